Source: an optimization exercise on an open RTL-to-GDS flow (aim: small area). Production flows keep margins and buffers that such runs may drop. At most, simulation tests tie the RTL to the original design; equivalence was not proved. The runs stand in the order in which they began. Some may have run side by side, so a run need not build on the results above it, and the first need not be the original design. Some runs may be left out. An edit can pass the tests and still lose a function that they never use. Only the layout flow was run in runs 2 to 6; the RTL was not checked for function there. The flow treats the clock pin as an ideal source, which a real chip does not have. No activity file was given, so power comes from the tool's default toggle rates.

[flow/run.sh]
#!/bin/bash
# synth_recipe.tcl (not shown) runs the flow's synth.tcl, then flattens the netlist and writes it again
# the make line also repeats each setting of config.mk as NAME=value (left out here)
make -C /OpenROAD-flow-scripts/flow DESIGN_CONFIG=/design/flow/config.mk WORK_HOME=/design/flow/orfs CLKGATE_MAP_FILE= SYNTH_SCRIPT=/design/flow/synth_recipe.tcl finish
[flow/config.mk]
export PLATFORM = sky130hd
export DESIGN_NAME = apb_slave_timer
export DESIGN_NICKNAME = apb_slave_timer
export VERILOG_FILES = /design/flow/design.v
export SDC_FILE = /design/flow/constraint.sdc
export NUM_CORES = 4
export LEC_CHECK = 0
export CAP_MARGIN = 20
export CORE_MARGIN = 2
export CORE_UTILIZATION = 40
export SLEW_MARGIN = 20
[flow/constraint.sdc]
create_clock -name core_clock -period 5.0 [get_ports {clk}]
set_input_delay 1.0000 -clock core_clock [delete_from_list [all_inputs] [get_ports {clk}]]
set_output_delay 1.0000 -clock core_clock [all_outputs]
set_load 0.01 [all_outputs]
[flow/design.v]
module apb_slave_timer(clk, rst,
			psel, penable, pwrite, paddr, pwdata, prdata,
			pready,
			irq);
	input	clk;
	input	rst;
	input	psel;
	input	penable;
	input	pwrite;
	input	[15:0] paddr;
	input	[31:0] pwdata;
	output	reg [31:0] prdata;
	output	reg pready;
	output	irq;
	reg	[1:0] tmr_cfg;
	reg	[31:0] tmr_cnt;
	reg	[31:0] tmr_div;
	reg	[31:0] tmr_free_cnt;
	assign irq = tmr_cfg[1];
always	@(posedge clk) begin
	tmr_free_cnt <= tmr_free_cnt + 1;
	if (tmr_cfg[0]) begin
		tmr_cnt <= tmr_cnt - 1;
		if (tmr_cnt == 0) begin
			tmr_cnt <= tmr_div;
			tmr_cfg[1] <= 1;
		end
	end
	prdata <= 'bx;
	pready <= 0;
	if (psel) begin
		pready <= penable;
		if (penable && pwrite) begin
			case (paddr)
				0: begin
					tmr_cfg <= pwdata[1:0];
					if (tmr_cfg[0] ^ pwdata[0]) begin
						if (pwdata[0]) begin
							tmr_cnt <= tmr_div;
						end
					end
				end
				1: tmr_cnt <= pwdata;
				2: begin tmr_div <= pwdata;
				end
				3: tmr_free_cnt <= pwdata;
			endcase
		end
		case (paddr)
			0: prdata[1:0] <= tmr_cfg;
			1: prdata <= tmr_cnt;
			2: prdata <= tmr_div;
			3: begin
				prdata <= tmr_free_cnt;
			end
		endcase
	end
	if (rst) begin
		tmr_free_cnt <= 0;
		tmr_cnt <= 0;
		tmr_div <= 0;
		tmr_cfg <= 0;
	end
end
endmodule
==> impl_metrics.toml, run 1 <==
[status]
status = "timing/DRC/antenna clean"

[layout]
n_antenna_cell = 0
multi_input_area_sq_mm = 0.004402
final_common_cell = "nand2_1"
seqCellArea_sq_mm = 0.002623
fillCellCount = 1848
syn_to_final_growth_pct = 21.86
fin_nets = 1069
drive_gt1_share_pct = 7.018
layout_common_cells = "nand2_1, dfxtp_1, clkdlybuf4s50_1, nor2_1, a21oi_1"

[flow_run]
drv_cap = 0

[pwr]
swShare_pct = 22.27
p_per_area_mw_per_mm2 = 277.5
pwr-share-seq_pct = 42.4
pwr-share-comb_pct = 5.5
power_frac_clock_pct = 52.1
p_leak_nw = 3.114
switchingPower_uw = 551.6
p_int_mw = 1.925
ir_drop_v = 0.0002486
power_mw = 2.477

[routing]
vias = 7493
drt_iter0_markers = 781
drt-pass1-iter-count = 7
postRouteWirelength_mm = 24.87
vias_per_cell = 5.971
ant_nets = 0
drcViolationCount = 0
post_drt_wl_per_cell_microns = 19.81

[min_path]
hold_start = "tmr_div[20]$_SDFFE_PP0P_"
whs_path_depth = 2
hp-class = "reg2reg"
min_to = "tmr_div[20]$_SDFFE_PP0P_"

[floorplan]
rows = 49
core_sq_mm = 0.01796
die_width_microns = 139.3
die_h_microns = 139.3
start_util_pct = 40.78
dieArea_sq_mm = 0.01941
io_pins = 87

[yosys]
synthFlopType = "dfxtp_1"
synth_cells = 962
yosysUniqueCellTypes = 64
ys_async_sr_fraction_pct = 0
syn_avg_cell_area_sq_um = 7.615
ys_ff_latch = 131
yosys_warnings = 1
synth_edf_count = 0
synth_nets = 1018
synth_area_sq_mm = 0.007326
ys_seq_area_share_pct = 35.80

[clock_tree]
cts_hold_buffers = 0
postCtsResizedCells = 0
numCtsBuffers = 17
cts_buffer_depth = 2
root_buffer = "clkbuf_16"
cts_max_level = 4
cts.clk_slew.worst_paths_ps = 60
tritoncts = "done"
cts_setup_buffers = 0
clk-insertion-delay-late_ps = 430
numClockSinks = 131

[placement]
place_congestion = 0.9825
port_buffers = 86
dp.final_hpwl_mm = 16.95

[critical_path]
critical_path.cell_chain = "clkdlybuf4s50_1, nor4_2, nand3_1, or2_1, or3_1, buf_4, nand2_1, a21oi_1"
cp_max_fo = 18
end_kind = "flip-flop"
reg2reg_setup_slack_ps = 1810
cp-start-kind = "primary input"
r2r_start = "tmr_cnt[4]$_SDFF_PP0_"
required_ps = 5260
r2r-end = "tmr_cnt[8]$_SDFF_PP0_"
crit_path_start = "paddr[13]"
reg2reg_depth = 6
cp.arrival_ps = 3600
cpPeakStageDelay_ps = 700
cpMaxStageDelayCell = "or3_1"
worst-setup-path-type = "in2reg"

[global_route]
grt_pass1_vias = 6995
grt_max_degree = 73
grt.total_usage_pct = 25.35
grt_pass1_wl_mm = 39.35
grt.overflow.total = 0
antenna_found_initial = 0

[timing]
fin_skew_ps = 7.714
setup_viol = 0
slew_headroom_pct = 37.91
setup-tns-final_ps = 0
hold_violations = 0
tightestPinTransition_ps = 927.9
rsz0062_at_grt = "no"
maxSlewViolCount = 0
layout_min_cycle_time_ps = 3334
timing.fmax_ghz = 0.2999
fin_crit_sh_pct = 66.68
[cell usage after synthesis (12+ instances only)]
| cell type | instances | area [sq um] |
|---|---|---|
| nand2_1 | 157 | 589.3 |
| dfxtp_1 | 131 | 2623 |
| nor2_1 | 83 | 311.6 |
| a21oi_1 | 76 | 380.4 |
| o21ai_0 | 61 | 305.3 |
| clkbuf_1 | 54 | 202.7 |
| a211oi_1 | 34 | 255.2 |
| nand3_1 | 31 | 155.2 |
| nor3_1 | 31 | 155.2 |
| xor2_1 | 25 | 219.0 |
| mux2i_1 | 24 | 240.2 |
| nand4_1 | 18 | 112.6 |
| nor2b_1 | 16 | 100.1 |
| xnor2_1 | 15 | 131.4 |
| and3_1 | 14 | 87.58 |
| inv_1 | 14 | 52.55 |
| o22ai_1 | 14 | 87.58 |
| a22oi_1 | 12 | 90.09 |
| nor4_1 | 12 | 75.07 |
[worst max-delay path, delay by kind of cell]
kind / cells / cell delay [ps]
AND/OR/NAND/NOR: 5 / 1770
buffers and inverters: 2 / 760
AO/OA/AOI/OAI: 1 / 60
[cell families (layout without fill, tap and decap cells)]
logic type	after synthesis	in the layout	synth area share, %
and+or+nand+nor	415	415	28.04
AOI/OAI and AO/OA	264	264	22.75
DFF	131	131	35.80
buffers and inverters	82	146	4.372
xor gates and xnor gates	40	40	4.782
muxes	27	27	3.740
adders and majority gates	3	3	0.5124
[worst max-delay path by stage]
stage | endpoint | slack, ps | depth (start not counted)
after global placement | tmr_div[20]$_SDFFE_PP0P_ | 1330 | 8
after floorplan | tmr_free_cnt[20]$_SDFF_PP0_ | 2210 | 8
after global routing | tmr_div[30]$_SDFFE_PP0P_ | 1470 | 8
after detailed placement | tmr_div[27]$_SDFFE_PP0P_ | 1220 | 8
after CTS | tmr_div[27]$_SDFFE_PP0P_ | 1660 | 8
final | tmr_div[22]$_SDFFE_PP0P_ | 1670 | 8
[through the flow]
stage               worst slack [ps]  utilization (%)  hold slack [ps]  instance area (sq um)  cells
global route                    1472            49.70            480.7                   8927   1255
finish                          1666            49.70            455.9                   8927   1255
global placement                1325            46.28            442.2                   8313   1223
floorplan                       2213                -            431.9                   7326    962
detailed placement              1224            46.28            447.4                   8313   1223
CTS                             1663            49.65            456.2                   8919   1255
[registers in the layout, indices dropped and copies added, names as in the netlist]
name and count:
prdata 32, pready 1, tmr_cfg 2, tmr_cnt 32
tmr_div 32, tmr_free_cnt 32
[power by group through the flow]
stage          Sequential [mW]  Clock [mW]  Combinational, mW
6_report                  1.05        1.29              0.136
3_5_place_dp              1.07           0              0.133
5_1_grt                   1.05        1.36              0.144
3_3_place_gp              1.07           0              0.134
4_1_cts                   1.05        1.31              0.134
2_1_floorplan             1.07           0             0.0595
[cell type report]
cell class	instances	share of cell area [%]
Multi-Input combinational cell	749	49.31
Timing Repair Buffer	100	10.74
Clock buffer	23	5.354
Sequential cell	131	29.38
Inverter	14	0.5886
Tap cell	229	3.210
Clock inverter	9	1.430
[metal layers]
layer	routed length [microns]	GRT usage (%)	up-vias
met4	495	8.666	0
met3	1864	5.299	42
met2	10920	38.31	313
met1	11580	35.93	3547
li1	-	-	3591
met5	0	0	-
==> run 2, diff against run 1 <==
==> flow/design.v (replaced) <==
module apb_slave_timer(clk, rst,
			psel, penable, pwrite, paddr, pwdata, prdata,
			pready,
			irq);
	input	clk;
	input	rst;
	input	psel;
	input	penable;
	input	pwrite;
	input	[15:0] paddr;
	input	[31:0] pwdata;
	output	reg [31:0] prdata;
	output	reg pready;
	output	irq;
	parameter INV_C = 1, INV_D = 0, INV_F = 0, INV_P = 0;
	reg	[1:0] tmr_cfg;
	reg	[31:0] cnt_q, div_q, free_q, prdata_q;
	wire	[31:0] tmr_cnt = cnt_q ^ {32{INV_C[0]}};
	wire	[31:0] tmr_div = div_q ^ {32{INV_D[0]}};
	wire	[31:0] tmr_free_cnt = free_q ^ {32{INV_F[0]}};
	always @* prdata = prdata_q ^ {32{INV_P[0]}};
	assign irq = tmr_cfg[1];
	wire	wr = psel & penable & pwrite & ~|paddr[15:2];
	wire	w0 = wr & (paddr[1:0] == 2'd0);
	wire	w1 = wr & (paddr[1:0] == 2'd1);
	wire	w2 = wr & (paddr[1:0] == 2'd2);
	wire	w3 = wr & (paddr[1:0] == 2'd3);
	wire	ld1 = w1 & ~rst, kp1 = ~(w1 | rst);
	wire	ld2 = w2 & ~rst, kp2 = ~(w2 | rst);
	wire	ld3 = w3 & ~rst, kp3 = ~(w3 | rst);
	wire	[32:0] fc;
	assign	fc[0] = 1'b1;
	genvar i;
	generate for (i = 0; i < 32; i = i + 1) begin : g_fc
		assign fc[i+1] = fc[i] & tmr_free_cnt[i];
	end endgenerate
	wire	[31:0] free_inc = tmr_free_cnt ^ fc[31:0];
	wire	[32:0] bc;
	assign	bc[0] = tmr_cfg[0];
	generate for (i = 0; i < 32; i = i + 1) begin : g_bc
		assign bc[i+1] = bc[i] & ~tmr_cnt[i];
	end endgenerate
	wire	[31:0] cnt_dec = tmr_cnt ^ bc[31:0];
	wire	hit = bc[32];
	wire	ld_en = w0 & ~tmr_cfg[0] & pwdata[0];
	wire	[31:0] cnt_nx = (cnt_dec | {32{ld_en}}) & (tmr_div | {32{~(hit | ld_en)}});
always	@(posedge clk) begin
	free_q <= {32{INV_F[0]}} ^ (({32{ld3}} & pwdata) | ({32{kp3}} & free_inc));
	div_q <= {32{INV_D[0]}} ^ (({32{ld2}} & pwdata) | ({32{kp2}} & tmr_div));
	cnt_q <= {32{INV_C[0]}} ^ (({32{ld1}} & pwdata) | ({32{kp1}} & cnt_nx));
	if (rst)
		tmr_cfg <= 2'b00;
	else if (w0)
		tmr_cfg <= pwdata[1:0];
	else if (hit)
		tmr_cfg[1] <= 1'b1;
	pready <= psel & penable;
	case (paddr[1:0])
		2'd0: prdata_q <= {32{INV_P[0]}} ^ {tmr_cnt[31:2], tmr_cfg};
		2'd1: prdata_q <= {32{INV_P[0]}} ^ tmr_cnt;
		2'd2: prdata_q <= {32{INV_P[0]}} ^ tmr_div;
		default: prdata_q <= {32{INV_P[0]}} ^ tmr_free_cnt;
	endcase
end
endmodule
--- a/flow/config.mk
+++ b/flow/config.mk
@@ -7,5 +7,7 @@
 export LEC_CHECK = 0
+export ABC_AREA = 1
 export CAP_MARGIN = 20
 export CORE_MARGIN = 2
-export CORE_UTILIZATION = 40
+export CORE_UTILIZATION = 70
+export CTS_BUF_LIST = sky130_fd_sc_hd__clkbuf_4 sky130_fd_sc_hd__clkbuf_8
 export SLEW_MARGIN = 20
==> run 2 against run 1 <==
Compared with the run above:
- the run now fails in 4_1_cts
- synthesized area fell by 25%
- synthesized cell count fell by 34%
==> impl_metrics.toml, run 2 <==
[floorplan]
rows = 32
die_width_microns = 92.78
start_util_pct = 71.76
die_h_microns = 92.78
io_pins = 87

[clock_tree]
cts_buffer_depth = 2
root_buffer = "clkbuf_8"
numCtsBuffers = 17
cts_setup_buffers = 1
numClockSinks = 131
cts_max_level = 4
cts_hold_buffers = 0
postCtsResizedCells = 64

[yosys]
synth_area_leaders = "dfxtp_1, ha_1, nand2_1, a21oi_1, inv_1"
yosys_warnings = 1
synth_area_sq_mm = 0.005517
synth_cells = 639
ys_seq_area_share_pct = 47.54
ys_async_sr_fraction_pct = 0
synth_top_cells_by_count = "dfxtp_1, nand2_1, inv_1"
synth_top_area_share_pct = 47.54
syn_avg_cell_area_sq_um = 8.633
synth_edf_count = 0
ys_ff_latch = 131
synth_nets = 754
yosysUniqueCellTypes = 23
synthFlopType = "dfxtp_1"
yosysMostFrequentCell = "dfxtp_1"
yosysTopAreaCell = "dfxtp_1"

[status]
lastStage = "4_1_cts"
firstError = "[ERROR DPL-0038] Utilization greater than 100%, impossible to legalize"
status = "did not finish"

[placement]
port_buffers = 86
placedCellCount = 807
place_congestion = 0.9271
placed_cell_area_sq_mm = 0.007232
dp.final_hpwl_mm = 12.16
## run 2: cell families after synthesis
logic type / count (synthesis) / synth area share, %
AO/OA/AOI/OAI: 167 / 18.12
buffers and inverters: 109 / 8.006
XOR/XNOR: 1 / 0.1588
AND/OR/NAND/NOR: 169 / 12.11
flip-flops: 131 / 47.54
adder cells (fa/ha/maj): 62 / 14.06
## run 2: worst max-delay path by stage
stage                     slack [ps]           endpoint
after floorplan                 -610  cnt_q[21]$_DFF_P_
after global placement          -800   cnt_q[0]$_DFF_P_
after detailed placement       -1080   cnt_q[2]$_DFF_P_
## run 2: metrics by stage
| stage | total power, mW | worst slack [ps] |
|---|---|---|
| 3_3_place_gp | 1.174 | -802.0 |
| 2_1_floorplan | 1.116 | -614.7 |
| 3_5_place_dp | 1.182 | -1075 |
## run 2: power groups by stage
stage                     registers [mW]  clock network [mW]  logic, mW
after global placement              1.07                   0      0.102
after detailed placement            1.07                   0      0.110
after floorplan                     1.07                   0     0.0427
==> run 3, diff against run 2 <==
--- a/flow/config.mk
+++ b/flow/config.mk
@@ -10,4 +10,3 @@
 export CORE_MARGIN = 2
-export CORE_UTILIZATION = 70
-export CTS_BUF_LIST = sky130_fd_sc_hd__clkbuf_4 sky130_fd_sc_hd__clkbuf_8
+export CORE_UTILIZATION = 40
 export SLEW_MARGIN = 20
==> run 3 against run 2 <==
Compared with the run above:
- now fails the layout checks on setup timing
- synthesized area stayed put
- synthesized cell count stayed put
==> impl_metrics.toml, run 3 <==
[status]
so_faults = "setup timing"
status = "finished with violations"

[critical_path]
cp.arrival_ps = 6090
r2r_start = "tmr_cfg[0]$_SDFFE_PP0P_"
cp-start-kind = "flip-flop"
crit_path_start = "tmr_cfg[0]$_SDFFE_PP0P_"
crit_top_cell = "ha_4"
reg2reg_depth = 36
cpMaxStageDelayCell = "dfxtp_2"
cp_max_fo = 8
worst-setup-path-type = "reg2reg"
end_kind = "flip-flop"
cpPeakStageDelay_ps = 330
required_ps = 5300

[global_route]
grt.total_usage_pct = 21.99
grt_pass1_vias = 4814
grt.overflow.total = 0
grt_pass1_wl_mm = 24.56
antenna_found_initial = 0
grt_max_degree = 37

[yosys]
synth_area_sq_mm = 0.005517
yosysUniqueCellTypes = 23
synth_area_leaders = "dfxtp_1, ha_1, nand2_1, a21oi_1, inv_1"
ys_async_sr_fraction_pct = 0
yosysTopAreaCell = "dfxtp_1"
yosys_warnings = 1
synthFlopType = "dfxtp_1"
syn_avg_cell_area_sq_um = 8.633
synth_edf_count = 0
ys_seq_area_share_pct = 47.54
yosysMostFrequentCell = "dfxtp_1"
synth_nets = 754
synth_top_area_share_pct = 47.54
synth_cells = 639
ys_ff_latch = 131
synth_top_cells_by_count = "dfxtp_1, nand2_1, inv_1"

[pwr]
power_mw = 2.303
ir_drop_v = 0.0002288
p_per_area_mw_per_mm2 = 279.6
p_leak_nw = 2.977

[timing]
timing.fmax_ghz = 0.1727
fin_crit_sh_pct = 115.8
fin_skew_ps = 9.536
layout_min_cycle_time_ps = 5789
rsz0062_at_grt = "yes"
slew_headroom_pct = 39.08
setup_ws_ps = -788.7
maxSlewViolCount = 0
hold_violations = 0
setup_viol = 36
tightestPinTransition_ps = 912.9

[flow_run]
drv_cap = 0

[layout]
fillCellCount = 1133
fin_nets = 848
n_antenna_cell = 0
multi_input_area_sq_mm = 0.003522
drive_gt1_share_pct = 23.12
final_cells = 920
syn_to_final_growth_pct = 49.29
layout_common_cells = "dfxtp_1, clkdlybuf4s50_1, nand2_1, inv_1, ha_4"
seqCellArea_sq_mm = 0.002628
final_common_cell = "dfxtp_1"

[clock_tree]
numClockSinks = 131
tritoncts = "done"
cts_buffer_depth = 2
root_buffer = "clkbuf_16"
cts_max_level = 4
cts.clk_slew.worst_paths_ps = 50
clk-insertion-delay-late_ps = 420
numCtsBuffers = 17
cts_hold_buffers = 0

[placement]
place_congestion = 0.8104
preCtsSetupSlack_ps = -951.7
placedCellCount = 885
dp.final_hpwl_mm = 9.968
port_buffers = 86

[floorplan]
die_h_microns = 121.4
start_util_pct = 41.33
core_sq_mm = 0.01335
dieArea_sq_mm = 0.01475
io_pins = 87
die_width_microns = 121.4
rows = 42

[min_path]
whs_path_depth = 2
hp-class = "reg2reg"
hold_start = "div_q[5]$_DFF_P_"

[routing]
vias = 4769
vias_per_cell = 5.184
drcViolationCount = 0
drt-pass1-iter-count = 5
post_drt_wl_per_cell_microns = 16.75
postRouteWirelength_mm = 15.41
ant_nets = 0
drt_iter0_markers = 222
==> run 3: cell counts after synthesis <==
Identical to the previous run, type by type.
==> run 3: stage by stage <==
stage	utilization [%]	cell area, sq um	TNS [ps]	hold WS, ps
2_1_floorplan	-	6295	-20040	452.5
3_3_place_gp	55.10	7355	-28820	484.3
3_5_place_dp	55.10	7355	-31370	499.9
4_1_cts	60.23	8039	-28580	505.8
5_1_grt	61.70	8235	-30540	525.4
6_report	61.70	8235	-26200	506.4
==> run 3: routing by layer <==
layer | GRT usage, % | up-vias | share of wire (%)
met5 | 0 | - | 0
met2 | 38.73 | 124 | 51
li1 | - | 2373 | -
met4 | 7.543 | 0 | 1.7
met1 | 25.95 | 2252 | 42
met3 | 5.498 | 20 | 5.0
==> run 3: cell families after synthesis <==
family | after synthesis | synth area share (%)
AOI/OAI and AO/OA | 167 | 18.12
xor gates and xnor gates | 1 | 0.1588
adders and majority gates | 62 | 14.06
buffers and inverters | 109 | 8.006
DFF | 131 | 47.54
and+or+nand+nor | 169 | 12.11
==> run 3: cell type report <==
type | instances | area share [%]
clock buffers | 24 | 5.849
flip-flops and latches | 131 | 31.91
inverters | 75 | 3.570
well taps | 176 | 2.674
clock inverters | 6 | 0.6685
multi-input cells | 402 | 42.77
repair buffers | 106 | 12.56
==> run 3: final timing paths <==
kind / endpoint / slack (ps)
worst max register to register: cnt_q[18]$_DFF_P_ / -790
worst min-delay path: div_q[5]$_DFF_P_ / 510
worst max-delay path: cnt_q[18]$_DFF_P_ / -790
worst min register to register: div_q[5]$_DFF_P_ / 510
==> run 3: worst max-delay path, delay by kind of cell, from the launching register on <==
family	cells	cell delay [ps]
and+or+nand+nor	2	230
buffers and inverters	1	100
adders and majority gates	32	4900
AOI/OAI and AO/OA	1	50
DFF	1	330
==> run 3: what timing repair did <==
| action | CTS | global route |
|---|---|---|
| gates resized for setup | 32 | 43 |
| setup buffers | 1 | 0 |
| pin swaps | 6 | 31 |
| endpoints found under the setup margin | 37 | 37 |
| gates cloned | 3 | 0 |
==> run 3: report_power, final <==
part	leakage (nW)	total, mW	switching, mW	internal [mW]
combinational	1.65	0.111	0.0600	0.0513
clock	0.269	1.14	0.429	0.712
sequential	1.06	1.05	0.00232	1.05
total	2.98	2.30	0.491	1.81
==> run 4, diff against run 3 <==
==> flow/design.v (replaced) <==
module apb_slave_timer(clk, rst,
			psel, penable, pwrite, paddr, pwdata, prdata,
			pready,
			irq);
	input	clk;
	input	rst;
	input	psel;
	input	penable;
	input	pwrite;
	input	[15:0] paddr;
	input	[31:0] pwdata;
	output	reg [31:0] prdata;
	output	reg pready;
	output	irq;
	localparam BLK = 8;
	reg	[1:0] tmr_cfg;
	reg	[31:0] tmr_cnt_n;	 
	reg	[31:0] tmr_div;
	reg	[31:0] tmr_free_cnt;
	wire	[31:0] tmr_cnt = ~tmr_cnt_n;
	assign irq = tmr_cfg[1];
	wire	wr = psel & penable & pwrite & ~|paddr[15:2];
	wire	w0 = wr & (paddr[1:0] == 2'd0);
	wire	w1 = wr & (paddr[1:0] == 2'd1);
	wire	w2 = wr & (paddr[1:0] == 2'd2);
	wire	w3 = wr & (paddr[1:0] == 2'd3);
	wire	ld1 = w1 & ~rst, kp1 = ~(w1 | rst);
	wire	ld2 = w2 & ~rst, kp2 = ~(w2 | rst);
	wire	ld3 = w3 & ~rst, kp3 = ~(w3 | rst);
	genvar i, k;
	wire	[32:0] fc;		 
	wire	[32/BLK:0] fbc;		 
	assign	fbc[0] = 1'b1;
	generate for (k = 0; k < 32/BLK; k = k + 1) begin : g_fb
		assign fbc[k+1] = fbc[k] & (&tmr_free_cnt[k*BLK +: BLK]);
		assign fc[k*BLK] = fbc[k];
		for (i = k*BLK; i < k*BLK + BLK - 1; i = i + 1) begin : g_fc
			assign fc[i+1] = fc[i] & tmr_free_cnt[i];
		end
	end endgenerate
	wire	[31:0] free_inc = tmr_free_cnt ^ fc[31:0];
	wire	[32:0] bc;
	wire	[32/BLK:0] bbc;
	assign	bbc[0] = tmr_cfg[0];
	generate for (k = 0; k < 32/BLK; k = k + 1) begin : g_bb
		assign bbc[k+1] = bbc[k] & (&tmr_cnt_n[k*BLK +: BLK]);
		assign bc[k*BLK] = bbc[k];
		for (i = k*BLK; i < k*BLK + BLK - 1; i = i + 1) begin : g_bc
			assign bc[i+1] = bc[i] & tmr_cnt_n[i];
		end
	end endgenerate
	wire	[31:0] cnt_dec = tmr_cnt ^ bc[31:0];
	wire	hit = bbc[32/BLK];	 
	wire	ld_en = w0 & ~tmr_cfg[0] & pwdata[0];
	wire	[31:0] cnt_nx = (cnt_dec | {32{ld_en}}) & (tmr_div | {32{~(hit | ld_en)}});
always	@(posedge clk) begin
	tmr_free_cnt <= ({32{ld3}} & pwdata) | ({32{kp3}} & free_inc);
	tmr_div <= ({32{ld2}} & pwdata) | ({32{kp2}} & tmr_div);
	tmr_cnt_n <= ~(({32{ld1}} & pwdata) | ({32{kp1}} & cnt_nx));
	if (rst)
		tmr_cfg <= 2'b00;
	else if (w0)
		tmr_cfg <= pwdata[1:0];
	else if (hit)
		tmr_cfg[1] <= 1'b1;
	pready <= psel & penable;
	case (paddr[1:0])
		2'd0: prdata <= {tmr_cnt[31:2], tmr_cfg};
		2'd1: prdata <= tmr_cnt;
		2'd2: prdata <= tmr_div;
		default: prdata <= tmr_free_cnt;
	endcase
end
endmodule
==> flow/flow/run.sh (new file) <==
#!/bin/bash
# Own layout flow: the standard ORFS flow with
#  - an area-oriented ABC mapping script (flow/abc_area.script) for synthesis,
#    otherwise the standard synthesis (same registers, names and cells);
#  - port buffers of the smallest buffer cell;
#  - a clock tree of small clock buffers, without dummy loads;
#  - power (area) recovery after global routing.
# Each tool's output goes to the ORFS logs under orfs/logs and to the
# make logs written here.
set -euo pipefail
W=$PWD
rm -rf "$W/own_scripts"
cp -r "$FLOW_HOME/scripts" "$W/own_scripts"
cp "$W/flow/abc_area.script" "$W/own_scripts/abc_area.script"
SCRIPTS_DIR="$W/own_scripts" bash standard.sh synth > "$W/make_synth.log" 2>&1

export BUFFER_PORTS_ARGS="-buffer_cell sky130_fd_sc_hd__buf_1"
export CTS_ARGS="${OWN_CTS_ARGS:--sink_clustering_enable -repair_clock_nets -dont_use_dummy_load -buf_list {sky130_fd_sc_hd__clkbuf_4 sky130_fd_sc_hd__clkbuf_8}}"
export RECOVER_POWER=100
bash standard.sh > "$W/make_layout.log" 2>&1
==> flow/flow/abc_area.script (new file) <==
&get -n
&st
&dch -f
&nf -a
&put
topo
==> flow/standard.sh (new file) <==
#!/bin/bash
# synth_recipe.tcl (not shown) runs the flow's synth.tcl, then flattens the netlist and writes it again
# the make line also repeats each setting of config.mk as NAME=value (left out here)
make -C /OpenROAD-flow-scripts/flow DESIGN_CONFIG=/design/flow/config.mk WORK_HOME=/design/flow/orfs CLKGATE_MAP_FILE= SYNTH_SCRIPT=/design/flow/synth_recipe.tcl "${@:-finish}"
--- a/flow/config.mk
+++ b/flow/config.mk
@@ -10,3 +10,3 @@
 export CORE_MARGIN = 2
-export CORE_UTILIZATION = 40
+export CORE_UTILIZATION = 60
 export SLEW_MARGIN = 20
removed: flow/run.sh
==> run 4 against run 3 <==
Compared with the run above:
- the layout fails its checks (capacitance limit, slew limit)
- design area shrank 25%
- largest cell class unchanged
- critical path depth is 30 lower
- total power decreased by 24%
- utilization rose by 9.1 points
- die area shrank 35%
==> impl_metrics.toml, run 4 <==
[status]
status = "finished with violations"
so_faults = "capacitance limit, slew limit"

[global_route]
grt_pass1_wl_mm = 22.90
grt.total_usage_pct = 29.85
grt_max_degree = 37
grt_pass1_vias = 4645
antenna_found_initial = 0
grt.overflow.total = 0

[clock_tree]
cts_max_level = 4
postCtsResizedCells = 0
numCtsBuffers = 17
cts_hold_buffers = 0
cts_setup_buffers = 0
cts_buffer_depth = 2
tritoncts = "done"
root_buffer = "clkbuf_8"
clk-insertion-delay-late_ps = 430
numClockSinks = 131
cts.clk_slew.worst_paths_ps = 60

[yosys]
syn_avg_cell_area_sq_um = 10.99
synth_edf_count = 0
synth_top_area_share_pct = 49.28
synth_nets = 592
synth_area_leaders = "dfxtp_1, ha_1, a22o_1, o21ai_0, o211a_1"
ys_ff_latch = 131
synth_cells = 484
ys_seq_area_share_pct = 49.28
synth_top_cells_by_count = "dfxtp_1, o21ai_0, a22o_1"
yosysTopAreaCell = "dfxtp_1"
synth_area_sq_mm = 0.005321
ys_async_sr_fraction_pct = 0
yosys_warnings = 1
yosysUniqueCellTypes = 25
yosysMostFrequentCell = "dfxtp_1"
synthFlopType = "dfxtp_1"

[critical_path]
cp-start-kind = "primary input"
end_kind = "flip-flop"
cp_max_fo = 33
cpPeakStageDelay_ps = 1450
worst-setup-path-type = "in2reg"
cpMaxStageDelayCell = "clkbuf_1"
crit_buf_inv = 3
reg2reg_setup_slack_ps = 1920
cp.arrival_ps = 4330
required_ps = 5300
critical_path.cell_chain = "buf_1, buf_4, nor2b_1, clkbuf_1, a21oi_4, a22o_1"
crit_family = "buffers and inverters"

[floorplan]
die_h_microns = 98.18
start_util_pct = 61.32
rows = 34
core_sq_mm = 0.008678
dieArea_sq_mm = 0.009638
die_width_microns = 98.18
io_pins = 87

[timing]
rsz0062_at_grt = "no"
fin_crit_sh_pct = 80.78
slew_headroom_pct = -32.63
layout_min_cycle_time_ps = 4039
fin_skew_ps = 23.06
timing.fmax_ghz = 0.2476
setup_viol = 0
tightestPinTransition_ps = 1989
setup-tns-final_ps = 0
maxSlewViolCount = 34
hold_violations = 0

[routing]
vias = 4641
post_drt_wl_per_cell_microns = 20.14
drcViolationCount = 0
drt-pass1-iter-count = 5
ant_nets = 0
drt_iter0_markers = 261
vias_per_cell = 6.546
postRouteWirelength_mm = 14.28

[layout]
fillCellCount = 720
seqCellArea_sq_mm = 0.002623
n_antenna_cell = 0
fin_util_pct = 70.79
final_common_cell = "dfxtp_1"
fin_nets = 711
layout_common_cells = "dfxtp_1, buf_1, o21ai_0, a22o_1, ha_1"
drive_gt1_share_pct = 5.158
syn_to_final_growth_pct = 15.45
multi_input_area_sq_mm = 0.002719

[pwr]
p_per_area_mw_per_mm2 = 286.4
p_leak_nw = 2.660
ir_drop_v = 0.0001877

[flow_run]
drv_cap = 1

[placement]
place_congestion = 0.8321
port_buffers = 86
dp.final_hpwl_mm = 8.983

[min_path]
hp-class = "reg2reg"
run 4: area by class of cell:
type                       count  share of cell area [%]
clock buffer                  17                   3.809
inverter                       2                  0.1222
multi-input combinational    351                   44.26
sequential                   131                   42.69
tap                          108                   2.200
timing repair buffer         100                   6.925
run 4: final timing paths:
path / startpoint / end / cells after the start
max: paddr[1] / tmr_div[7]$_DFF_P_ / 6
min: tmr_cnt_n[30]$_DFF_P_ / prdata[30]$_DFF_P_ / 1
max reg2reg: tmr_free_cnt[0]$_DFF_P_ / tmr_free_cnt[30]$_DFF_P_ / 12
min reg2reg: tmr_cnt_n[30]$_DFF_P_ / prdata[30]$_DFF_P_ / 1
run 4: cells by family after synthesis:
kind of cell,synth area share (%)
simple gates,5.855
flops,49.28
buf+inv,0.1411
xor+xnor,1.317
fa+ha+maj,12.93
compound gates,30.47
run 4: power by group:
part,internal (mW),switching (mW)
Combinational,0.0170,0.0545
Clock,0.299,0.340
Sequential,1.05,0.00197
Total,1.36,0.397
run 4: metal layers:
layer	GRT usage, %	routed length [microns]	up-vias
li1	-	-	2165
met1	37.76	6247	2275
met2	50.00	6956	177
met3	6.514	837	24
met4	11.59	238	0
met5	0	0	-
run 4: stage by stage:
stage	setup slack (ps)	total power, mW	area, sq um	std cells	hold slack, ps
final	960.9	1.759	6143	709	475.0
after global routing	869.5	1.816	6143	709	491.9
after CTS	1906	1.766	6167	709	472.7
after detailed placement	1756	1.143	5933	692	468.3
after global placement	1829	1.142	5933	692	460.7
after floorplan	884.2	1.093	5321	484	439.8
==> run 5, diff against run 4 <==
--- a/flow/flow/run.sh
+++ b/flow/flow/run.sh
@@ -6,3 +6,3 @@
 #  - a clock tree of small clock buffers, without dummy loads;
-#  - power (area) recovery after global routing.
+#  - the ORFS defaults elsewhere.
 # Each tool's output goes to the ORFS logs under orfs/logs and to the
@@ -17,4 +17,3 @@
 export BUFFER_PORTS_ARGS="-buffer_cell sky130_fd_sc_hd__buf_1"
-export CTS_ARGS="${OWN_CTS_ARGS:--sink_clustering_enable -repair_clock_nets -dont_use_dummy_load -buf_list {sky130_fd_sc_hd__clkbuf_4 sky130_fd_sc_hd__clkbuf_8}}"
-export RECOVER_POWER=100
+export CTS_ARGS="${OWN_CTS_ARGS:--sink_clustering_enable -repair_clock_nets -dont_use_dummy_load -sink_clustering_size 30 -sink_clustering_max_diameter 200 -buf_list {sky130_fd_sc_hd__clkbuf_4 sky130_fd_sc_hd__clkbuf_8}}"
 bash standard.sh > "$W/make_layout.log" 2>&1
--- a/flow/config.mk
+++ b/flow/config.mk
@@ -10,3 +10,3 @@
 export CORE_MARGIN = 2
-export CORE_UTILIZATION = 60
+export CORE_UTILIZATION = 70
 export SLEW_MARGIN = 20
==> run 5 against run 4 <==
Compared with the run above:
- now clean on timing, DRC and antenna
- fmax up 34%
- combinational power up 3.4%
- register-to-register slack better by 60 ps
- wire length up 3.5%
- flip-flop and latch count unchanged
- clock skew up 3.1 ps
- synthesized area unchanged
- first-iteration DRC count up 74%
- clock power down 0.9%
- final cell count down 0.99%
- total power down 0.20%
- critical path type is now reg2reg
- largest cell class unchanged
- highest routed layer unchanged
==> impl_metrics.toml, run 5 <==
[routing]
drcViolationCount = 0
vias = 4844
ant_nets = 0
vias_per_cell = 6.900
post_drt_wl_per_cell_microns = 21.04
postRouteWirelength_mm = 14.77
drt-pass1-iter-count = 5
drt_iter0_markers = 455

[layout]
drive_gt1_share_pct = 6.633
final_cells = 702
syn_to_final_growth_pct = 15.73
fin_util_pct = 84.45
postLayoutCellArea_sq_mm = 0.006158
layout_common_cells = "dfxtp_1, buf_1, o21ai_0, a22o_1, ha_1"
final_common_cell = "dfxtp_1"
n_antenna_cell = 0
fin_nets = 713

[timing]
maxSlewViolCount = 0
setup_viol = 0
tightestPinTransition_ps = 1046
slew_headroom_pct = 30.08
whs_ps = 477.6
rsz0062_at_grt = "no"
timing.fmax_ghz = 0.3312
setup-tns-final_ps = 0
layout_min_cycle_time_ps = 3019
fin_crit_sh_pct = 60.38
fin_skew_ps = 26.21
setup_ws_ps = 1981
hold_violations = 0

[global_route]
grt_max_degree = 37
antenna_found_initial = 0
grt.total_usage_pct = 35.97
grt.overflow.total = 0
grt_pass1_vias = 4909
grt_pass1_wl_mm = 23.70

[pwr]
p_int_mw = 1.365
pwr-share-seq_pct = 59.7
power_mw = 1.756
power_frac_clock_pct = 36.0
p_leak_nw = 2.683
p_per_area_mw_per_mm2 = 285.1
swShare_pct = 22.27
ir_drop_v = 0.0002025
pwr-share-comb_pct = 4.2
switchingPower_uw = 391.1

[clock_tree]
numClockSinks = 131
postCtsResizedCells = 0
numCtsBuffers = 17
tritoncts = "done"
cts_hold_buffers = 0
cts.clk_slew.worst_paths_ps = 70
root_buffer = "clkbuf_8"
cts_max_level = 4
cts_buffer_depth = 2
clk-insertion-delay-late_ps = 420
cts_setup_buffers = 0

[yosys]
yosysTopAreaCell = "dfxtp_1"
synthFlopType = "dfxtp_1"
synth_top_cells_by_count = "dfxtp_1, o21ai_0, a22o_1"
ys_async_sr_fraction_pct = 0
synth_edf_count = 0
synth_nets = 592
syn_avg_cell_area_sq_um = 10.99
synth_cells = 484
yosys_warnings = 1
ys_ff_latch = 131
synth_area_leaders = "dfxtp_1, ha_1, a22o_1, o21ai_0, o211a_1"
yosysUniqueCellTypes = 25
synth_top_area_share_pct = 49.28
ys_seq_area_share_pct = 49.28
synth_area_sq_mm = 0.005321
yosysMostFrequentCell = "dfxtp_1"

[floorplan]
io_pins = 87
rows = 31
die_width_microns = 91.19
die_h_microns = 91.19
dieArea_sq_mm = 0.008316
start_util_pct = 72.98
core_sq_mm = 0.007292

[critical_path]
r2r_start = "tmr_cnt_n[1]$_DFF_P_"
required_ps = 5350
cp_max_fo = 4
reg2reg_depth = 14
cp-start-kind = "flip-flop"
cp.arrival_ps = 3370
end_kind = "flip-flop"
worst-setup-path-type = "reg2reg"
r2r-end = "tmr_cnt_n[31]$_DFF_P_"
reg2reg_setup_slack_ps = 1980

[min_path]
hold_start = "tmr_cnt_n[21]$_DFF_P_"
hp-class = "reg2reg"
min_to = "prdata[21]$_DFF_P_"
whs_path_depth = 1

[placement]
placedCellCount = 685
preCtsSetupSlack_ps = 1800
port_buffers = 86
dp.final_hpwl_mm = 9.438
place_congestion = 0.9213
placed_cell_area_sq_mm = 0.005924

[status]
status = "timing/DRC/antenna clean"

[flow_run]
drv_cap = 0
## run 5: cell counts after synthesis
No cell type changed its count.
## run 5: power by group through the flow
| stage | combinational, mW | sequential [mW] | clock, mW |
|---|---|---|---|
| final | 0.0739 | 1.05 | 0.633 |
| after global routing | 0.0785 | 1.05 | 0.676 |
| after CTS | 0.0714 | 1.05 | 0.631 |
| after detailed placement | 0.0701 | 1.07 | 0 |
| after global placement | 0.0695 | 1.07 | 0 |
| after floorplan | 0.0212 | 1.07 | 0 |
## run 5: final cells by class
cell class | count | area [sq um]
inverters | 2 | 7.507
fillers | 467 | 1134
well taps | 99 | 123.9
multi-input cells | 351 | 2728
clock buffers | 17 | 234.0
flip-flops and latches | 131 | 2623
repair buffers | 102 | 442.9
## run 5: cell families after synthesis
| logic type | after synthesis | synth area share (%) |
|---|---|---|
| compound gates | 230 | 30.47 |
| flops | 131 | 49.28 |
| simple gates | 58 | 5.855 |
| fa+ha+maj | 55 | 12.93 |
| xor+xnor | 8 | 1.317 |
| buf+inv | 2 | 0.1411 |
## run 5: per-layer routing
layer / wire length (microns) / global-route usage, % / vias up
li1: - / - / 2175
met1: 5767 / 42.54 / 2329
met2: 7356 / 62.10 / 294
met3: 1280 / 8.050 / 46
met4: 369 / 16.54 / 0
met5: 0 / 0 / -
## run 5: how the worst max path moves through the flow
stage	from	end	slack, ps	cells past startpoint
floorplan	paddr[3]	tmr_cnt_n[0]$_DFF_P_	880	4
global placement	paddr[1]	tmr_cnt_n[9]$_DFF_P_	1840	7
detailed placement	paddr[3]	tmr_free_cnt[7]$_DFF_P_	1800	8
CTS	tmr_cnt_n[1]$_DFF_P_	tmr_cnt_n[31]$_DFF_P_	2040	14
global route	tmr_cnt_n[1]$_DFF_P_	tmr_cnt_n[31]$_DFF_P_	1860	14
finish	tmr_cnt_n[1]$_DFF_P_	tmr_cnt_n[31]$_DFF_P_	1980	14
## run 5: worst max-delay path: stages (launching register included)
cell and delay, ps:
dfxtp_1 390, nand3_1 120, nor3_1 620, and3_1 250
ha_1 140, ha_1 170, ha_1 160, ha_1 170
ha_1 160, ha_1 150, ha_1 150, xor2_1 140
o21ai_0 100, o211a_1 150, a21oi_1 100
==> run 6, diff against run 5 <==
--- a/flow/config.mk
+++ b/flow/config.mk
@@ -10,3 +10,3 @@
 export CORE_MARGIN = 2
-export CORE_UTILIZATION = 70
+export CORE_UTILIZATION = 60
 export SLEW_MARGIN = 20
==> run 6 against run 5 <==
Compared with the run above:
- synthesized cell count unchanged
- critical endpoint is now tmr_free_cnt[30]$_DFF_P_
- worst hold slack worse by 4.0 ps
- largest power group unchanged
- final cell count up 1.0%
- clock skew down 1.2 ps
- via count down 3.9%
- non-clock buffer count down 2
- sequential power about the same
- utilization down 13 points
- combinational power down 1%
==> impl_metrics.toml, run 6 <==
[status]
status = "timing/DRC/antenna clean"

[yosys]
synth_top_area_share_pct = 49.28
synth_top_cells_by_count = "dfxtp_1, o21ai_0, a22o_1"
yosysUniqueCellTypes = 25
synth_edf_count = 0
synth_cells = 484
synth_nets = 592
yosysTopAreaCell = "dfxtp_1"
yosys_warnings = 1
synth_area_sq_mm = 0.005321
synthFlopType = "dfxtp_1"
synth_area_leaders = "dfxtp_1, ha_1, a22o_1, o21ai_0, o211a_1"
syn_avg_cell_area_sq_um = 10.99
ys_async_sr_fraction_pct = 0
ys_seq_area_share_pct = 49.28
ys_ff_latch = 131
yosysMostFrequentCell = "dfxtp_1"

[routing]
drcViolationCount = 0
post_drt_wl_per_cell_microns = 20.13
postRouteWirelength_mm = 14.27
ant_nets = 0
vias = 4653
vias_per_cell = 6.563
drt_iter0_markers = 274
drt-pass1-iter-count = 5

[placement]
dp.final_hpwl_mm = 8.983
place_congestion = 0.8321
port_buffers = 86
preCtsSetupSlack_ps = 1756
placedCellCount = 692

[timing]
maxSlewViolCount = 0
fin_crit_sh_pct = 61.48
setup_ws_ps = 1926
setup-tns-final_ps = 0
timing.fmax_ghz = 0.3253
slew_headroom_pct = 26.01
hold_violations = 0
fin_skew_ps = 25.02
tightestPinTransition_ps = 1107
layout_min_cycle_time_ps = 3074
rsz0062_at_grt = "no"
whs_ps = 473.6
setup_viol = 0

[layout]
drive_gt1_share_pct = 6.323
n_antenna_cell = 0
final_common_cell = "dfxtp_1"
fillCellCount = 713
fin_nets = 711
fin_util_pct = 71.06
final_cells = 709
layout_common_cells = "dfxtp_1, buf_1, o21ai_0, a22o_1, ha_1"
syn_to_final_growth_pct = 15.89

[clock_tree]
cts_buffer_depth = 2
root_buffer = "clkbuf_8"
numCtsBuffers = 17
cts.clk_slew.worst_paths_ps = 70
cts_setup_buffers = 0
cts_max_level = 4
clk-insertion-delay-late_ps = 430
numClockSinks = 131
postCtsResizedCells = 0
cts_hold_buffers = 0
tritoncts = "done"

[pwr]
ir_drop_v = 0.0001900
p_per_area_mw_per_mm2 = 286.6
p_leak_nw = 2.676

[global_route]
grt_pass1_wl_mm = 22.90
grt_max_degree = 37
grt_pass1_vias = 4645
antenna_found_initial = 0
grt.overflow.total = 0
grt.total_usage_pct = 29.85

[flow_run]
drv_cap = 0

[critical_path]
worst-setup-path-type = "reg2reg"
cp.arrival_ps = 3390
required_ps = 5310
end_kind = "flip-flop"
cp_max_fo = 3
cp-start-kind = "flip-flop"

[floorplan]
die_h_microns = 98.18
io_pins = 87
die_width_microns = 98.18
rows = 34
dieArea_sq_mm = 0.009638
start_util_pct = 61.32
core_sq_mm = 0.008678

[min_path]
hp-class = "reg2reg"
[run 6: metal layers]
layer / vias up / track usage [%] / wire length, microns
met4: 0 / 11.59 / 269
met5: - / 0 / 0
met2: 190 / 50.00 / 6992
met3: 29 / 6.514 / 897
met1: 2270 / 37.76 / 6114
li1: 2164 / - / -
[run 6: final timing paths]
kind	startpoint	endpoint	slack, ps	cells past startpoint
min reg2reg	tmr_cnt_n[16]$_DFF_P_	prdata[16]$_DFF_P_	470	1
max	tmr_free_cnt[0]$_DFF_P_	tmr_free_cnt[30]$_DFF_P_	1930	12
max reg2reg	tmr_free_cnt[0]$_DFF_P_	tmr_free_cnt[30]$_DFF_P_	1930	12
min	tmr_cnt_n[16]$_DFF_P_	prdata[16]$_DFF_P_	470	1
[run 6: final cells by class]
type / count / area (sq um) / share of cell area [%]
inverters: 2 / 7.507 / 0.1217
multi-input cells: 351 / 2728 / 44.23
clock buffers: 17 / 234.0 / 3.794
repair buffers: 100 / 440.4 / 7.141
flip-flops and latches: 131 / 2623 / 42.52
well taps: 108 / 135.1 / 2.191
[run 6: report_power, final]
| group | internal, mW | leakage (nW) | switching [mW] |
|---|---|---|---|
| sequential | 1.05 | 1.06 | 0.00203 |
| clock | 0.299 | 0.122 | 0.347 |
| combinational | 0.0183 | 1.50 | 0.0546 |
| total | 1.36 | 2.68 | 0.403 |
[run 6: per-stage QoR]
| stage | instance area, sq um | total power, mW |
|---|---|---|
| floorplan | 5321 | 1.093 |
| CTS | 6167 | 1.766 |
| detailed placement | 5933 | 1.143 |
| global placement | 5933 | 1.142 |
| finish | 6167 | 1.767 |
| global route | 6167 | 1.818 |
[run 6: cells by family (layout without fill, tap and decap cells)]
logic type      Yosys count  count (layout)  share of synthesized area, %
compound gates          230             230                         30.47
xor+xnor                  8               8                         1.317
flops                   131             131                         49.28
simple gates             58              58                         5.855
fa+ha+maj                55              55                         12.93
buf+inv                   2             119                        0.1411
[run 6: worst max-delay path: stages (launching register included)]
cell and delay, ps:
dfxtp_1 370, ha_1 200, nand3_1 150, nor4_1 670
and2_0 230, ha_1 180, ha_1 160, ha_1 150
ha_1 150, ha_1 150, ha_1 140, ha_1 220
a22o_1 200
==> run 7, diff against run 6 <==
--- a/flow/design.v
+++ b/flow/design.v
@@ -17,5 +17,6 @@
 	reg	[31:0] tmr_cnt_n;	 
-	reg	[31:0] tmr_div;
+	reg	[31:0] tmr_div_n;	 
 	reg	[31:0] tmr_free_cnt;
 	wire	[31:0] tmr_cnt = ~tmr_cnt_n;
+	wire	[31:0] tmr_div = ~tmr_div_n;
 	assign irq = tmr_cfg[1];
@@ -57,3 +58,3 @@
 	tmr_free_cnt <= ({32{ld3}} & pwdata) | ({32{kp3}} & free_inc);
-	tmr_div <= ({32{ld2}} & pwdata) | ({32{kp2}} & tmr_div);
+	tmr_div_n <= ~(({32{ld2}} & pwdata) | ({32{kp2}} & tmr_div));
 	tmr_cnt_n <= ~(({32{ld1}} & pwdata) | ({32{kp1}} & cnt_nx));
==> flow/flow/run.sh (replaced) <==
#!/bin/bash
# Own layout flow: the standard ORFS flow, except
#  - synthesis: the standard synthesis runs first (its registers, names and
#    cells are kept); then flow/gen_netlist.py writes the datapath as cells
#    with those register names, Yosys/ABC (flow/abc_area.script) maps the
#    remaining control logic, and that netlist replaces 1_2_yosys.v. If any
#    of this fails, the standard netlist is kept.
#  - port buffers of the smallest buffer cell;
#  - a clock tree of small clock buffers, without dummy loads.
# Each tool's output goes to its own log file here (and ORFS's under orfs/logs).
set -euo pipefail
W=$PWD
PLAT=${FLOW_PLATFORM:-sky130hd}
RES=$W/orfs/results/$PLAT/apb_slave_timer/base
LOGS=$W/orfs/logs/$PLAT/apb_slave_timer/base
LIB=$FLOW_HOME/platforms/$PLAT/lib/sky130_fd_sc_hd__tt_025C_1v80.lib

bash standard.sh synth > "$W/make_synth.log" 2>&1
cp "$RES/1_2_yosys.v" "$W/standard_1_2_yosys.v"

own_ok=0
if python3 "$W/flow/gen_netlist.py" "$W/standard_1_2_yosys.v" "$W/mixed.v" > "$W/gen_netlist.log" 2>&1; then
  DU=$(grep -o -- '-dont_use [^ ]*' "$LOGS/1_2_yosys.log" | sort -u | tr '\n' ' ')
  sed -e "s|@LIB@|$LIB|g" -e "s|@MIXED@|$W/mixed.v|" -e "s|@ABC@|$W/flow/abc_area.script|" \
      -e "s|@DONTUSE@|$DU|" -e "s|@OUT@|$W/own_1_2_yosys.v|" "$W/flow/own_synth.ys.in" > "$W/own_synth.ys"
  if yosys -l "$W/own_synth.log" "$W/own_synth.ys" > /dev/null 2>&1; then
    own_ok=1
  fi
fi
echo "own synthesis used: $own_ok" | tee "$W/own_synth_used.txt"
if [[ $own_ok == 1 ]]; then
  cp "$W/own_1_2_yosys.v" "$RES/1_2_yosys.v"
  rm -f "$RES/1_synth.odb" "$RES/1_synth.sdc"
  bash standard.sh synth > "$W/make_synth2.log" 2>&1
fi

export BUFFER_PORTS_ARGS="-buffer_cell sky130_fd_sc_hd__buf_1"
export CTS_ARGS="-sink_clustering_enable -repair_clock_nets -dont_use_dummy_load -buf_list {sky130_fd_sc_hd__clkbuf_4 sky130_fd_sc_hd__clkbuf_8}"
bash standard.sh > "$W/make_layout.log" 2>&1
==> flow/flow/gen_netlist.py (new file) <==
#!/usr/bin/env python3
"""Write the design's datapath as sky130hd cells, with the control logic left as
Verilog for Yosys/ABC to map.

usage: gen_netlist.py STANDARD_NETLIST OUT.v

STANDARD_NETLIST is the standard synthesis of rtl/apb_slave_timer.v; the
flip-flops here take its instance names (one per register bit), so the layout
keeps the standard synthesis's registers.  Exits non-zero if the registers do
not match what this script builds.
"""
import re
import sys

std, out = sys.argv[1], sys.argv[2]
txt = open(std).read()
names = {}
for typ, inst in re.findall(r'\n\s*(sky130_fd_sc_hd__\w+)\s+(\\\S+|\w+)\s*\(', txt):
    if not typ.startswith('sky130_fd_sc_hd__df'):
        continue
    if typ != 'sky130_fd_sc_hd__dfxtp_1':
        sys.exit(f'unexpected register cell {typ} {inst}')
    m = re.match(r'\\(\w+)(?:\[(\d+)\])?\$_\w+$', inst)
    if not m:
        sys.exit(f'unexpected register name {inst}')
    key = (m.group(1), int(m.group(2)) if m.group(2) is not None else None)
    names[key] = inst

want = {('pready', None)}
for i in range(2):
    want.add(('tmr_cfg', i))
for r in ('tmr_cnt_n', 'tmr_div_n', 'tmr_free_cnt', 'prdata'):
    for i in range(32):
        want.add((r, i))
if set(names) != want:
    sys.exit(f'registers differ: {sorted(set(names) ^ want)}')

# carry blocks of the free-running counter and the countdown borrow chain:
# block start bits (each block ripples through half adders from its carry in)
FREE_BLOCKS = [0, 12, 22]
CNT_BLOCKS = [0, 11, 22]

L = []
w = L.append
cells = []
n_inst = [0]


def cell(typ, **pins):
    n_inst[0] += 1
    conn = ', '.join(f'.{p}({n})' for p, n in pins.items())
    cells.append(f'  sky130_fd_sc_hd__{typ} g{n_inst[0]} ({conn});')


def ff(reg, i, d, q):
    inst = names[(reg, i)]
    cells.append(f'  sky130_fd_sc_hd__dfxtp_1 {inst} (.CLK(clk), .D({d}), .Q({q}));')


w('module apb_slave_timer(clk, rst, psel, penable, pwrite, paddr, pwdata, prdata, pready, irq);')
w('  input clk; input rst; input psel; input penable; input pwrite;')
w('  input [15:0] paddr; input [31:0] pwdata;')
w('  output [31:0] prdata; output pready; output irq;')
w('  wire [1:0] tmr_cfg; wire [31:0] tmr_cnt_n, tmr_div_n, tmr_free_cnt;')
w('  wire [31:0] cn_d, dn_d, fr_d, pr_d;')
w('  wire [32:0] fc, bc;')
w('  wire [31:0] fs, cs, cy, rn;')
w('  wire cfg0_d, cfg1_d, pready_d;')
w('  assign irq = tmr_cfg[1];')
# control, mapped by ABC
w('  wire wr = psel & penable & pwrite & ~|paddr[15:2];')
w('  wire w0 = wr & (paddr[1:0] == 2\'d0);')
w('  wire w1 = wr & (paddr[1:0] == 2\'d1);')
w('  wire w2 = wr & (paddr[1:0] == 2\'d2);')
w('  wire w3 = wr & (paddr[1:0] == 2\'d3);')
w('  wire ld1 = w1 & ~rst, kp1n = w1 | rst;')
w('  wire ld2 = w2 & ~rst, kp2n = w2 | rst;')
w('  wire ld3 = w3 & ~rst, kp3 = ~(w3 | rst);')
w('  wire hit = tmr_cfg[0] & (&tmr_cnt_n);')
w('  wire ld_en = w0 & ~tmr_cfg[0] & pwdata[0];')
w('  wire len = ~ld_en;')
w('  wire rl = hit | ld_en;')
w('  wire s2n = ~(paddr[1] & ~paddr[0]);')
w('  wire s3 = paddr[1] & paddr[0];')
w('  assign pready_d = psel & penable;')
w('  assign cfg0_d = rst ? 1\'b0 : w0 ? pwdata[0] : tmr_cfg[0];')
w('  assign cfg1_d = rst ? 1\'b0 : w0 ? pwdata[1] : (tmr_cfg[1] | hit);')
w('  wire [1:0] cfgr = paddr[1] ? (paddr[0] ? tmr_free_cnt[1:0] : ~tmr_div_n[1:0]) : (paddr[0] ? ~tmr_cnt_n[1:0] : tmr_cfg);')
w('  assign pr_d[1:0] = cfgr;')
# block carries (lookahead), mapped by ABC
w("  assign fc[0] = 1'b1;")
for k, b in enumerate(FREE_BLOCKS):
    if b:
        w(f'  assign fc[{b}] = &tmr_free_cnt[{b-1}:0];')
w('  assign bc[0] = tmr_cfg[0];')
for k, b in enumerate(CNT_BLOCKS):
    if b:
        w(f'  assign bc[{b}] = tmr_cfg[0] & (&tmr_cnt_n[{b-1}:0]);')
# free bit 0: no half adder (carry in is 1)
w("  assign fr_d[0] = (ld3 & pwdata[0]) | (kp3 & ~tmr_free_cnt[0]);")
w('  assign fc[1] = tmr_free_cnt[0];')

for i in range(32):
    # free-running counter: sum through a half adder (xor at a block's end)
    if i > 0:
        last = (i + 1 in FREE_BLOCKS) or i == 31
        if last:
            cell('xor2_1', A=f'tmr_free_cnt[{i}]', B=f'fc[{i}]', X=f'fs[{i}]')
        else:
            cell('ha_1', A=f'tmr_free_cnt[{i}]', B=f'fc[{i}]', SUM=f'fs[{i}]', COUT=f'fc[{i+1}]')
        cell('a22o_1', A1='ld3', A2=f'pwdata[{i}]', B1='kp3', B2=f'fs[{i}]', X=f'fr_d[{i}]')
    # divisor (held inverted): ~((div & keep) | (load & pwdata))
    cell('a2bb2oi_1', A1_N=f'tmr_div_n[{i}]', A2_N='kp2n', B1='ld2', B2=f'pwdata[{i}]', Y=f'dn_d[{i}]')
    # countdown (held inverted): cs = ~(cnt - borrow)
    last = (i + 1 in CNT_BLOCKS) or i == 31
    if last:
        cell('xor2_1', A=f'tmr_cnt_n[{i}]', B=f'bc[{i}]', X=f'cs[{i}]')
    else:
        cell('ha_1', A=f'tmr_cnt_n[{i}]', B=f'bc[{i}]', SUM=f'cs[{i}]', COUT=f'bc[{i+1}]')
    # cy = keep & ((dec | ld_en) & (div | ~rl)); on a hit dec is all ones
    cell('a221oi_1', A1=f'cs[{i}]', A2='len', B1=f'tmr_div_n[{i}]', B2='rl', C1='kp1n', Y=f'cy[{i}]')
    cell('a21oi_1', A1='ld1', A2=f'pwdata[{i}]', B1=f'cy[{i}]', Y=f'cn_d[{i}]')
    # read mux, bits 31:2: paddr[1] ? (paddr[0] ? free : div) : cnt
    if i >= 2:
        cell('a2bb2oi_1', A1_N=f'tmr_div_n[{i}]', A2_N='s2n', B1='s3', B2=f'tmr_free_cnt[{i}]', Y=f'rn[{i}]')
        cell('o21ai_0', A1='paddr[1]', A2=f'tmr_cnt_n[{i}]', B1=f'rn[{i}]', Y=f'pr_d[{i}]')

for i in range(32):
    ff('tmr_free_cnt', i, f'fr_d[{i}]', f'tmr_free_cnt[{i}]')
    ff('tmr_div_n', i, f'dn_d[{i}]', f'tmr_div_n[{i}]')
    ff('tmr_cnt_n', i, f'cn_d[{i}]', f'tmr_cnt_n[{i}]')
    ff('prdata', i, f'pr_d[{i}]', f'prdata[{i}]')
ff('tmr_cfg', 0, 'cfg0_d', 'tmr_cfg[0]')
ff('tmr_cfg', 1, 'cfg1_d', 'tmr_cfg[1]')
ff('pready', None, 'pready_d', 'pready')

open(out, 'w').write('\n'.join(L + cells + ['endmodule', '']))
==> flow/flow/own_synth.ys.in (new file) <==
# Own synthesis: the datapath cells written by gen_netlist.py are kept as
# they are; the control logic is mapped by ABC with flow/abc_area.script.
read_liberty -lib @LIB@
read_verilog @MIXED@
hierarchy -check -top apb_slave_timer
synth -top apb_slave_timer -flatten -nofsm -noshare
opt -purge
abc -script @ABC@ -liberty @LIB@ @DONTUSE@
opt_clean -purge
setundef -zero
hilomap -singleton -hicell sky130_fd_sc_hd__conb_1 HI -locell sky130_fd_sc_hd__conb_1 LO
insbuf -buf sky130_fd_sc_hd__buf_4 A X
splitnets
opt_clean -purge
check -assert
write_verilog -noattr -nohex -nodec @OUT@
stat -liberty @LIB@
==> run 7 against run 6 <==
Compared with the run above:
- clock skew up 5.4 ps
- combinational power up 13%
- critical path depth down 4
- count of clock-buffer cells in the layout unchanged
- non-clock buffer count down 3
- critical path type is now in2reg
==> impl_metrics.toml, run 7 <==
[layout]
fillCellCount = 655
fin_nets = 672
n_antenna_cell = 0
final_cells = 665
final_common_cell = "dfxtp_1"
drive_gt1_share_pct = 6.071
syn_to_final_growth_pct = 15.88
layout_common_cells = "dfxtp_1, buf_1, a2bb2oi_1, ha_1, a21oi_1"
postLayoutCellArea_sq_mm = 0.005989

[pwr]
p_per_area_mw_per_mm2 = 294.7
p_leak_nw = 2.380
pwr-share-seq_pct = 59.4
switchingPower_uw = 391.7
p_int_mw = 1.373
power_frac_clock_pct = 35.9
ir_drop_v = 0.0001934
power_mw = 1.765
swShare_pct = 22.19
pwr-share-comb_pct = 4.7

[floorplan]
io_pins = 87
die_h_microns = 96.82
die_width_microns = 96.82
rows = 33
start_util_pct = 62.28
dieArea_sq_mm = 0.009373
core_sq_mm = 0.008299

[critical_path]
crit_family = "simple AND/OR/NAND/NOR gates"
reg2reg_setup_slack_ps = 1830
r2r-end = "tmr_cnt_n[30]$_DFF_P_"
cp-start-kind = "primary input"
crit_buf_inv = 2
cpPeakStageDelay_ps = 650
reg2reg_depth = 15
cpMaxStageDelayCell = "o21bai_2"
required_ps = 5350
cp_num_cells = 8
r2r_start = "tmr_cnt_n[6]$_DFF_P_"
cp_max_fo = 17
cp.arrival_ps = 3630
critical_path.cell_chain = "buf_1, nor4_1, nand3_1, or4_1, o21bai_2, buf_4, a221oi_1, a21oi_1"
worst-setup-path-type = "in2reg"
end_kind = "flip-flop"

[clock_tree]
cts_setup_buffers = 0
numClockSinks = 131
numCtsBuffers = 17
postCtsResizedCells = 0
clk-insertion-delay-late_ps = 430
cts_buffer_depth = 2
cts.clk_slew.worst_paths_ps = 60
cts_hold_buffers = 0
tritoncts = "done"
root_buffer = "clkbuf_8"
cts_max_level = 4

[routing]
vias_per_cell = 6.639
postRouteWirelength_mm = 13.59
vias = 4415
ant_nets = 0
drt_iter0_markers = 226
post_drt_wl_per_cell_microns = 20.43
drcViolationCount = 0
drt-pass1-iter-count = 5

[timing]
hold_violations = 0
setup_viol = 0
maxSlewViolCount = 0
setup-tns-final_ps = 0
tightestPinTransition_ps = 787.5
layout_min_cycle_time_ps = 3284
fin_crit_sh_pct = 65.68
timing.fmax_ghz = 0.3045
fin_skew_ps = 30.45
slew_headroom_pct = 47.46
rsz0062_at_grt = "no"

[placement]
port_buffers = 86
dp.final_hpwl_mm = 8.648
placed_cell_area_sq_mm = 0.005756
place_congestion = 0.8213
placedCellCount = 648

[min_path]
min_to = "prdata[20]$_DFF_P_"
hold_start = "tmr_cnt_n[20]$_DFF_P_"
hp-class = "reg2reg"
whs_path_depth = 1

[yosys]
yosys_warnings = 1
syn_avg_cell_area_sq_um = 11.59
synth_cells = 446
synth_nets = 556
synth_area_sq_mm = 0.005169

[global_route]
grt_pass1_vias = 4317
antenna_found_initial = 0
grt.total_usage_pct = 29.42
grt_max_degree = 33
grt_pass1_wl_mm = 22.00
grt.overflow.total = 0

[status]
status = "timing/DRC/antenna clean"

[flow_run]
drv_cap = 0
[run 7: power by group through the flow]
stage	clock network (mW)	registers [mW]	logic, mW
after floorplan	0	1.07	0.0338
after global placement	0	1.07	0.0797
after detailed placement	0	1.07	0.0811
after CTS	0.641	1.05	0.0812
after global routing	0.692	1.05	0.0883
final	0.633	1.05	0.0824
[run 7: worst reg2reg max path, cell delays in order (launching register included)]
cell,delay [ps]
dfxtp_1,370
nand4_1,190
nor2_1,200
nand2_1,70
nor3_1,400
ha_1,240
ha_1,150
ha_1,140
ha_1,130
ha_1,140
ha_1,150
ha_1,150
ha_1,150
ha_1,220
a221oi_1,260
a21oi_1,60
[run 7: how the worst max path moves through the flow]
stage                     startpoint               endpoint  slack (ps)
after floorplan             paddr[0]   tmr_div_n[0]$_DFF_P_         610
after global placement      paddr[4]   tmr_cnt_n[6]$_DFF_P_        1410
after detailed placement    paddr[8]  tmr_cnt_n[12]$_DFF_P_        1320
after CTS                   paddr[8]  tmr_cnt_n[14]$_DFF_P_        1770
after global routing        paddr[8]  tmr_cnt_n[12]$_DFF_P_        1540
final                       paddr[8]   tmr_cnt_n[9]$_DFF_P_        1720
[run 7: metal layers]
layer	vias to the layer above	track usage [%]	share of wire (%)
li1	2059	-	-
met3	19	7.081	7.7
met4	0	9.751	0.97
met5	-	0	0
met2	200	47.76	47
met1	2137	38.69	45
[run 7: cell type report]
class	instances	area, sq um	area share, %
sequential	131	2623	43.79
clock buffer	17	234.0	3.906
tap	105	131.4	2.193
timing repair buffer	97	405.4	6.768
inverter	5	18.77	0.3133
multi-input combinational	310	2577	43.03
[run 7: metrics by stage]
step	setup slack (ps)	hold WS, ps	utilization [%]
finish	1716	470.3	72.17
global route	1542	499.2	72.17
CTS	1773	470.8	72.17
detailed placement	1322	462.4	69.35
global placement	1407	456.8	69.35
floorplan	606.3	439.8	-
==> run 8, diff against run 7 <==
--- a/flow/flow/run.sh
+++ b/flow/flow/run.sh
@@ -8,3 +8,5 @@
 #  - port buffers of the smallest buffer cell;
-#  - a clock tree of small clock buffers, without dummy loads.
+#  - a clock tree of clkbuf_4 buffers, without dummy loads; flow/cts_hook.tcl
+#    then swaps any clock buffer whose flip-flop clock pins see a slew above
+#    OWN_CTS_MAX_SLEW for the next stronger one.
 # Each tool's output goes to its own log file here (and ORFS's under orfs/logs).
@@ -37,3 +39,5 @@
 export BUFFER_PORTS_ARGS="-buffer_cell sky130_fd_sc_hd__buf_1"
-export CTS_ARGS="-sink_clustering_enable -repair_clock_nets -dont_use_dummy_load -buf_list {sky130_fd_sc_hd__clkbuf_4 sky130_fd_sc_hd__clkbuf_8}"
+export CTS_ARGS="-sink_clustering_enable -repair_clock_nets -dont_use_dummy_load -buf_list {sky130_fd_sc_hd__clkbuf_4}"
+export PRE_CTS_TCL="$W/flow/cts_hook.tcl"
+export OWN_CTS_MAX_SLEW=0.110
 bash standard.sh > "$W/make_layout.log" 2>&1
==> flow/flow/cts_hook.tcl (new file) <==
# PRE_CTS hook. clock_tree_synthesis (run by ORFS's cts.tcl with CTS_ARGS) is
# wrapped: after the tree is built from small clock buffers, every clock
# buffer whose flip-flop clock pins see a slew above OWN_CTS_MAX_SLEW (ns,
# placement estimate) is swapped for the next stronger clock buffer, until
# none does. cts.tcl legalizes the placement right after.
rename clock_tree_synthesis own_orig_clock_tree_synthesis
proc clock_tree_synthesis { args } {
  own_orig_clock_tree_synthesis {*}$args
  set_propagated_clock [all_clocks]
  set limit $::env(OWN_CTS_MAX_SLEW)
  set next [dict create sky130_fd_sc_hd__clkbuf_1 sky130_fd_sc_hd__clkbuf_2 \
    sky130_fd_sc_hd__clkbuf_2 sky130_fd_sc_hd__clkbuf_4 \
    sky130_fd_sc_hd__clkbuf_4 sky130_fd_sc_hd__clkbuf_8 \
    sky130_fd_sc_hd__clkbuf_8 sky130_fd_sc_hd__clkbuf_16]
  set db [ord::get_db]
  for {set pass 0} {$pass < 4} {incr pass} {
    estimate_parasitics -placement
    set swapped 0
    foreach inst [[ord::get_db_block] getInsts] {
      set m [[$inst getMaster] getName]
      if {![dict exists $next $m]} continue
      set x [$inst findITerm X]
      if {$x eq "NULL" || [$x getNet] eq "NULL"} continue
      set worst 0
      foreach it [[$x getNet] getITerms] {
        if {[[$it getMTerm] getName] ne "CLK"} continue
        set pin [get_pins "[[$it getInst] getName]/CLK"]
        set s [get_property $pin slew_max]
        if {$s > $worst} { set worst $s }
      }
      if {$worst > $limit} {
        $inst swapMaster [$db findMaster [dict get $next $m]]
        incr swapped
        puts "own cts: [$inst getName] $m -> [dict get $next $m] (flip-flop clock slew $worst)"
      }
    }
    if {$swapped == 0} break
  }
}
==> run 8 against run 7 <==
Compared with the run above:
- worst hold slack worse by 28 ps
- via count fell by 0.79%
- clock skew up 2.9 ps
- critical path depth stayed put
- sequential power is essentially flat
- synthesized area stayed put
- design area is 1.5% lower
- largest cell class unchanged
==> impl_metrics.toml, run 8 <==
[timing]
slew_headroom_pct = 47.04
maxSlewViolCount = 0
tightestPinTransition_ps = 793.9
layout_min_cycle_time_ps = 3240
hold_violations = 0
setup-tns-final_ps = 0
rsz0062_at_grt = "no"
timing.fmax_ghz = 0.3086
fin_skew_ps = 33.35
setup_viol = 0
fin_crit_sh_pct = 64.81

[clock_tree]
tritoncts = "done"
cts_setup_buffers = 0
numClockSinks = 131
cts_hold_buffers = 0
numCtsBuffers = 17
clk-insertion-delay-late_ps = 520
postCtsResizedCells = 0
cts.clk_slew.worst_paths_ps = 100

[critical_path]
cp-start-kind = "primary input"
end_kind = "flip-flop"
required_ps = 5420
reg2reg_depth = 15
worst-setup-path-type = "in2reg"
reg2reg_setup_slack_ps = 1830
cp.arrival_ps = 3660
cp_max_fo = 17
r2r-end = "tmr_cnt_n[30]$_DFF_P_"
r2r_start = "tmr_cnt_n[4]$_DFF_P_"

[global_route]
grt_max_degree = 33
grt_pass1_vias = 4341
grt_pass1_wl_mm = 21.92
grt.overflow.total = 0
gr-usage-met1_pct = 38.59
grt_use_met2_pct = 47.44
use_met3_pct = 7.225
grt.total_usage_pct = 29.10
top_usage_layer = "met2"
antenna_found_initial = 0

[min_path]
whs_path_depth = 1
hp-class = "reg2reg"
min_to = "prdata[26]$_DFF_P_"
hold_start = "tmr_cnt_n[26]$_DFF_P_"

[floorplan]
dieArea_sq_mm = 0.009373
core_sq_mm = 0.008299
start_util_pct = 62.28
rows = 33
die_width_microns = 96.82
die_h_microns = 96.82
io_pins = 87

[pwr]
ir_drop_v = 0.0002128
pwr-share-comb_pct = 5.1
power_frac_clock_pct = 30.4
switchingPower_uw = 370.3
pwr-share-seq_pct = 64.5
p_int_mw = 1.254
swShare_pct = 22.80
p_per_area_mw_per_mm2 = 275.2
p_leak_nw = 2.344

[placement]
place_congestion = 0.8213
dp.final_hpwl_mm = 8.648
port_buffers = 86
placedCellCount = 648

[routing]
vias_per_cell = 6.586
drcViolationCount = 0
vias = 4380
ant_nets = 0
post_drt_wl_per_cell_microns = 20.24
drt_iter0_markers = 233
postRouteWirelength_mm = 13.46
drt-pass1-iter-count = 5

[yosys]
yosys_warnings = 1
syn_avg_cell_area_sq_um = 11.59
synth_cells = 446
synth_area_sq_mm = 0.005169
synth_nets = 556

[layout]
drive_gt1_share_pct = 6.071
fin_nets = 672
layout_common_cells = "dfxtp_1, buf_1, a2bb2oi_1, ha_1, a21oi_1"
final_common_cell = "dfxtp_1"
syn_to_final_growth_pct = 14.19
n_antenna_cell = 0
final_cells = 665

[status]
status = "timing/DRC/antenna clean"

[flow_run]
drv_cap = 0
==> run 8: worst max-delay path by stage <==
stage,slack [ps],cells past startpoint,to,from
2_1_floorplan,610,3,tmr_div_n[0]$_DFF_P_,paddr[0]
3_3_place_gp,1410,8,tmr_cnt_n[6]$_DFF_P_,paddr[4]
6_report,1760,8,tmr_cnt_n[0]$_DFF_P_,paddr[8]
5_1_grt,1630,8,tmr_cnt_n[12]$_DFF_P_,paddr[8]
4_1_cts,1830,8,tmr_cnt_n[0]$_DFF_P_,paddr[8]
3_5_place_dp,1320,8,tmr_cnt_n[12]$_DFF_P_,paddr[8]
==> run 8: final cells by class <==
type / instances / area [sq um]
flip-flops and latches: 131 / 2623
multi-input cells: 310 / 2577
fillers: 657 / 2397
repair buffers: 97 / 405.4
clock buffers: 17 / 146.4
well taps: 105 / 131.4
inverters: 5 / 18.77
==> run 8: power by group through the flow <==
stage | registers, mW | clock network [mW] | logic, mW
finish | 1.05 | 0.494 | 0.0824
detailed placement | 1.07 | 0 | 0.0811
CTS | 1.05 | 0.501 | 0.0814
global route | 1.05 | 0.552 | 0.0885
floorplan | 1.07 | 0 | 0.0338
global placement | 1.07 | 0 | 0.0797
==> run 8: critical path, stage by stage <==
cell      delay [ps]
buf_1             70
nor4_1           270
nand3_1          420
or4_1            620
o21bai_2         650
buf_4            370
a221oi_1         110
a21oi_1          140
==> run 8: per-layer routing <==
layer / vias to the layer above / wire length, microns
li1: 2060 / -
met1: 2125 / 6090
met2: 170 / 6233
met3: 25 / 951
met4: 0 / 183
met5: - / 0
==> run 8: per-stage QoR <==
step | worst slack [ps] | hold WS, ps | cell area, sq um | utilization, % | total power, mW
detailed placement | 1322 | 462.4 | 5756 | 69.35 | 1.153
global route | 1634 | 465.6 | 5902 | 71.11 | 1.688
global placement | 1407 | 456.8 | 5756 | 69.35 | 1.152
CTS | 1826 | 438.7 | 5902 | 71.11 | 1.630
floorplan | 606.3 | 439.8 | 5169 | - | 1.106
finish | 1760 | 441.9 | 5902 | 71.11 | 1.624
==> run 9, diff against run 8 <==
==> flow/flow/abc_area.script (replaced) <==
&get -n
&st
&dc2
&dch -f
&nf -a -p
&put
topo
--- a/flow/config.mk
+++ b/flow/config.mk
@@ -8,5 +8,6 @@
 export ABC_AREA = 1
-export CAP_MARGIN = 20
+export CAP_MARGIN = 5
 export CORE_MARGIN = 2
 export CORE_UTILIZATION = 60
-export SLEW_MARGIN = 20
+export GPL_TIMING_DRIVEN = 0
+export SLEW_MARGIN = 5
==> run 9 against run 8 <==
Compared with the run above:
- synthesized cell count fell by 0.67%
- still clean
- first-iteration DRC count fell by 13%
- largest power group unchanged
- final cell count fell by 0.60%
- die area fell by 0.28%
==> impl_metrics.toml, run 9 <==
[status]
status = "timing/DRC/antenna clean"

[floorplan]
core_sq_mm = 0.008258
die_h_microns = 96.68
io_pins = 87
rows = 33
start_util_pct = 62.41
dieArea_sq_mm = 0.009347
die_width_microns = 96.68

[timing]
tightestPinTransition_ps = 930.7
hold_violations = 0
setup_viol = 0
whs_ps = 477.4
rsz0062_at_grt = "no"
setup_ws_ps = 1765
timing.fmax_ghz = 0.3091
slew_headroom_pct = 37.62
layout_min_cycle_time_ps = 3235
maxSlewViolCount = 0
fin_skew_ps = 42.98
fin_crit_sh_pct = 64.70

[yosys]
synth_cells = 443
synth_area_sq_mm = 0.005154
yosys_warnings = 1
synth_nets = 553
syn_avg_cell_area_sq_um = 11.63

[clock_tree]
numCtsBuffers = 17
cts_setup_buffers = 0
tritoncts = "done"
numClockSinks = 131
postCtsResizedCells = 0
cts.clk_slew.worst_paths_ps = 100
clk-insertion-delay-late_ps = 520
cts_hold_buffers = 0

[critical_path]
cp_max_fo = 3
required_ps = 5400
worst-setup-path-type = "reg2reg"
end_kind = "flip-flop"
cp-start-kind = "flip-flop"
cp.arrival_ps = 3630
crit_path_start = "tmr_cnt_n[1]$_DFF_P_"
r2r-end = "tmr_cnt_n[20]$_DFF_P_"
reg2reg_setup_slack_ps = 1770
reg2reg_depth = 15
r2r_start = "tmr_cnt_n[1]$_DFF_P_"

[pwr]
pwr-share-seq_pct = 64.4
power_frac_clock_pct = 30.2
p_per_area_mw_per_mm2 = 271.6
pwr-share-comb_pct = 5.4
p_int_mw = 1.250
swShare_pct = 23.23
p_leak_nw = 2.385
switchingPower_uw = 378.3
ir_drop_v = 0.0001763

[global_route]
antenna_found_initial = 0
grt_max_degree = 37
grt_pass1_vias = 4513
grt.overflow.total = 0
grt.total_usage_pct = 29.26
grt_pass1_wl_mm = 22.00

[min_path]
hp-class = "reg2reg"
whs_path_depth = 1
hold_start = "tmr_cnt_n[23]$_DFF_P_"
min_to = "prdata[23]$_DFF_P_"

[placement]
dp.final_hpwl_mm = 8.888
preCtsSetupSlack_ps = 1069
placed_cell_area_sq_mm = 0.005854
port_buffers = 86
place_congestion = 0.8712

[flow_run]
drv_cap = 0

[routing]
vias = 4382
drt_iter0_markers = 203
post_drt_wl_per_cell_microns = 20.49
drcViolationCount = 0
drt-pass1-iter-count = 5
ant_nets = 0
postRouteWirelength_mm = 13.55
vias_per_cell = 6.629

[layout]
postLayoutCellArea_sq_mm = 0.005996
fin_nets = 668
n_antenna_cell = 0
final_common_cell = "dfxtp_1"
drive_gt1_share_pct = 6.655
layout_common_cells = "dfxtp_1, buf_1, a2bb2oi_1, ha_1"
syn_to_final_growth_pct = 16.34
fillCellCount = 644
==> run 9: cell count changes in the layout (fill, tap and decap cells not counted), moves of 3 or more <==
cell      change
nor4_2        -3
buf_16        +4
buf_4        -10
clkinv_1      -3
o21ai_4       +3
buf_6         +3
==> run 9: per-layer routing <==
metal / vias up / part of all wire, % / track usage [%]
met4: 0 / 1.3 / 12.13
li1: 2046 / - / -
met3: 18 / 6.5 / 7.876
met1: 2137 / 44 / 37.99
met2: 181 / 48 / 46.26
met5: - / 0 / 0
==> run 9: stage by stage <==
stage	power, mW	TNS, ps	util [%]	cells
global placement	1.151	-147920	67.91	634
floorplan	1.107	0	-	443
detailed placement	1.159	0	70.89	644
global route	1.684	0	72.61	661
finish	1.629	0	72.61	661
CTS	1.635	0	72.59	661
==> run 9: power by group through the flow <==
stage                     clock network (mW)  logic, mW  registers, mW
after floorplan                            0     0.0342           1.07
after global placement                     0     0.0792           1.07
after detailed placement                   0     0.0863           1.07
after CTS                              0.500     0.0864           1.05
after global routing                   0.541     0.0937           1.05
final                                  0.493     0.0877           1.05
==> run 9: final cells by class <==
class	instances	area [sq um]	area share, %
timing repair buffer	96	510.5	8.514
sequential	131	2623	43.74
tap	105	131.4	2.191
inverter	2	7.507	0.1252
multi-input combinational	310	2584	43.09
clock buffer	17	140.1	2.337
==> run 9: critical path, stage by stage, from the launching register on <==
cell and delay, ps:
dfxtp_1 400, nand4_1 140, nor3_1 470, and2_0 230, ha_1 150, ha_1 140
ha_1 170, ha_1 160, ha_1 150, ha_1 140, ha_1 150, ha_1 150
ha_1 140, ha_1 220, a221oi_1 260, a21oi_1 60
==> run 9: worst max path at each step <==
stage	slack, ps	depth (start not counted)	to
final	1770	15	tmr_cnt_n[20]$_DFF_P_
after global routing	1570	16	tmr_cnt_n[21]$_DFF_P_
after CTS	1600	4	tmr_free_cnt[7]$_DFF_P_
after detailed placement	1070	4	tmr_free_cnt[24]$_DFF_P_
after global placement	-2510	4	tmr_div_n[16]$_DFF_P_
after floorplan	1110	6	tmr_cnt_n[0]$_DFF_P_
==> run 10, diff against run 9 <==
--- a/flow/config.mk
+++ b/flow/config.mk
@@ -8,6 +8,5 @@
 export ABC_AREA = 1
-export CAP_MARGIN = 5
+export CAP_MARGIN = 10
 export CORE_MARGIN = 2
 export CORE_UTILIZATION = 60
-export GPL_TIMING_DRIVEN = 0
-export SLEW_MARGIN = 5
+export SLEW_MARGIN = 10
==> run 10 against run 9 <==
Compared with the run above:
- count of clock-buffer cells in the layout is the same
- utilization shrank 1.8 points
- total power shrank 1.9%
- synthesized cell count is the same
- critical endpoint is now tmr_cnt_n[21]$_DFF_P_
- first-iteration DRC count grew 23%
- synthesized area is the same
- register-to-register slack gained 90 ps
- wire length shrank 3.5%
- design area shrank 2.4%
- clock power shrank 4.9%
==> impl_metrics.toml, run 10 <==
[pwr]
p_per_area_mw_per_mm2 = 273.2
ir_drop_v = 0.0001913
switchingPower_uw = 360.5
p_int_mw = 1.237
pwr-share-comb_pct = 5.0
pwr-share-seq_pct = 65.6
power_mw = 1.598
swShare_pct = 22.56
power_frac_clock_pct = 29.4
p_leak_nw = 2.335

[flow_run]
drv_cap = 0

[routing]
vias = 4429
postRouteWirelength_mm = 13.07
vias_per_cell = 6.700
ant_nets = 0
drt-pass1-iter-count = 5
post_drt_wl_per_cell_microns = 19.77
drt_iter0_markers = 249
drcViolationCount = 0

[floorplan]
dieArea_sq_mm = 0.009347
rows = 33
die_width_microns = 96.68
io_pins = 87
die_h_microns = 96.68
start_util_pct = 62.41
core_sq_mm = 0.008258

[layout]
postLayoutCellArea_sq_mm = 0.005849
layout_common_cells = "dfxtp_1, buf_1, a2bb2oi_1, ha_1"
fin_util_pct = 70.83
final_common_cell = "dfxtp_1"
syn_to_final_growth_pct = 13.50
fin_nets = 668
n_antenna_cell = 0
drive_gt1_share_pct = 5.935
final_cells = 661

[critical_path]
cp.arrival_ps = 3520
cp_max_fo = 3
critical_path.cell_chain = "nand4_1, nor3_1, and2_0, ha_1, ha_1, ha_1, ha_1, ha_1, ha_1, ha_1, ha_1, ha_1, ha_1, xor2_1, a221oi_1, a21oi_1"
cpPeakStageDelay_ps = 360
crit_top_cell = "ha_1"
reg2reg_setup_slack_ps = 1850
end_kind = "flip-flop"
cp_num_cells = 16
crit_family = "adder cells"
cp-start-kind = "flip-flop"
crit_buf_inv = 0
required_ps = 5370
reg2reg_depth = 16
cpMaxStageDelayCell = "dfxtp_1"
worst-setup-path-type = "reg2reg"

[placement]
placedCellCount = 644
dp.final_hpwl_mm = 8.480
port_buffers = 86
place_congestion = 0.8178
placed_cell_area_sq_mm = 0.005715
preCtsSetupSlack_ps = 1889

[global_route]
grt_max_degree = 33
grt_pass1_vias = 4344
grt_pass1_wl_mm = 21.43
grt.overflow.total = 0
grt.total_usage_pct = 28.38
antenna_found_initial = 0

[timing]
rsz0062_at_grt = "no"
hold_violations = 0
layout_min_cycle_time_ps = 3150
fin_crit_sh_pct = 63.00
timing.fmax_ghz = 0.3175
setup_viol = 0
setup-tns-final_ps = 0
fin_skew_ps = 36.03
slew_headroom_pct = 33.05
maxSlewViolCount = 0
setup_ws_ps = 1850
whs_ps = 468.4
tightestPinTransition_ps = 1002

[status]
status = "timing/DRC/antenna clean"

[yosys]
syn_avg_cell_area_sq_um = 11.63
synth_nets = 553
synth_cells = 443
yosys_warnings = 1
synth_area_sq_mm = 0.005154

[clock_tree]
numClockSinks = 131
tritoncts = "done"
clk-insertion-delay-late_ps = 490
postCtsResizedCells = 0
cts_hold_buffers = 0
numCtsBuffers = 17
cts_setup_buffers = 0
cts.clk_slew.worst_paths_ps = 100

[min_path]
hp-class = "reg2reg"
whs_path_depth = 1
[run 10: path summary, 6_finish.rpt]
check,startpoint,end
min reg2reg,tmr_cnt_n[19]$_DFF_P_,prdata[19]$_DFF_P_
max,tmr_cnt_n[1]$_DFF_P_,tmr_cnt_n[21]$_DFF_P_
max reg2reg,tmr_cnt_n[1]$_DFF_P_,tmr_cnt_n[21]$_DFF_P_
min,tmr_cnt_n[19]$_DFF_P_,prdata[19]$_DFF_P_
[run 10: power by group through the flow]
stage / clock network [mW] / registers [mW] / logic [mW]
floorplan: 0 / 1.07 / 0.0342
global placement: 0 / 1.07 / 0.0773
detailed placement: 0 / 1.07 / 0.0785
CTS: 0.478 / 1.05 / 0.0789
global route: 0.517 / 1.05 / 0.0865
finish: 0.469 / 1.05 / 0.0804
[run 10: final cells by class]
class                      instances  area (sq um)
clock buffer                      17         133.9
multi-input combinational        310          2556
inverter                           2         7.507
tap                              105         131.4
sequential                       131          2623
fill                             684          2409
timing repair buffer              96         397.9
[run 10: per-layer routing]
metal,GRT usage [%],share of wire (%),up-vias
met2,44.02,46,221
met3,7.731,8.0,22
met1,38.08,44,2137
met5,0,0,-
met4,10.62,1.6,0
li1,-,-,2049
==> run 11, diff against run 10 <==
--- a/flow/config.mk
+++ b/flow/config.mk
@@ -8,5 +8,5 @@
 export ABC_AREA = 1
-export CAP_MARGIN = 10
+export CAP_MARGIN = 20
 export CORE_MARGIN = 2
 export CORE_UTILIZATION = 60
-export SLEW_MARGIN = 10
+export SLEW_MARGIN = 20
==> run 11 against run 10 <==
Compared with the run above:
- largest cell class unchanged
- critical path type unchanged
- critical endpoint unchanged
- sequential share of layout area stayed put
- clock skew stayed put
- worst hold slack stayed put
- largest power group unchanged
- design area stayed put
- critical path depth stayed put
- count of clock-buffer cells in the layout stayed put
==> impl_metrics.toml, run 11 <==
[routing]
ant_nets = 0
drcViolationCount = 0
drt_iter0_markers = 249
vias = 4429
postRouteWirelength_mm = 13.07
vias_per_cell = 6.700
drt-pass1-iter-count = 5
post_drt_wl_per_cell_microns = 19.77

[global_route]
grt_pass1_wl_mm = 21.43
grt.overflow.total = 0
grt.total_usage_pct = 28.38
antenna_found_initial = 0
grt_pass1_vias = 4344
grt_max_degree = 33

[timing]
setup-tns-final_ps = 0
tightestPinTransition_ps = 1002
slew_headroom_pct = 33.05
rsz0062_at_grt = "no"
setup_viol = 0
fin_skew_ps = 36.03
fin_crit_sh_pct = 63.00
hold_violations = 0
maxSlewViolCount = 0
timing.fmax_ghz = 0.3175
layout_min_cycle_time_ps = 3150

[clock_tree]
postCtsResizedCells = 0
cts_hold_buffers = 0
clk-insertion-delay-late_ps = 490
numClockSinks = 131
cts_setup_buffers = 0
cts.clk_slew.worst_paths_ps = 100
tritoncts = "done"
numCtsBuffers = 17

[placement]
placed_cell_area_sq_mm = 0.005715
placedCellCount = 644
place_congestion = 0.8178
dp.final_hpwl_mm = 8.480
port_buffers = 86

[min_path]
hold_start = "tmr_cnt_n[19]$_DFF_P_"
whs_path_depth = 1
hp-class = "reg2reg"
min_to = "prdata[19]$_DFF_P_"

[critical_path]
crit_top_cell = "ha_1"
critical_path.cell_chain = "nand4_1, nor3_1, and2_0, ha_1, ha_1, ha_1, ha_1, ha_1, ha_1, ha_1, ha_1, ha_1, ha_1, xor2_1, a221oi_1, a21oi_1"
reg2reg_depth = 16
crit_family = "adder cells"
cp-start-kind = "flip-flop"
cpPeakStageDelay_ps = 360
r2r_start = "tmr_cnt_n[1]$_DFF_P_"
cp_max_fo = 3
r2r-end = "tmr_cnt_n[21]$_DFF_P_"
end_kind = "flip-flop"
reg2reg_setup_slack_ps = 1850
cpMaxStageDelayCell = "dfxtp_1"
crit_buf_inv = 0
required_ps = 5370
cp.arrival_ps = 3520
worst-setup-path-type = "reg2reg"

[floorplan]
start_util_pct = 62.41
dieArea_sq_mm = 0.009347
die_width_microns = 96.68
die_h_microns = 96.68
io_pins = 87
core_sq_mm = 0.008258
rows = 33

[pwr]
p_leak_nw = 2.335
swShare_pct = 22.56
ir_drop_v = 0.0001913
pwr-share-comb_pct = 5.0
pwr-share-seq_pct = 65.6
switchingPower_uw = 360.5
p_int_mw = 1.237
power_mw = 1.598
p_per_area_mw_per_mm2 = 273.2
power_frac_clock_pct = 29.4

[yosys]
yosys_warnings = 1
synth_nets = 553
synth_cells = 443
synth_area_sq_mm = 0.005154
syn_avg_cell_area_sq_um = 11.63

[layout]
n_antenna_cell = 0
drive_gt1_share_pct = 5.935
postLayoutCellArea_sq_mm = 0.005849
fin_nets = 668
syn_to_final_growth_pct = 13.50
layout_common_cells = "dfxtp_1, buf_1, a2bb2oi_1, ha_1"
final_cells = 661
final_common_cell = "dfxtp_1"
fin_util_pct = 70.83

[flow_run]
drv_cap = 0

[status]
status = "timing/DRC/antenna clean"
==> run 11: worst max path at each step <==
stage,cells after the start,from,to,slack [ps]
floorplan,6,paddr[3],tmr_cnt_n[0]$_DFF_P_,1110
global placement,13,tmr_free_cnt[0]$_DFF_P_,tmr_free_cnt[30]$_DFF_P_,1900
detailed placement,5,paddr[1],tmr_free_cnt[10]$_DFF_P_,1890
CTS,16,tmr_cnt_n[1]$_DFF_P_,tmr_cnt_n[21]$_DFF_P_,1850
global route,14,tmr_free_cnt[0]$_DFF_P_,tmr_free_cnt[31]$_DFF_P_,1640
finish,16,tmr_cnt_n[1]$_DFF_P_,tmr_cnt_n[21]$_DFF_P_,1850
==> run 11: power groups by stage <==
stage                     Sequential (mW)  Combinational [mW]  Clock, mW
after floorplan                      1.07              0.0342          0
after global placement               1.07              0.0773          0
after detailed placement             1.07              0.0785          0
after CTS                            1.05              0.0789      0.478
after global routing                 1.05              0.0865      0.517
final                                1.05              0.0804      0.469
==> run 11: layout make-up <==
type,instances,area (sq um)
clock buffers,17,133.9
flip-flops and latches,131,2623
fillers,684,2409
inverters,2,7.507
well taps,105,131.4
multi-input cells,310,2556
repair buffers,96,397.9
==> run 11: routing by layer <==
layer  global-route usage, %  part of all wire, %  vias to the layer above
li1                        -                    -                     2049
met5                       0                    0                        -
met4                   10.62                  1.6                        0
met2                   44.02                   46                      221
met1                   38.08                   44                     2137
met3                   7.731                  8.0                       22
==> run 11: worst reg2reg max path: cells and delay by family (launching register included) <==
kind | cells | cell delay, ps
AND/OR/NAND/NOR | 3 | 390
AO/OA/AOI/OAI | 2 | 330
flip-flops | 1 | 360
adder cells (fa/ha/maj) | 10 | 1800
XOR/XNOR | 1 | 140
==> run 11: through the flow <==
step                setup slack, ps  hold slack, ps
floorplan                      1106           439.8
global placement               1902           466.0
detailed placement             1889           467.4
CTS                            1846           466.3
global route                   1639           481.9
finish                         1850           468.4
==> run 12, diff against run 11 <==
--- a/flow/config.mk
+++ b/flow/config.mk
@@ -10,3 +10,3 @@
 export CORE_MARGIN = 2
-export CORE_UTILIZATION = 60
+export CORE_UTILIZATION = 70
 export SLEW_MARGIN = 20
==> run 12 against run 11 <==
Compared with the run above:
- sequential power is essentially flat
- global-route usage up 5.3 points
- total power increased by 0.29%
- synthesized area did not move
- fmax down 1.2%
- worst hold slack improved by 8.1 ps
- critical path type unchanged
- clock power increased by 0.9%
==> impl_metrics.toml, run 12 <==
[clock_tree]
numCtsBuffers = 17
numClockSinks = 131
postCtsResizedCells = 0
cts_hold_buffers = 0
clk-insertion-delay-late_ps = 520
cts.clk_slew.worst_paths_ps = 100
tritoncts = "done"
cts_setup_buffers = 0

[pwr]
p_per_area_mw_per_mm2 = 274.3
p_leak_nw = 2.335
switchingPower_uw = 365.5
pwr-share-comb_pct = 5.1
swShare_pct = 22.81
ir_drop_v = 0.0002577
p_int_mw = 1.237
power_frac_clock_pct = 29.5
pwr-share-seq_pct = 65.4

[layout]
syn_to_final_growth_pct = 13.35
fillCellCount = 472
drive_gt1_share_pct = 5.935
layout_common_cells = "dfxtp_1, buf_1, a2bb2oi_1, ha_1"
final_common_cell = "dfxtp_1"
n_antenna_cell = 0
fin_nets = 668

[yosys]
synth_cells = 443
synth_area_sq_mm = 0.005154
syn_avg_cell_area_sq_um = 11.63
yosys_warnings = 1
synth_nets = 553

[timing]
layout_min_cycle_time_ps = 3187
tightestPinTransition_ps = 1064
setup_ws_ps = 1813
setup_viol = 0
timing.fmax_ghz = 0.3138
setup-tns-final_ps = 0
whs_ps = 476.5
maxSlewViolCount = 0
fin_crit_sh_pct = 63.74
fin_skew_ps = 31.40
rsz0062_at_grt = "no"
slew_headroom_pct = 28.90
hold_violations = 0

[routing]
ant_nets = 0
drt-pass1-iter-count = 5
vias_per_cell = 6.869
drt_iter0_markers = 369
drcViolationCount = 0
postRouteWirelength_mm = 13.41
vias = 4499
post_drt_wl_per_cell_microns = 20.48

[global_route]
grt_max_degree = 33
grt.overflow.total = 0
grt.total_usage_pct = 33.65
grt_pass1_wl_mm = 21.41
grt_pass1_vias = 4392
antenna_found_initial = 0

[min_path]
whs_path_depth = 1
hp-class = "reg2reg"
hold_start = "tmr_cnt_n[19]$_DFF_P_"
min_to = "prdata[19]$_DFF_P_"

[critical_path]
r2r-end = "tmr_free_cnt[31]$_DFF_P_"
reg2reg_setup_slack_ps = 1810
end_kind = "flip-flop"
cp.arrival_ps = 3640
reg2reg_depth = 14
worst-setup-path-type = "reg2reg"
required_ps = 5450
r2r_start = "tmr_free_cnt[7]$_DFF_P_"
cp-start-kind = "flip-flop"
cp_max_fo = 3

[status]
status = "timing/DRC/antenna clean"

[floorplan]
core_sq_mm = 0.007176
dieArea_sq_mm = 0.008065
io_pins = 87
die_width_microns = 89.81
die_h_microns = 89.81
rows = 31
start_util_pct = 71.82

[placement]
preCtsSetupSlack_ps = 1746
port_buffers = 86
place_congestion = 0.8443
dp.final_hpwl_mm = 8.777

[flow_run]
drv_cap = 0
==> run 12: worst max-delay path by stage <==
stage,startpoint,to,slack [ps],cells after the start
2_1_floorplan,paddr[3],tmr_cnt_n[0]$_DFF_P_,1110,6
3_3_place_gp,paddr[1],tmr_free_cnt[27]$_DFF_P_,1820,5
3_5_place_dp,paddr[1],tmr_free_cnt[31]$_DFF_P_,1750,5
4_1_cts,tmr_cnt_n[3]$_DFF_P_,tmr_cnt_n[21]$_DFF_P_,1820,16
5_1_grt,tmr_cnt_n[3]$_DFF_P_,tmr_cnt_n[21]$_DFF_P_,1630,16
6_report,tmr_free_cnt[7]$_DFF_P_,tmr_free_cnt[31]$_DFF_P_,1810,14
==> run 12: routing by layer <==
metal  global-route usage, %  part of all wire (%)
met3                   8.466                   8.7
met2                   54.92                    48
met1                   42.94                    40
met4                   13.85                   2.8
met5                       0                     0
==> run 12: through the flow <==
step	std cells	utilization [%]	cell area [sq um]	power, mW
5_1_grt	655	81.41	5842	1.662
6_report	655	81.41	5842	1.603
3_3_place_gp	638	79.55	5708	1.149
3_5_place_dp	638	79.55	5708	1.152
2_1_floorplan	443	-	5154	1.107
4_1_cts	655	81.41	5842	1.604
==> run 12: worst max-delay path, cell delays in order, from the launching register on <==
cell	delay, ps
dfxtp_1	420
nand4_1	140
nor3_1	360
nor4b_1	390
ha_1	220
ha_1	170
ha_1	160
ha_1	140
ha_1	160
ha_1	150
ha_1	150
ha_1	160
ha_1	160
xor2_1	180
a22o_1	160
==> run 12: power groups by stage <==
stage	sequential [mW]	clock (mW)	combinational (mW)
2_1_floorplan	1.07	0	0.0342
3_3_place_gp	1.07	0	0.0769
4_1_cts	1.05	0.476	0.0795
5_1_grt	1.05	0.527	0.0866
3_5_place_dp	1.07	0	0.0791
6_report	1.05	0.473	0.0816
==> run 12: final cells by class <==
cell class | instances | area, sq um | share of cell area, %
Clock buffer | 17 | 133.9 | 2.292
Timing Repair Buffer | 96 | 397.9 | 6.811
Multi-Input combinational cell | 310 | 2556 | 43.76
Tap cell | 99 | 123.9 | 2.120
Inverter | 2 | 7.507 | 0.1285
Sequential cell | 131 | 2623 | 44.89
==> run 13, diff against run 12 <==
--- a/flow/flow/gen_netlist.py
+++ b/flow/flow/gen_netlist.py
@@ -39,4 +39,4 @@
 # block start bits (each block ripples through half adders from its carry in)
-FREE_BLOCKS = [0, 12, 22]
-CNT_BLOCKS = [0, 11, 22]
+FREE_BLOCKS = [0, 17]
+CNT_BLOCKS = [0, 12, 22]
 
--- a/flow/config.mk
+++ b/flow/config.mk
@@ -10,3 +10,3 @@
 export CORE_MARGIN = 2
-export CORE_UTILIZATION = 70
+export CORE_UTILIZATION = 60
 export SLEW_MARGIN = 20
==> run 13 against run 12 <==
Compared with the run above:
- flip-flop and latch count unchanged
- non-clock buffer count decreased by 1
- die area increased by 16%
- sequential share of layout area decreased by 0.21 points
- fmax decreased by 14%
- worst hold slack got worse by 15 ps
- final cell count increased by 0.61%
- sequential power about the same
- synthesized area about the same
- via count decreased by 2.7%
==> impl_metrics.toml, run 13 <==
[floorplan]
die_h_microns = 96.64
dieArea_sq_mm = 0.009338
die_width_microns = 96.64
core_sq_mm = 0.008258
io_pins = 87
rows = 33
start_util_pct = 62.35

[critical_path]
r2r_start = "tmr_free_cnt[6]$_DFF_P_"
cp-start-kind = "flip-flop"
end_kind = "flip-flop"
crit_path_start = "tmr_free_cnt[6]$_DFF_P_"
required_ps = 5400
cp.arrival_ps = 4080
cp_max_fo = 3
worst-setup-path-type = "reg2reg"

[timing]
fin_crit_sh_pct = 73.68
timing.fmax_ghz = 0.2714
rsz0062_at_grt = "no"
tightestPinTransition_ps = 1020
setup_viol = 0
maxSlewViolCount = 0
setup-tns-final_ps = 0
hold_violations = 0
fin_skew_ps = 29.87
slew_headroom_pct = 31.74
whs_ps = 461.2
layout_min_cycle_time_ps = 3684

[layout]
multi_input_area_sq_mm = 0.002559
postLayoutCellArea_sq_mm = 0.005869
fin_nets = 667
fin_util_pct = 71.08
drive_gt1_share_pct = 5.776
syn_to_final_growth_pct = 14.00
layout_common_cells = "dfxtp_1, buf_1, a2bb2oi_1, ha_1, a21oi_1"
seqCellArea_sq_mm = 0.002623
fillCellCount = 684
n_antenna_cell = 0
final_common_cell = "dfxtp_1"

[routing]
vias_per_cell = 6.642
postRouteWirelength_mm = 13.04
post_drt_wl_per_cell_microns = 19.79
drt-pass1-iter-count = 5
drcViolationCount = 0
top_layer_used = "met4"
drt_iter0_markers = 215
wl_met3_microns = 831
m1WireLength_mm = 5.523
ant_nets = 0
vias = 4377
wl_met2_mm = 6.461

[min_path]
hp-class = "reg2reg"
hold_start = "tmr_cnt_n[22]$_DFF_P_"

[pwr]
ir_drop_v = 0.0001856
p_leak_nw = 2.343
p_int_mw = 1.254
swShare_pct = 22.66
power_mw = 1.621
p_per_area_mw_per_mm2 = 276.2
power_frac_clock_pct = 30.4
switchingPower_uw = 367.2
pwr-share-comb_pct = 5.0
pwr-share-seq_pct = 64.6

[yosys]
yosys_warnings = 1
synth_area_sq_mm = 0.005149
syn_avg_cell_area_sq_um = 11.65
synth_cells = 442
synth_nets = 553

[clock_tree]
numCtsBuffers = 17
cts_setup_buffers = 0
postCtsResizedCells = 0
tritoncts = "done"
cts.clk_slew.worst_paths_ps = 90
numClockSinks = 131
cts_hold_buffers = 0
clk-insertion-delay-late_ps = 510

[placement]
dp.final_hpwl_mm = 8.562
port_buffers = 86
place_congestion = 0.8650
placed_cell_area_sq_mm = 0.005723

[status]
status = "timing/DRC/antenna clean"

[global_route]
grt.overflow.total = 0
grt_pass1_vias = 4429
antenna_found_initial = 0
grt.total_usage_pct = 28.65
grt_max_degree = 33
grt_pass1_wl_mm = 21.74

[flow_run]
drv_cap = 0
[run 13: stage by stage]
| step | cells | setup slack [ps] |
|---|---|---|
| after CTS | 659 | 1299 |
| after global routing | 659 | 1103 |
| final | 659 | 1316 |
| after floorplan | 442 | 1106 |
| after detailed placement | 642 | 1329 |
| after global placement | 642 | 1388 |
[run 13: path summary, 6_finish.rpt]
check	endpoint	slack, ps	cells after the start
hold / removal	prdata[22]$_DFF_P_	460	1
setup reg to reg	tmr_free_cnt[31]$_DFF_P_	1320	19
setup / recovery	tmr_free_cnt[31]$_DFF_P_	1320	19
hold reg to reg	prdata[22]$_DFF_P_	460	1
[run 13: cell type report]
type	instances	area share, %
clock buffers	17	2.494
inverters	2	0.1279
multi-input cells	309	43.59
flip-flops and latches	131	44.68
well taps	105	2.238
repair buffers	95	6.864
[run 13: routing by layer]
layer	GRT usage (%)	vias to the layer above
met4	10.83	0
met2	49.73	184
met5	0	-
met3	6.358	21
li1	-	2038
met1	34.69	2134
[run 13: worst max-delay path: stages, from the launching register on]
cell and delay (ps):
dfxtp_1 340, and4_1 200, nand3_1 90, nor4_1 80, ha_1 180, ha_1 180, ha_1 180, ha_1 180
ha_1 180, ha_1 190, ha_1 200, ha_1 180, ha_1 180, ha_1 180, ha_1 180, ha_1 180
ha_1 180, ha_1 180, xor2_1 140, a22o_1 190
[run 13: power groups by stage]
stage / sequential, mW / combinational (mW) / clock (mW)
after global routing: 1.05 / 0.0860 / 0.548
final: 1.05 / 0.0804 / 0.493
after CTS: 1.05 / 0.0795 / 0.505
after global placement: 1.07 / 0.0785 / 0
after detailed placement: 1.07 / 0.0793 / 0
after floorplan: 1.07 / 0.0342 / 0

-- re-timing with driven ports --
Ports are ideal in the flow. The routed layouts listed here were re-timed in OpenROAD.
Step 1 (the two cells are an assumption about what drives the block):
set clk [get_ports {clk}]
set_driving_cell -lib_cell sky130_fd_sc_hd__clkbuf_16 $clk
set_driving_cell -lib_cell sky130_fd_sc_hd__buf_2 [delete_from_list [all_inputs] $clk]
Step 2 moves the port delays by t, midway between the first and last clock arrival at a register: inputs arrive t later, outputs are due t later. That takes back most of the time a late clock gives input paths.
a / b / c = ideal ports / drivers / drivers and shift; a / b = the first two.
run	shift t [ns]	setup slack, ns	hold slack, ns	worst slew at a driven data input, ns
run 1	0.468	1.666 / 1.682 / 1.215	0.456 / 0.456 / 0.456	0.04
run 3	0.457	-0.789 / -0.789 / -0.789	0.506 / 0.506 / 0.506	0.05
run 4	0.452	0.961 / 0.971 / 0.519	0.475 / 0.475 / 0.475	0.03
run 5	0.443	1.981 / 1.981 / 1.703	0.478 / 0.478 / 0.478	0.06
run 6	0.456	1.926 / 1.926 / 1.708	0.474 / 0.474 / 0.474	0.03
run 7	0.452	1.716 / 1.731 / 1.279	0.470 / 0.470 / 0.470	0.05
run 8	0.537	1.760 / 1.773 / 1.236	0.442 / 0.442 / 0.442	0.05
run 9	0.528	1.765 / 1.765 / 1.422	0.477 / 0.477 / 0.477	0.04
run 10	0.508	1.850 / 1.850 / 1.791	0.468 / 0.468 / 0.468	0.04
run 11	0.508	1.850 / 1.850 / 1.791	0.468 / 0.468 / 0.468	0.04
run 12	0.537	1.813 / 1.813 / 1.631	0.477 / 0.477 / 0.477	0.05
run 13	0.524	1.316 / 1.316 / 1.316	0.461 / 0.461 / 0.461	0.04
For run 8, which loses most, drivers alone change the setup slack by +0.013 ns; drivers and shift together by -0.524 ns.
